This design comes from an exercise in tuning for small area on the open sky130 flow, not from production work. Where RTL was checked, it was by simulation tests only, not by an equivalence proof against the original. Order is by start time. A run may have started before the one above it ended, and the first run may already hold edits. Not every run is shown, and edits may drop behaviour that the tests do not exercise. Function not checked in runs 2 and 3: the RTL went through the layout flow alone. The clock port is modelled as an ideal driver; clocking choices that lean on that would not hold on a real chip. Power is estimated from default activity; no workload was simulated.

[design.v]
module PWM_gen_x (
    input clk,
    input reset,
    input [11:0] num_1,
    input [11:0] num_2,
    output reg PWM
);
    reg [12:0] sav_num;
    always @(posedge clk, posedge reset) begin
        if (reset) begin
            sav_num <= 13'd0;
            PWM <= 1'b0;
        end else begin
            PWM <= sav_num[12];
            sav_num <= sav_num[11:0] + num_1[11:3] + num_2[11:3] + sav_num[12];
        end
    end
endmodule
module tri_voice (
    input clk,
    input reset,
    input take,             
    input free,             
    input [7:0] note,
    input [10:0] ds_in,
    input [7:0] n1_in,
    input [10:0] ts_in,
    output busy,
    output match,
    output [9:0] num
);
    localparam [10:0] TERM = 11'h7FF;
    reg sel;
    reg [7:0] note_r;
    reg [10:0] ds, ts;
    reg [7:0] n1;
    reg [10:0] q;
    reg ph;
    reg [10:0] z;
    assign busy = sel;
    assign match = (note_r == note);
    assign num = ({10{q[10]}} | q[9:0]) ^ {10{ph}};
    wire ev = (z == TERM);
    wire [10:0] z_step = {z[9:2], z[1] ^ z[10], z[0], z[10]};
    wire rise_end = q[10] & (q[7:0] == n1);
    wire fall_end = &q[9:0];
    always @(posedge clk) begin
        if (!sel) begin
            note_r <= note;
            ds <= ds_in;
            n1 <= n1_in;
            ts <= ts_in;
        end
    end
    always @(posedge clk, posedge reset) begin
        if (reset) begin
            sel <= 1'b0;
        end else begin
            sel <= sel ? !free : take;
        end
    end
    always @(posedge clk, posedge reset) begin
        if (reset) begin
            q <= 11'd0;
            ph <= 1'b0;
        end else begin
            if (!sel || (ev && ph && q[10])) begin
                q <= 11'd0;
                ph <= 1'b0;
            end else if (ev) begin
                if (!ph && rise_end) begin
                    q <= 11'd1;
                    ph <= 1'b1;
                end else begin
                    q <= q + 11'd1;
                end
            end
        end
    end
    always @(posedge clk) begin
        if (!sel || (ev && ph && q[10]))
            z <= TERM;
        else if (ev)
            z <= (ph && fall_end) ? ts : ds;
        else
            z <= z_step;
    end
endmodule
module note_rom(input [7:0] note, output reg [10:0] ds, output reg [7:0] n1, output reg [10:0] ts);
    always @(*) begin
        case (note)
            8'h18: begin ds = 11'd35; n1 = 8'd1; ts = 11'd131; end
            8'h19: begin ds = 11'd919; n1 = 8'd1; ts = 11'd1943; end
            8'h1A: begin ds = 11'd1376; n1 = 8'd1; ts = 11'd2028; end
            8'h1B: begin ds = 11'd660; n1 = 8'd1; ts = 11'd1147; end
            8'h1C: begin ds = 11'd1665; n1 = 8'd1; ts = 11'd370; end
            8'h1D: begin ds = 11'd1119; n1 = 8'd1; ts = 11'd1843; end
            8'h1E: begin ds = 11'd1270; n1 = 8'd1; ts = 11'd680; end
            8'h1F: begin ds = 11'd136; n1 = 8'd1; ts = 11'd20; end
            8'h20: begin ds = 11'd1605; n1 = 8'd1; ts = 11'd1415; end
            8'h21: begin ds = 11'd1940; n1 = 8'd1; ts = 11'd1884; end
            8'h22: begin ds = 11'd696; n1 = 8'd2; ts = 11'd1066; end
            8'h23: begin ds = 11'd1909; n1 = 8'd1; ts = 11'd1399; end
            8'h24: begin ds = 11'd1140; n1 = 8'd1; ts = 11'd434; end
            8'h25: begin ds = 11'd706; n1 = 8'd1; ts = 11'd667; end
            8'h26: begin ds = 11'd1165; n1 = 8'd2; ts = 11'd1496; end
            8'h27: begin ds = 11'd881; n1 = 8'd1; ts = 11'd1075; end
            8'h28: begin ds = 11'd732; n1 = 8'd1; ts = 11'd221; end
            8'h29: begin ds = 11'd1644; n1 = 8'd1; ts = 11'd1072; end
            8'h2A: begin ds = 11'd180; n1 = 8'd2; ts = 11'd340; end
            8'h2B: begin ds = 11'd536; n1 = 8'd1; ts = 11'd1803; end
            8'h2C: begin ds = 11'd1589; n1 = 8'd1; ts = 11'd1856; end
            8'h2D: begin ds = 11'd1550; n1 = 8'd3; ts = 11'd1874; end
            8'h2E: begin ds = 11'd1441; n1 = 8'd3; ts = 11'd1259; end
            8'h2F: begin ds = 11'd1623; n1 = 8'd3; ts = 11'd275; end
            8'h30: begin ds = 11'd1129; n1 = 8'd3; ts = 11'd1611; end
            8'h31: begin ds = 11'd1368; n1 = 8'd3; ts = 11'd170; end
            8'h32: begin ds = 11'd125; n1 = 8'd1; ts = 11'd1157; end
            8'h33: begin ds = 11'd636; n1 = 8'd1; ts = 11'd334; end
            8'h34: begin ds = 11'd362; n1 = 8'd4; ts = 11'd64; end
            8'h35: begin ds = 11'd1037; n1 = 8'd3; ts = 11'd663; end
            8'h36: begin ds = 11'd1125; n1 = 8'd4; ts = 11'd1447; end
            8'h37: begin ds = 11'd1993; n1 = 8'd1; ts = 11'd1531; end
            8'h38: begin ds = 11'd1808; n1 = 8'd4; ts = 11'd1016; end
            8'h39: begin ds = 11'd759; n1 = 8'd5; ts = 11'd1254; end
            8'h3A: begin ds = 11'd604; n1 = 8'd3; ts = 11'd793; end
            8'h3B: begin ds = 11'd1618; n1 = 8'd4; ts = 11'd433; end
            8'h3C: begin ds = 11'd1813; n1 = 8'd3; ts = 11'd472; end
            8'h3D: begin ds = 11'd423; n1 = 8'd2; ts = 11'd898; end
            8'h3E: begin ds = 11'd1951; n1 = 8'd1; ts = 11'd2020; end
            8'h3F: begin ds = 11'd123; n1 = 8'd1; ts = 11'd1660; end
            8'h40: begin ds = 11'd1225; n1 = 8'd7; ts = 11'd252; end
            8'h41: begin ds = 11'd1021; n1 = 8'd7; ts = 11'd1346; end
            8'h42: begin ds = 11'd1155; n1 = 8'd8; ts = 11'd1868; end
            8'h43: begin ds = 11'd232; n1 = 8'd5; ts = 11'd1414; end
            8'h44: begin ds = 11'd1078; n1 = 8'd6; ts = 11'd997; end
            8'h45: begin ds = 11'd591; n1 = 8'd10; ts = 11'd1280; end
            8'h46: begin ds = 11'd922; n1 = 8'd8; ts = 11'd1215; end
            8'h47: begin ds = 11'd1772; n1 = 8'd9; ts = 11'd937; end
            8'h48: begin ds = 11'd1527; n1 = 8'd3; ts = 11'd482; end
            8'h49: begin ds = 11'd1707; n1 = 8'd2; ts = 11'd1308; end
            8'h4A: begin ds = 11'd1298; n1 = 8'd1; ts = 11'd649; end
            8'h4B: begin ds = 11'd516; n1 = 8'd7; ts = 11'd447; end
            8'h4C: begin ds = 11'd168; n1 = 8'd14; ts = 11'd635; end
            8'h4D: begin ds = 11'd645; n1 = 8'd15; ts = 11'd85; end
            8'h4E: begin ds = 11'd65; n1 = 8'd16; ts = 11'd1503; end
            8'h4F: begin ds = 11'd520; n1 = 8'd5; ts = 11'd1957; end
            8'h50: begin ds = 11'd148; n1 = 8'd15; ts = 11'd1631; end
            8'h51: begin ds = 11'd1184; n1 = 8'd10; ts = 11'd67; end
            8'h52: begin ds = 11'd1300; n1 = 8'd8; ts = 11'd1760; end
            8'h53: begin ds = 11'd177; n1 = 8'd9; ts = 11'd876; end
            8'h54: begin ds = 11'd1416; n1 = 8'd14; ts = 11'd1597; end
            8'h55: begin ds = 11'd1578; n1 = 8'd2; ts = 11'd959; end
            8'h56: begin ds = 11'd334; n1 = 8'd13; ts = 11'd1924; end
            8'h57: begin ds = 11'd1336; n1 = 8'd7; ts = 11'd31; end
            8'h58: begin ds = 11'd465; n1 = 8'd29; ts = 11'd1; end
            8'h59: begin ds = 11'd1860; n1 = 8'd30; ts = 11'd64; end
            8'h5A: begin ds = 11'd1311; n1 = 8'd32; ts = 11'd955; end
            8'h5B: begin ds = 11'd571; n1 = 8'd5; ts = 11'd1251; end
            8'h5C: begin ds = 11'd233; n1 = 8'd15; ts = 11'd1049; end
            8'h5D: begin ds = 11'd932; n1 = 8'd29; ts = 11'd190; end
            8'h5E: begin ds = 11'd1864; n1 = 8'd8; ts = 11'd1970; end
            8'h5F: begin ds = 11'd1327; n1 = 8'd31; ts = 11'd1422; end
            8'h60: begin ds = 11'd603; n1 = 8'd14; ts = 11'd739; end
            8'h61: begin ds = 11'd1206; n1 = 8'd2; ts = 11'd354; end
            8'h62: begin ds = 11'd722; n1 = 8'd39; ts = 11'd947; end
            8'h63: begin ds = 11'd1444; n1 = 8'd34; ts = 11'd777; end
            8'h64: begin ds = 11'd845; n1 = 8'd29; ts = 11'd765; end
            8'h65: begin ds = 11'd1690; n1 = 8'd30; ts = 11'd2018; end
            8'h66: begin ds = 11'd1329; n1 = 8'd32; ts = 11'd612; end
            8'h67: begin ds = 11'd615; n1 = 8'd39; ts = 11'd183; end
            8'h68: begin ds = 11'd1230; n1 = 8'd52; ts = 11'd793; end
            8'h69: begin ds = 11'd409; n1 = 8'd69; ts = 11'd1074; end
            8'h6A: begin ds = 11'd409; n1 = 8'd8; ts = 11'd1182; end
            8'h6B: begin ds = 11'd818; n1 = 8'd31; ts = 11'd1397; end
            default: begin ds = 11'd2045; n1 = 8'd226; ts = 11'd855; end
        endcase
    end
endmodule
module tri_track (
    input clk,
    input reset,
    input on,
    input valid,
    input on_off,
    input [7:0] note,
    output [11:0] num
);
    wire [10:0] ds, ts;
    wire [7:0] n1;
    wire [3:0] busy, match;
    wire [9:0] num_1, num_2, num_3, num_4;
    wire note_on = valid & on_off;
    wire note_off = valid & ~on_off;
    wire [3:0] take = {note_on & busy[0] & busy[1] & busy[2] & ~busy[3],
                       note_on & busy[0] & busy[1] & ~busy[2],
                       note_on & busy[0] & ~busy[1],
                       note_on & ~busy[0]};
    wire [3:0] free = {4{note_off}} & match;
    note_rom rom(.note(note), .ds(ds), .n1(n1), .ts(ts));
    tri_voice v1(.clk(clk), .reset(reset), .take(take[0]), .free(free[0]), .note(note),
                 .ds_in(ds), .n1_in(n1), .ts_in(ts), .busy(busy[0]), .match(match[0]), .num(num_1));
    tri_voice v2(.clk(clk), .reset(reset), .take(take[1]), .free(free[1]), .note(note),
                 .ds_in(ds), .n1_in(n1), .ts_in(ts), .busy(busy[1]), .match(match[1]), .num(num_2));
    tri_voice v3(.clk(clk), .reset(reset), .take(take[2]), .free(free[2]), .note(note),
                 .ds_in(ds), .n1_in(n1), .ts_in(ts), .busy(busy[2]), .match(match[2]), .num(num_3));
    tri_voice v4(.clk(clk), .reset(reset), .take(take[3]), .free(free[3]), .note(note),
                 .ds_in(ds), .n1_in(n1), .ts_in(ts), .busy(busy[3]), .match(match[3]), .num(num_4));
    assign num = on ? (num_1 + num_2 + num_3 + num_4) : 12'd0;
endmodule
module wave_synth(
    input clk,
    input rst,
    input on,
    input valid_1,
    input on_off_1,
    input [7:0] note_1,
    input valid_2,
    input on_off_2,
    input [7:0] note_2,
    output [11:0] num_track_1,
    output [11:0] num_track_2,
    output pwm
);
    tri_track track_1(.clk(clk), .reset(rst), .on(on), .valid(valid_1), .on_off(on_off_1),
                      .note(note_1), .num(num_track_1));
    tri_track track_2(.clk(clk), .reset(rst), .on(on), .valid(valid_2), .on_off(on_off_2),
                      .note(note_2), .num(num_track_2));
    PWM_gen_x all_track(.clk(clk), .reset(rst), .num_1(num_track_1), .num_2(num_track_2), .PWM(pwm));
endmodule
[run.sh]
#!/bin/bash
# synth_recipe.tcl (not shown) runs the flow's synth.tcl, then flattens the netlist and writes it again
# the make line also repeats each setting of config.mk as NAME=value (left out here)
make -C /OpenROAD-flow-scripts/flow DESIGN_CONFIG=/design/flow/config.mk WORK_HOME=/design/flow/orfs CLKGATE_MAP_FILE= SYNTH_SCRIPT=/design/flow/synth_recipe.tcl finish
[config.mk]
export PLATFORM = sky130hd
export DESIGN_NAME = wave_synth
export DESIGN_NICKNAME = wave_synth
export VERILOG_FILES = /design/flow/design.v
export SDC_FILE = /design/flow/constraint.sdc
export NUM_CORES = 4
export LEC_CHECK = 0
export CAP_MARGIN = 20
export CORE_MARGIN = 2
export CORE_UTILIZATION = 30
export SLEW_MARGIN = 20
[constraint.sdc]
create_clock -name core_clock -period 200.0 [get_ports {clk}]
set_input_delay 40.0000 -clock core_clock [delete_from_list [all_inputs] [get_ports {clk}]]
set_output_delay 40.0000 -clock core_clock [all_outputs]
set_load 0.01 [all_outputs]
==> out/results.txt, run 1 <==
Post-cts repair resize count - 0
Initial antenna violation count - 5
Antenna-violating nets left - 0
Overflow left after global routing - 0
Share of the clock period used by the worst path after layout - 40.86%
CTS tree - done
Std-Cell Rows - 118
Number of remaining DRC errors - 0
VDD IR-drop max - 0.006340 mV
Portion of the post-synthesis area used by sequential elements - 43.93%
Most Crowded Layer GR - met2
Total area of sequential cells - 13,840 um2
Pin count of the biggest net entering global routing - 79
WHS - 0.3949 ns
DIE AREA - 107,700 um2
Die width - 328.1 um
Data required time at the worst endpoint - 160.00 ns
IO Count - 48
Startpoint of the most critical hold path - all_track.sav_num[12]
Via total after detailed routing - 26,430
Result of the run - complete, no violations
Total standard cell area after synthesis - 31,510 um2
Upper clock frequency limit - 0.01224 GHz
Drt initial violations - 3,184
Top cells by area, synth - sky130_fd_sc_hd__edfxtp_1 29%, sky130_fd_sc_hd__dfrtp_1 9.4%, sky130_fd_sc_hd__dfxtp_1 5.6%
Max-Cap Viols - 0
Final setup viols - 0
Cell type with the largest total area after synthesis - sky130_fd_sc_hd__edfxtp_1
Layout overhead on the synthesized area - 10.36%
Starting Density - 30.36%
Maximum clock path buffer count - 3
Number of enable-type register cells in the synthesized netlist - 304
Area of placed instances - 33,060 um2
Via-per-instance ratio - 5.551
Maximum level of the CTS H-tree - 2
Syn Area/Cell - 9.169 um2
Reg2Reg Launch Point - track_1.v1.ph
Most numerous cell types in the synthesized netlist - 358 x sky130_fd_sc_hd__nand2_1, 304 x sky130_fd_sc_hd__edfxtp_1, 298 x sky130_fd_sc_hd__o21ai_0
Post-Route Skew - 0.01413 ns
Net count after synthesis - 3,586
Master cell of the clock root buffer - sky130_fd_sc_hd__clkbuf_16
Clock buffer count from CTS - 53
Kind of path behind the tightest hold check - flop to flop
Clock transition at the register clock pins on the worst setup and hold paths after CTS - 0.06 ns
Worst max-slew margin expressed relative to the limit - 24.59%
Number of post-CTS setup repair buffers - 0
Most frequent cell after synthesis - sky130_fd_sc_hd__nand2_1
Die span in y - 328.1 um
Number of flip-flops in the largest register - 13
Multi-input gate area in the final layout - 16,370 um2
Total power per unit cell area - 8.377 nW/um2
Number of fill cells in the layout - 10,580
Post-layout minimum cycle time - 81.71 ns
FFs w/ async S/R, synth - 23.14%
Total count of max-transition violations in the final report - 0
Type of element launching the critical path - input port
Fraction of synthesized cell area taken by the top area cell type - 28.97%
Summed area of non-filler cells in the final layout - 34,780 um2
Clock sink total - 510
Quantity of I/O buffers inserted on ports - 47
Global-route wire length before repair - 148.7 mm
Flip-flop cell with the highest count after synthesis - sky130_fd_sc_hd__edfxtp_1
Fin. Hold Viols - 0
First element of the critical path - on
# nets final - 3,485
Unique cell type count in the Yosys netlist - 77
Setup Crit Path Kind - input port to primary output
Cts hold-fix bufs - 0
Critical path arrival - 41.71 ns
Mean routed wirelength per cell - 20.34 um
Final setup TNS - 0 ns
Count of TritonRoute iterations in the first routing pass - 6
Estimated wirelength of the detail-placed design - 65.67 mm
Number of synthesized register bits - 510
Final RePlAce weighted congestion - 0.9711
Reported leakage power - 12.66 nW
Transition at the pin with the smallest max-transition slack - 1.129 ns
CP endpoint kind - primary output
Setup repair after global routing missed its margin - false
Clock latency (worst-skew pair) - 0.60 ns
CORE AREA - 103,800 um2
Vias in the first global route - 24,480
Met3 GRT Util - 3.478%
Total routed wirelength - 96.83 mm
Fraction of final layout cells with drive strength greater than 1 - 6.450%
Synthesized instance count - 3,437
Met2 usage - 25.78%
Most flop-heavy register - all_track.sav_num
Global Route met1 Usage - 25.04%
Synthesis Warnings - 3
Total global routing track utilization - 17.50%
Maximum fanout along the worst path - 29
==> routing by layer <==
metal  part of all wire [%]  vias up
met5                  0.043        -
met4                    4.0        8
met3                    8.6      276
met2                     42     1267
met1                     45    12640
li1                       -    12240
==> worst max-delay path, stage by stage <==
cell and delay [ns]:
sky130_fd_sc_hd__clkdlybuf4s50_1 0.46, sky130_fd_sc_hd__buf_4 0.28, sky130_fd_sc_hd__nor3b_1 0.36, sky130_fd_sc_hd__clkdlybuf4s50_1 0.61
==> through the flow <==
stage,setup WS (ns),power [W],cells,utilization [%]
4_1_cts,118.24,0.0002931,4759,33.48
2_1_floorplan,119.51,0.0001768,3437,-
6_report,118.29,0.0002913,4761,33.51
5_1_grt,118.13,0.0003057,4760,33.51
3_5_place_dp,118.26,0.0001965,4660,31.85
3_3_place_gp,118.32,0.0001962,4660,31.85
==> path summary, 6_finish.rpt <==
kind | to | slack (ns) | depth (start not counted)
max | num_track_2[3] | 118.29 | 4
min | all_track.PWM | 0.39 | 0
max reg2reg | all_track.sav_num[12] | 193.24 | 23
min reg2reg | all_track.PWM | 0.39 | 0
max in group asynchronous | track_1.v1.q[3] | 158.94 | 3
min in group asynchronous | track_2.v1.sel | 39.88 | 2
==> cells in the final DEF (no fill, tap or decap), types with 88 or more instances in the layout <==
master	synthesis	final
sky130_fd_sc_hd__a21oi_1	240	240
sky130_fd_sc_hd__dfrtp_1	118	118
sky130_fd_sc_hd__dfxtp_1	88	88
sky130_fd_sc_hd__edfxtp_1	304	304
sky130_fd_sc_hd__ha_1	92	92
sky130_fd_sc_hd__nand2_1	358	358
sky130_fd_sc_hd__nand3_1	104	104
sky130_fd_sc_hd__nor2_1	275	275
sky130_fd_sc_hd__nor3_1	102	101
sky130_fd_sc_hd__o21ai_0	298	296
sky130_fd_sc_hd__xnor2_1	186	186
==> logic make-up (layout without fill, tap and decap cells) <==
family                     Yosys count  count (layout)  share of synthesized area, %
adders and majority gates          127             127                         5.844
xor gates and xnor gates           256             256                         7.115
AOI/OAI and AO/OA                  972             972                         19.36
muxes                               62              62                         2.136
buffers and inverters              343             286                         4.173
DFF                                510             510                         43.93
other                                0               1                             0
and+or+nand+nor                   1167            1167                         17.44
==> area by class of cell <==
type	count	area share, %
inverter	92	1.007
timing repair buffer	95	2.295
sequential	510	39.80
clock inverter	25	0.5900
antenna	1	0.007195
clock buffer	74	4.256
tap	1380	4.965
multi-input combinational	2584	47.08
==> power breakdown <==
part / switching [W] / total (W) / internal (W)
sequential: 0.00000889 / 0.000137 / 0.000128
clock: 0.0000412 / 0.0000956 / 0.0000544
combinational: 0.0000360 / 0.0000584 / 0.0000224
==> run 2, diff against run 1 <==
--- a/design.v
+++ b/design.v
@@ -6,13 +6,24 @@
     output reg PWM
 );
     reg [12:0] sav_num;
+    wire [8:0] x = num_1[11:3], y = num_2[11:3];
+    wire [11:0] a = sav_num[11:0];
+    wire [12:0] s1 = {1'b0, a ^ {3'b0, x} ^ {3'b0, y}};
+    wire [12:0] c1 = {(a & {3'b0, x}) | ({3'b0, y} & (a ^ {3'b0, x})), sav_num[12]};
+    wire [13:0] rc;
+    assign rc[0] = 1'b0;
+    genvar gi;
+    generate for (gi = 0; gi < 13; gi = gi + 1) begin : rca
+        assign rc[gi+1] = (s1[gi] & c1[gi]) | (rc[gi] & (s1[gi] ^ c1[gi]));
+    end endgenerate
+    wire [12:0] acc_next = s1 ^ c1 ^ rc[12:0];
     always @(posedge clk, posedge reset) begin
         if (reset) begin
             sav_num <= 13'd0;
             PWM <= 1'b0;
         end else begin
             PWM <= sav_num[12];
-            sav_num <= sav_num[11:0] + num_1[11:3] + num_2[11:3] + sav_num[12];
+            sav_num <= acc_next;
         end
     end
 endmodule
@@ -40,6 +51,13 @@
     assign busy = sel;
     assign match = (note_r == note);
     assign num = ({10{q[10]}} | q[9:0]) ^ {10{ph}};
+    wire [11:0] qc;
+    assign qc[0] = 1'b1;
+    genvar gi;
+    generate for (gi = 0; gi < 11; gi = gi + 1) begin : inc
+        assign qc[gi+1] = qc[gi] & q[gi];
+    end endgenerate
+    wire [10:0] q_inc = q ^ qc[10:0];
     wire ev = (z == TERM);
     wire [10:0] z_step = {z[9:2], z[1] ^ z[10], z[0], z[10]};
     wire rise_end = q[10] & (q[7:0] == n1);
@@ -72,7 +90,7 @@
                     q <= 11'd1;
                     ph <= 1'b1;
                 end else begin
-                    q <= q + 11'd1;
+                    q <= q_inc;
                 end
             end
         end
@@ -206,7 +224,20 @@
                  .ds_in(ds), .n1_in(n1), .ts_in(ts), .busy(busy[2]), .match(match[2]), .num(num_3));
     tri_voice v4(.clk(clk), .reset(reset), .take(take[3]), .free(free[3]), .note(note),
                  .ds_in(ds), .n1_in(n1), .ts_in(ts), .busy(busy[3]), .match(match[3]), .num(num_4));
-    assign num = on ? (num_1 + num_2 + num_3 + num_4) : 12'd0;
+    wire [9:0] s1 = num_1 ^ num_2 ^ num_3;
+    wire [9:0] c1 = (num_1 & num_2) | (num_3 & (num_1 ^ num_2));
+    wire [10:0] s2 = {1'b0, s1} ^ {c1, 1'b0} ^ {1'b0, num_4};
+    wire [10:0] c2 = ({1'b0, s1} & {c1, 1'b0}) | ({1'b0, num_4} & ({1'b0, s1} ^ {c1, 1'b0}));
+    wire [12:0] rc;
+    wire [11:0] a = {1'b0, s2};
+    wire [11:0] b = {c2, 1'b0};
+    assign rc[0] = 1'b0;
+    genvar gi;
+    generate for (gi = 0; gi < 12; gi = gi + 1) begin : rca
+        assign rc[gi+1] = (a[gi] & b[gi]) | (rc[gi] & (a[gi] ^ b[gi]));
+    end endgenerate
+    wire [11:0] sum = a ^ b ^ rc[11:0];
+    assign num = on ? sum : 12'd0;
 endmodule
 module wave_synth(
     input clk,
--- a/config.mk
+++ b/config.mk
@@ -7,5 +7,6 @@
 export LEC_CHECK = 0
 export CAP_MARGIN = 20
 export CORE_MARGIN = 2
-export CORE_UTILIZATION = 30
+export CORE_UTILIZATION = 50
+export CTS_BUF_LIST = sky130_fd_sc_hd__clkbuf_2
 export SLEW_MARGIN = 20
==> run 2 against run 1 <==
Against the previous run:
- still clean on timing, DRC and antenna
- worst setup slack got worse by 0.11 ns
- routed wire length fell by 1.4%
- clock skew rose by 0.063 ns
- flip-flop and latch count did not move
- critical path depth did not move
- die area fell by 42%
- non-clock buffer count rose by 2
- total power fell by 12%
- core utilization rose by 21 points
- register-to-register slack got worse by 2.2 ns
- highest routed layer is now met4
==> out/results.txt, run 2 <==
Layout overhead on the synthesized area - 7.198% (was 10.36%)
Count of TritonRoute iterations in the first routing pass - 6 (unchanged)
Pin count of the biggest net entering global routing - 79 (unchanged)
Drt initial violations - 2,607 (was 3,184)
Number of cells on the worst hold path - 2 (was 0)
Std-Cell Rows - 90 (was 118)
FFs w/ async S/R, synth - 23.14% (unchanged)
Unique cell type count in the Yosys netlist - 91 (was 77)
Share of the clock period used by the worst path after layout - 40.91% (was 40.86%)
Fin. Hold Viols - 0 (unchanged)
Post-Route Skew - 0.07686 ns (was 0.01413 ns)
Setup repair after global routing missed its margin - false (unchanged)
Overflow left after global routing - 0 (unchanged)
CTS tree - done (unchanged)
Post-layout minimum cycle time - 81.83 ns (was 81.71 ns)
Transition at the pin with the smallest max-transition slack - 1.208 ns (was 1.129 ns)
Number of flip-flops in the largest register - 13 (unchanged)
Total count of max-transition violations in the final report - 0 (unchanged)
IO Count - 48 (unchanged)
Cts hold-fix bufs - 0 (unchanged)
Reg2Reg Setup Slack - 191.06 ns (was 193.24 ns)
Portion of the post-synthesis area used by sequential elements - 45.64% (was 43.93%)
Commonest cells after routing, fill and taps aside - 304 x sky130_fd_sc_hd__edfxtp_1, 287 x sky130_fd_sc_hd__nand2_1, 204 x sky130_fd_sc_hd__nor2_1 (was 358 x sky130_fd_sc_hd__nand2_1, 304 x sky130_fd_sc_hd__edfxtp_1, 296 x sky130_fd_sc_hd__o21ai_0)
Flip-flop cell with the highest count after synthesis - sky130_fd_sc_hd__edfxtp_1 (unchanged)
Initial antenna violation count - 3 (was 5)
Capture instance of the worst register-to-register path - all_track.sav_num[11] (was all_track.sav_num[12])
Most numerous cell types in the synthesized netlist - 304 x sky130_fd_sc_hd__edfxtp_1, 287 x sky130_fd_sc_hd__nand2_1, 206 x sky130_fd_sc_hd__o21ai_0 (was 358 x sky130_fd_sc_hd__nand2_1, 304 x sky130_fd_sc_hd__edfxtp_1, 298 x sky130_fd_sc_hd__o21ai_0)
Final RePlAce weighted congestion - 0.9916 (was 0.9711)
Final setup TNS - 0 ns (unchanged)
Vias in the first global route - 23,400 (was 24,480)
Estimated wirelength of the detail-placed design - 66.44 mm (was 65.67 mm)
Maximum clock path buffer count - 3 (unchanged)
Synthesized instance count - 2,982 (was 3,437)
Net count after synthesis - 3,192 (was 3,586)
CP endpoint kind - primary output (unchanged)
Upper clock frequency limit - 0.01222 GHz (was 0.01224 GHz)
Reg2Reg Launch Point - track_2.v2.ph (was track_1.v1.ph)
Mean routed wirelength per cell - 24.59 um (was 20.34 um)
Reported leakage power - 12.85 nW (was 12.66 nW)
Total global routing track utilization - 30.42% (was 17.50%)
Maximum fanout along the worst path - 24 (was 29)
Setup Crit Path Kind - input port to primary output (unchanged)
Cell type with the largest total area after synthesis - sky130_fd_sc_hd__edfxtp_1 (unchanged)
Result of the run - complete, no violations (unchanged)
Instance count after placement with tap cells included - 3,652 (was 4,660)
DIE AREA - 62,660 um2 (was 107,700 um2)
R2R depth - 25 (was 23)
Via-per-instance ratio - 6.216 (was 5.551)
Data required time at the worst endpoint - 160.00 ns (about the same)
Share of cell area taken by muxes after synthesis - 3.457% (was 2.136%)
Final setup viols - 0 (unchanged)
Startpoint of the most critical hold path - track_1.v4.z[9] (was all_track.sav_num[12])
Most frequent cell after synthesis - sky130_fd_sc_hd__edfxtp_1 (was sky130_fd_sc_hd__nand2_1)
Fraction of final layout cells with drive strength greater than 1 - 10.69% (was 6.450%)
Top cells by area, synth - sky130_fd_sc_hd__edfxtp_1 30%, sky130_fd_sc_hd__dfrtp_1 9.7%, sky130_fd_sc_hd__dfxtp_1 5.8% (was sky130_fd_sc_hd__edfxtp_1 29%, sky130_fd_sc_hd__dfrtp_1 9.4%, sky130_fd_sc_hd__dfxtp_1 5.6%)
Master cell of the clock root buffer - sky130_fd_sc_hd__clkbuf_2 (was sky130_fd_sc_hd__clkbuf_16)
Global-route wire length before repair - 145.4 mm (was 148.7 mm)
Total power per unit cell area - 7.923 nW/um2 (was 8.377 nW/um2)
Filler-free cell count of the finished design - 3,881 (was 4,761)
# nets final - 3,201 (was 3,485)
Maximum level of the CTS H-tree - 3 (was 2)
Fraction of synthesized cell area taken by the top area cell type - 30.09% (was 28.97%)
Post-cts repair resize count - 0 (unchanged)
Kind of path behind the tightest hold check - flop to flop (unchanged)
Critical path arrival - 41.83 ns (was 41.71 ns)
Synthesis Warnings - 3 (unchanged)
Dominant combinational cell family by area after synthesis - compound AO/OA/AOI/OAI gates (unchanged)
VDD IR-drop max - 0.004234 mV (was 0.006340 mV)
WHS - 0.4141 ns (was 0.3949 ns)
CORE AREA - 60,130 um2 (was 103,800 um2)
Syn Area/Cell - 10.17 um2 (was 9.169 um2)
Max-Cap Viols - 0 (unchanged)
Synth Area in XOR/XNOR - 6.237% (was 7.115%)
Type of element launching the critical path - input port (unchanged)
Most common cell after layout, fill and taps aside - sky130_fd_sc_hd__edfxtp_1 (was sky130_fd_sc_hd__nand2_1)
Core utilization of the finished layout - 54.08% (was 33.51%)
Die span in y - 250.3 um (was 328.1 um)
Hold endpoint - track_1.v4.z[10] (was all_track.PWM)
Clock latency (worst-skew pair) - 1.10 ns (was 0.60 ns)
Clock transition at the register clock pins on the worst setup and hold paths after CTS - 0.11 ns (was 0.06 ns)
Synthesized-area fraction occupied by and/or/nand/nor cells - 13.62% (was 17.44%)
Via total after detailed routing - 24,130 (was 26,430)
Total routed wirelength - 95.43 mm (was 96.83 mm)
Antenna-violating nets left - 0 (unchanged)
Number of enable-type register cells in the synthesized netlist - 304 (unchanged)
Worst max-slew margin expressed relative to the limit - 19.48% (was 24.59%)
Share of the synthesized area in compound gates (AO/OA/AOI/OAI) - 16.96% (was 19.36%)
Starting Density - 50.45% (was 30.36%)
Total standard cell area after synthesis - 30,330 um2 (was 31,510 um2)
Number of synthesized register bits - 510 (unchanged)
Clock buffer count from CTS - 118 (was 53)
Number of remaining DRC errors - 0 (unchanged)
Quantity of I/O buffers inserted on ports - 47 (unchanged)
Clock sink total - 510 (unchanged)
Synth Area in Adders - 9.578% (was 5.844%)
Die width - 250.3 um (was 328.1 um)
Most flop-heavy register - all_track.sav_num (unchanged)
Number of post-CTS setup repair buffers - 0 (unchanged)
[run 2: cell count changes after synthesis, moves of 28 or more]
cell	change
sky130_fd_sc_hd__mux2i_1	+33
sky130_fd_sc_hd__a22o_1	+41
sky130_fd_sc_hd__a21oi_1	-73
sky130_fd_sc_hd__clkbuf_1	-91
sky130_fd_sc_hd__inv_1	+28
sky130_fd_sc_hd__nor3_1	-53
sky130_fd_sc_hd__xnor2_1	-65
sky130_fd_sc_hd__o21ai_0	-92
sky130_fd_sc_hd__fa_1	+40
sky130_fd_sc_hd__nor2_1	-71
sky130_fd_sc_hd__buf_2	+63
sky130_fd_sc_hd__nand2_1	-71
sky130_fd_sc_hd__nand3_1	-42
[run 2: cells by family (layout without fill, tap and decap cells)]
family,after synthesis,count (layout)
AO/OA/AOI/OAI,773,773
XOR/XNOR,216,216
adder cells (fa/ha/maj),188,188
buffers and inverters,328,442
flip-flops,510,510
multiplexers,98,98
other,0,3
AND/OR/NAND/NOR,869,869
[run 2: layer usage]
metal	track usage, %	share of wire (%)
met1	43.46	44
met2	45.67	44
met3	5.632	7.9
met4	12.47	3.8
met5	0	0
[run 2: metrics by stage]
stage	instance area, um2	setup slack, ns	total power, W
2_1_floorplan	30330	119.51	0.0001702
3_3_place_gp	31260	118.25	0.0001875
3_5_place_dp	31260	118.18	0.0001886
4_1_cts	32460	118.18	0.0002594
6_report	32520	118.17	0.0002576
5_1_grt	32520	118.06	0.0002724
[run 2: worst max path at each step]
stage | from | end | slack [ns]
floorplan | on | num_track_1[6] | 119.51
global placement | on | num_track_2[5] | 118.25
detailed placement | on | num_track_2[5] | 118.18
CTS | on | num_track_2[5] | 118.18
global route | on | num_track_2[5] | 118.06
finish | on | num_track_2[5] | 118.17
[run 2: power breakdown]
group          leakage (nW)  switching (W)  total [W]  internal [W]
combinational          6.95      0.0000327  0.0000514     0.0000187
sequential             5.03     0.00000868   0.000136      0.000127
clock                 0.873      0.0000412  0.0000701     0.0000289
total                  12.9      0.0000826   0.000258      0.000175
[run 2: layout make-up]
type	count	area [um2]
well taps	782	978.4
fillers	5441	27620
flip-flops and latches	510	13840
repair buffers	97	810.8
diodes	3	7.507
inverters	120	455.4
clock inverters	66	410.4
multi-input cells	2144	15220
clock buffers	159	795.8
[run 2: worst max-delay path: stages]
cell	delay (ns)
sky130_fd_sc_hd__clkdlybuf4s50_1	0.93
sky130_fd_sc_hd__nand2_1	0.26
sky130_fd_sc_hd__inv_1	0.10
sky130_fd_sc_hd__clkdlybuf4s50_1	0.53
==> run 3, diff against run 2 <==
--- a/config.mk
+++ b/config.mk
@@ -8,5 +8,5 @@
 export CAP_MARGIN = 20
 export CORE_MARGIN = 2
 export CORE_UTILIZATION = 50
-export CTS_BUF_LIST = sky130_fd_sc_hd__clkbuf_2
+export CTS_BUF_LIST = sky130_fd_sc_hd__clkbuf_4
 export SLEW_MARGIN = 20
==> run 3 against run 2 <==
Against the previous run:
- critical path depth stayed put
- register-to-register slack better by 0.08 ns
- area after synthesis is the same
- synthesized cell count is the same
- worst setup slack better by 0.010 ns
- sequential share of layout area down 0.84 points
- critical endpoint unchanged
- largest power group unchanged
==> out/results.txt, run 3 <==
Portion of the post-synthesis area used by sequential elements - 45.64% (unchanged)
Most numerous cell on the critical path - sky130_fd_sc_hd__clkdlybuf4s50_1 (unchanged)
Fraction of final layout cells with drive strength greater than 1 - 11.96% (was 10.69%)
Post-cts repair resize count - 0 (unchanged)
Number of synthesized register bits - 510 (unchanged)
Total global routing track utilization - 30.54% (was 30.42%)
Number of post-CTS setup repair buffers - 0 (unchanged)
Setup repair after global routing missed its margin - false (unchanged)
Total count of max-transition violations in the final report - 0 (unchanged)
# nets final - 3,213 (was 3,201)
Worst max-slew margin expressed relative to the limit - 19.11% (was 19.48%)
FFs w/ async S/R, synth - 23.14% (unchanged)
Most common cell after layout, fill and taps aside - sky130_fd_sc_hd__edfxtp_1 (unchanged)
Net count after synthesis - 3,192 (unchanged)
Post-Route Skew - 0.06502 ns (was 0.07686 ns)
Type of element launching the critical path - input port (unchanged)
Number of flip-flops in the largest register - 13 (unchanged)
Data required time at the worst endpoint - 160.00 ns (about the same)
Fraction of synthesized cell area taken by the top area cell type - 30.09% (unchanged)
IO Count - 48 (unchanged)
Critical Path Max Stage Delay - 0.93 ns (about the same)
Clock transition at the register clock pins on the worst setup and hold paths after CTS - 0.06 ns (was 0.11 ns)
Critical path arrival - 41.82 ns (was 41.83 ns)
Worst Setup Slack, final - 118.18 ns (was 118.17 ns)
Setup Crit Path Kind - input port to primary output (unchanged)
Top cells by area, synth - sky130_fd_sc_hd__edfxtp_1 30%, sky130_fd_sc_hd__dfrtp_1 9.7%, sky130_fd_sc_hd__dfxtp_1 5.8% (unchanged)
Count of TritonRoute iterations in the first routing pass - 6 (unchanged)
Total power per unit cell area - 8.580 nW/um2 (was 7.923 nW/um2)
Layout overhead on the synthesized area - 9.363% (was 7.198%)
Clock sink total - 510 (unchanged)
Total routed wirelength - 96.02 mm (was 95.43 mm)
Overflow left after global routing - 0 (unchanged)
Core utilization of the finished layout - 55.17% (was 54.08%)
Fin. Hold Viols - 0 (unchanged)
Number of enable-type register cells in the synthesized netlist - 304 (unchanged)
Die span in y - 250.3 um (unchanged)
Multi-input gate area in the final layout - 15,220 um2 (unchanged)
Clock buffer count from CTS - 130 (was 118)
Cell type with the largest total area after synthesis - sky130_fd_sc_hd__edfxtp_1 (unchanged)
Reported leakage power - 13.09 nW (was 12.85 nW)
Quantity of I/O buffers inserted on ports - 47 (unchanged)
Commonest cells after routing, fill and taps aside - 304 x sky130_fd_sc_hd__edfxtp_1, 287 x sky130_fd_sc_hd__nand2_1, 212 x sky130_fd_sc_hd__clkbuf_4 (was 304 x sky130_fd_sc_hd__edfxtp_1, 287 x sky130_fd_sc_hd__nand2_1, 204 x sky130_fd_sc_hd__nor2_1)
CP endpoint kind - primary output (unchanged)
Slowest CP cell - sky130_fd_sc_hd__clkdlybuf4s50_1 (unchanged)
Via total after detailed routing - 24,370 (was 24,130)
Starting Density - 50.45% (unchanged)
Drt initial violations - 2,658 (was 2,607)
Initial antenna violation count - 2 (was 3)
Share of the clock period used by the worst path after layout - 40.91% (about the same)
Total standard cell area after synthesis - 30,330 um2 (unchanged)
Critical-path cell list - clkdlybuf4s50_1, nand2_1, inv_1, clkdlybuf4s50_1 (unchanged)
Upper clock frequency limit - 0.01222 GHz (about the same)
Mean routed wirelength per cell - 24.65 um (was 24.59 um)
Final setup viols - 0 (unchanged)
Final RePlAce weighted congestion - 0.9916 (unchanged)
Synthesis Warnings - 3 (unchanged)
Transition at the pin with the smallest max-transition slack - 1.201 ns (was 1.208 ns)
CP delay by family, top - buffers and inverters (unchanged)
Max-Cap Viols - 0 (unchanged)
Cts hold-fix bufs - 0 (unchanged)
Std-Cell Rows - 90 (unchanged)
Estimated wirelength of the detail-placed design - 66.44 mm (unchanged)
Most frequent cell after synthesis - sky130_fd_sc_hd__edfxtp_1 (unchanged)
Post-layout minimum cycle time - 81.82 ns (was 81.83 ns)
Vias in the first global route - 23,550 (was 23,400)
Most numerous cell types in the synthesized netlist - 304 x sky130_fd_sc_hd__edfxtp_1, 287 x sky130_fd_sc_hd__nand2_1, 206 x sky130_fd_sc_hd__o21ai_0 (unchanged)
Maximum fanout along the worst path - 24 (unchanged)
Result of the run - complete, no violations (unchanged)
Total area of sequential cells - 13,840 um2 (unchanged)
DIE AREA - 62,660 um2 (unchanged)
Via-per-instance ratio - 6.254 (was 6.216)
Number of remaining DRC errors - 0 (unchanged)
VDD IR-drop max - 0.004801 mV (was 0.004234 mV)
Pin count of the biggest net entering global routing - 79 (unchanged)
Global-route wire length before repair - 145.8 mm (was 145.4 mm)
Unique cell type count in the Yosys netlist - 91 (unchanged)
Synthesized instance count - 2,982 (unchanged)
Syn Area/Cell - 10.17 um2 (unchanged)
Final setup TNS - 0 ns (unchanged)
CORE AREA - 60,130 um2 (unchanged)
Maximum level of the CTS H-tree - 4 (was 3)
Buffers plus inverters on the worst setup path - 3 (unchanged)
Flip-flop cell with the highest count after synthesis - sky130_fd_sc_hd__edfxtp_1 (unchanged)
CTS tree - done (unchanged)
Clock latency (worst-skew pair) - 0.87 ns (was 1.10 ns)
Die width - 250.3 um (unchanged)
Antenna-violating nets left - 0 (unchanged)
Kind of path behind the tightest hold check - flop to flop (unchanged)
Maximum clock path buffer count - 3 (unchanged)
Most flop-heavy register - all_track.sav_num (unchanged)
Number of fill cells in the layout - 5,341 (was 5,441)
Pre-CTS setup slack - 118.18 ns (unchanged)
Master cell of the clock root buffer - sky130_fd_sc_hd__clkbuf_4 (was sky130_fd_sc_hd__clkbuf_2)
==> run 3: cell counts after synthesis <==
Identical to the previous run, type by type.
==> run 3: final timing paths <==
check | depth (start not counted) | to | start | slack (ns)
worst min-delay path | 0 | all_track.PWM | all_track.sav_num[12] | 0.41
worst max-delay path | 4 | num_track_2[5] | on | 118.18
min in group asynchronous | 2 | all_track.sav_num[12] | rst | 39.65
worst max register to register | 25 | all_track.sav_num[11] | track_2.v3.ph | 191.14
worst min register to register | 0 | all_track.PWM | all_track.sav_num[12] | 0.41
max in group asynchronous | 3 | track_1.v3.q[0] | rst | 159.06
==> run 3: per-stage QoR <==
step / area (um2) / power (W) / hold slack (ns) / instances
floorplan: 30330 / 0.0001702 / 0.3597 / 2982
global placement: 31260 / 0.0001875 / 0.3955 / 3652
detailed placement: 31260 / 0.0001886 / 0.3978 / 3652
CTS: 33120 / 0.0002865 / 0.4177 / 3892
global route: 33170 / 0.0002991 / 0.4316 / 3894
finish: 33170 / 0.0002846 / 0.4064 / 3896
==> run 3: cell type report <==
| type | count | share of cell area, % |
|---|---|---|
| sequential | 510 | 41.73 |
| tap | 782 | 2.949 |
| inverter | 120 | 1.373 |
| antenna | 3 | 0.02263 |
| multi-input combinational | 2144 | 45.87 |
| clock buffer | 211 | 4.775 |
| clock inverter | 29 | 0.8411 |
| timing repair buffer | 97 | 2.444 |
==> run 3: logic make-up (layout without fill, tap and decap cells) <==
family,Yosys count,in the layout,synth area share [%]
buffers and inverters,328,457,4.517
multiplexers,98,98,3.457
flip-flops,510,510,45.64
XOR/XNOR,216,216,6.237
adder cells (fa/ha/maj),188,188,9.578
other,0,3,0
AND/OR/NAND/NOR,869,869,13.62
AO/OA/AOI/OAI,773,773,16.96
==> run 3: layer usage <==
metal | vias to the layer above | global-route usage [%] | wire length (um) | share of wire, %
li1 | 10960 | - | - | -
met1 | 11980 | 43.32 | 41970 | 44
met2 | 1183 | 45.91 | 42660 | 44
met3 | 241 | 5.819 | 7790 | 8.1
met4 | 0 | 12.88 | 3602 | 3.8
met5 | - | 0 | 0 | 0
==> run 3: report_power, final <==
group	switching (W)	internal [W]	leakage [nW]
Clock	0.0000413	0.0000556	1.11
Sequential	0.00000864	0.000128	5.03
Combinational	0.0000328	0.0000187	6.95
==> run 4, diff against run 3 <==
==> design.v (replaced) <==
module PWM_gen_x (
    input clk,
    input reset,
    input [11:0] num_1,
    input [11:0] num_2,
    output reg PWM
);
    reg [12:0] sav_num;
    wire [8:0] x = num_1[11:3], y = num_2[11:3];
    wire [11:0] a = sav_num[11:0];
    wire [12:0] s1 = {1'b0, a ^ {3'b0, x} ^ {3'b0, y}};
    wire [12:0] c1 = {(a & {3'b0, x}) | ({3'b0, y} & (a ^ {3'b0, x})), sav_num[12]};
    wire [13:0] rc;
    assign rc[0] = 1'b0;
    genvar gi;
    generate for (gi = 0; gi < 13; gi = gi + 1) begin : rca
        assign rc[gi+1] = (s1[gi] & c1[gi]) | (rc[gi] & (s1[gi] ^ c1[gi]));
    end endgenerate
    wire [12:0] acc_next = s1 ^ c1 ^ rc[12:0];
    always @(posedge clk, posedge reset) begin
        if (reset) begin
            sav_num <= 13'd0;
            PWM <= 1'b0;
        end else begin
            PWM <= sav_num[12];
            sav_num <= acc_next;
        end
    end
endmodule
module tri_voice (
    input clk,
    input reset,
    input take,             
    input slot,             
    input free,             
    input [7:0] note,
    input [10:0] ds_in,
    input [10:0] aux_in,
    output busy,
    output phase,
    output match,
    output [7:0] note_q,
    output [9:0] num
);
    localparam [10:0] TERM = 11'd1282;
    reg sel;
    reg [7:0] note_r;
    reg [10:0] ds;
    reg [10:0] aux;    
    reg [10:0] q;
    reg ph;
    reg [10:0] z;
    assign busy = sel;
    assign phase = ph;
    assign note_q = note_r;
    assign match = (note_r == note);
    assign num = ({10{q[10]}} | q[9:0]) ^ {10{ph}};
    wire [11:0] qc;
    assign qc[0] = 1'b1;
    genvar gi;
    generate for (gi = 0; gi < 11; gi = gi + 1) begin : inc
        assign qc[gi+1] = qc[gi] & q[gi];
    end endgenerate
    wire [10:0] q_inc = q ^ qc[10:0];
    wire ev = (z == TERM);
    wire [10:0] z_step = {z[9:0], z[10] ^ z[8]};
    wire rise_end = q[10] & (q[7:0] == aux[7:0]);
    wire fall_end = &q[9:0];
    always @(posedge clk) begin
        if (!sel) begin
            note_r <= note;
            ds <= ds_in;
        end
    end
    always @(posedge clk) begin
        if (slot)
            aux <= aux_in;
    end
    always @(posedge clk, posedge reset) begin
        if (reset) begin
            sel <= 1'b0;
        end else begin
            sel <= sel ? !free : take;
        end
    end
    always @(posedge clk) begin
        if (!sel || (ev && ph && q[10])) begin
            q <= 11'd0;
            ph <= 1'b0;
        end else if (ev) begin
            if (!ph && rise_end) begin
                q <= 11'd1;
                ph <= 1'b1;
            end else begin
                q <= q_inc;
            end
        end
    end
    always @(posedge clk) begin
        if (!sel || (ev && ph && q[10]))
            z <= TERM;
        else if (ev)
            z <= (ph && fall_end) ? aux : ds;
        else
            z <= z_step;
    end
endmodule
module ds_rom(input [7:0] note, output reg [10:0] ds);
    always @(*) begin
        case (note)
            8'h18: ds = 11'd1137;
            8'h19: ds = 11'd1336;
            8'h1A: ds = 11'd1966;
            8'h1B: ds = 11'd226;
            8'h1C: ds = 11'd1631;
            8'h1D: ds = 11'd1876;
            8'h1E: ds = 11'd614;
            8'h1F: ds = 11'd1728;
            8'h20: ds = 11'd499;
            8'h21: ds = 11'd1817;
            8'h22: ds = 11'd475;
            8'h23: ds = 11'd1089;
            8'h24: ds = 11'd1321;
            8'h25: ds = 11'd1048;
            8'h26: ds = 11'd1124;
            8'h27: ds = 11'd1316;
            8'h28: ds = 11'd1672;
            8'h29: ds = 11'd1037;
            8'h2A: ds = 11'd992;
            8'h2B: ds = 11'd292;
            8'h2C: ds = 11'd1471;
            8'h2D: ds = 11'd987;
            8'h2E: ds = 11'd1221;
            8'h2F: ds = 11'd617;
            8'h30: ds = 11'd1019;
            8'h31: ds = 11'd1416;
            8'h32: ds = 11'd1671;
            8'h33: ds = 11'd1655;
            8'h34: ds = 11'd66;
            8'h35: ds = 11'd1192;
            8'h36: ds = 11'd753;
            8'h37: ds = 11'd429;
            8'h38: ds = 11'd211;
            8'h39: ds = 11'd1269;
            8'h3A: ds = 11'd1604;
            8'h3B: ds = 11'd1710;
            8'h3C: ds = 11'd1044;
            8'h3D: ds = 11'd547;
            8'h3E: ds = 11'd1367;
            8'h3F: ds = 11'd1538;
            8'h40: ds = 11'd772;
            8'h41: ds = 11'd1250;
            8'h42: ds = 11'd749;
            8'h43: ds = 11'd1685;
            8'h44: ds = 11'd716;
            8'h45: ds = 11'd1567;
            8'h46: ds = 11'd2035;
            8'h47: ds = 11'd1217;
            8'h48: ds = 11'd63;
            8'h49: ds = 11'd2019;
            8'h4A: ds = 11'd1121;
            8'h4B: ds = 11'd1079;
            8'h4C: ds = 11'd1779;
            8'h4D: ds = 11'd1850;
            8'h4E: ds = 11'd935;
            8'h4F: ds = 11'd1341;
            8'h50: ds = 11'd979;
            8'h51: ds = 11'd1692;
            8'h52: ds = 11'd1252;
            8'h53: ds = 11'd1831;
            8'h54: ds = 11'd315;
            8'h55: ds = 11'd1262;
            8'h56: ds = 11'd1911;
            8'h57: ds = 11'd1501;
            8'h58: ds = 11'd1770;
            8'h59: ds = 11'd938;
            8'h5A: ds = 11'd1706;
            8'h5B: ds = 11'd1365;
            8'h5C: ds = 11'd1364;
            8'h5D: ds = 11'd1360;
            8'h5E: ds = 11'd672;
            8'h5F: ds = 11'd640;
            8'h60: ds = 11'd1280;
            8'h61: ds = 11'd512;
            8'h62: ds = 11'd1;
            8'h63: ds = 11'd2;
            8'h64: ds = 11'd4;
            8'h65: ds = 11'd8;
            8'h66: ds = 11'd16;
            8'h67: ds = 11'd32;
            8'h68: ds = 11'd64;
            8'h69: ds = 11'd128;
            8'h6A: ds = 11'd128;
            8'h6B: ds = 11'd256;
            default: ds = 11'd641;
        endcase
    end
endmodule
module nt_rom(input [7:0] note, output reg [7:0] n1, output reg [10:0] ts);
    always @(*) begin
        case (note)
            8'h18: begin n1 = 8'd1; ts = 11'd1166; end
            8'h19: begin n1 = 8'd1; ts = 11'd859; end
            8'h1A: begin n1 = 8'd1; ts = 11'd1369; end
            8'h1B: begin n1 = 8'd1; ts = 11'd97; end
            8'h1C: begin n1 = 8'd1; ts = 11'd599; end
            8'h1D: begin n1 = 8'd1; ts = 11'd1186; end
            8'h1E: begin n1 = 8'd1; ts = 11'd1474; end
            8'h1F: begin n1 = 8'd1; ts = 11'd799; end
            8'h20: begin n1 = 8'd1; ts = 11'd1139; end
            8'h21: begin n1 = 8'd1; ts = 11'd447; end
            8'h22: begin n1 = 8'd2; ts = 11'd2015; end
            8'h23: begin n1 = 8'd1; ts = 11'd243; end
            8'h24: begin n1 = 8'd1; ts = 11'd765; end
            8'h25: begin n1 = 8'd1; ts = 11'd1450; end
            8'h26: begin n1 = 8'd2; ts = 11'd1348; end
            8'h27: begin n1 = 8'd1; ts = 11'd1547; end
            8'h28: begin n1 = 8'd1; ts = 11'd1656; end
            8'h29: begin n1 = 8'd1; ts = 11'd585; end
            8'h2A: begin n1 = 8'd2; ts = 11'd737; end
            8'h2B: begin n1 = 8'd1; ts = 11'd1668; end
            8'h2C: begin n1 = 8'd1; ts = 11'd1196; end
            8'h2D: begin n1 = 8'd3; ts = 11'd1846; end
            8'h2E: begin n1 = 8'd3; ts = 11'd1204; end
            8'h2F: begin n1 = 8'd3; ts = 11'd451; end
            8'h30: begin n1 = 8'd3; ts = 11'd1914; end
            8'h31: begin n1 = 8'd3; ts = 11'd368; end
            8'h32: begin n1 = 8'd1; ts = 11'd616; end
            8'h33: begin n1 = 8'd1; ts = 11'd1911; end
            8'h34: begin n1 = 8'd4; ts = 11'd102; end
            8'h35: begin n1 = 8'd3; ts = 11'd1184; end
            8'h36: begin n1 = 8'd4; ts = 11'd1088; end
            8'h37: begin n1 = 8'd1; ts = 11'd309; end
            8'h38: begin n1 = 8'd4; ts = 11'd37; end
            8'h39: begin n1 = 8'd5; ts = 11'd1663; end
            8'h3A: begin n1 = 8'd3; ts = 11'd893; end
            8'h3B: begin n1 = 8'd4; ts = 11'd1727; end
            8'h3C: begin n1 = 8'd3; ts = 11'd807; end
            8'h3D: begin n1 = 8'd2; ts = 11'd1510; end
            8'h3E: begin n1 = 8'd1; ts = 11'd853; end
            8'h3F: begin n1 = 8'd1; ts = 11'd20; end
            8'h40: begin n1 = 8'd7; ts = 11'd1418; end
            8'h41: begin n1 = 8'd7; ts = 11'd30; end
            8'h42: begin n1 = 8'd8; ts = 11'd1446; end
            8'h43: begin n1 = 8'd5; ts = 11'd1970; end
            8'h44: begin n1 = 8'd6; ts = 11'd1783; end
            8'h45: begin n1 = 8'd10; ts = 11'd2043; end
            8'h46: begin n1 = 8'd8; ts = 11'd1997; end
            8'h47: begin n1 = 8'd9; ts = 11'd1947; end
            8'h48: begin n1 = 8'd3; ts = 11'd1666; end
            8'h49: begin n1 = 8'd2; ts = 11'd744; end
            8'h4A: begin n1 = 8'd1; ts = 11'd1584; end
            8'h4B: begin n1 = 8'd7; ts = 11'd54; end
            8'h4C: begin n1 = 8'd14; ts = 11'd1331; end
            8'h4D: begin n1 = 8'd15; ts = 11'd184; end
            8'h4E: begin n1 = 8'd16; ts = 11'd1536; end
            8'h4F: begin n1 = 8'd5; ts = 11'd242; end
            8'h50: begin n1 = 8'd15; ts = 11'd1125; end
            8'h51: begin n1 = 8'd10; ts = 11'd1060; end
            8'h52: begin n1 = 8'd8; ts = 11'd1483; end
            8'h53: begin n1 = 8'd9; ts = 11'd1014; end
            8'h54: begin n1 = 8'd14; ts = 11'd947; end
            8'h55: begin n1 = 8'd2; ts = 11'd775; end
            8'h56: begin n1 = 8'd13; ts = 11'd768; end
            8'h57: begin n1 = 8'd7; ts = 11'd337; end
            8'h58: begin n1 = 8'd29; ts = 11'd961; end
            8'h59: begin n1 = 8'd30; ts = 11'd102; end
            8'h5A: begin n1 = 8'd32; ts = 11'd1025; end
            8'h5B: begin n1 = 8'd5; ts = 11'd696; end
            8'h5C: begin n1 = 8'd15; ts = 11'd1975; end
            8'h5D: begin n1 = 8'd29; ts = 11'd623; end
            8'h5E: begin n1 = 8'd8; ts = 11'd1967; end
            8'h5F: begin n1 = 8'd31; ts = 11'd446; end
            8'h60: begin n1 = 8'd14; ts = 11'd2026; end
            8'h61: begin n1 = 8'd2; ts = 11'd1614; end
            8'h62: begin n1 = 8'd39; ts = 11'd525; end
            8'h63: begin n1 = 8'd34; ts = 11'd1892; end
            8'h64: begin n1 = 8'd29; ts = 11'd1402; end
            8'h65: begin n1 = 8'd30; ts = 11'd976; end
            8'h66: begin n1 = 8'd32; ts = 11'd1122; end
            8'h67: begin n1 = 8'd39; ts = 11'd1954; end
            8'h68: begin n1 = 8'd52; ts = 11'd893; end
            8'h69: begin n1 = 8'd69; ts = 11'd1482; end
            8'h6A: begin n1 = 8'd8; ts = 11'd1087; end
            8'h6B: begin n1 = 8'd31; ts = 11'd1904; end
            default: begin n1 = 8'd226; ts = 11'd1426; end
        endcase
    end
endmodule
module tri_track (
    input clk,
    input reset,
    input on,
    input started,
    input valid,
    input on_off,
    input [7:0] note,
    input [3:0] slot,
    input [10:0] aux,
    output [31:0] notes,
    output [3:0] phases,
    output [11:0] num
);
    wire [10:0] ds;
    wire [3:0] busy, match;
    wire [9:0] num_1, num_2, num_3, num_4;
    wire note_on = valid & on_off;
    wire note_off = valid & ~on_off;
    wire [3:0] take = {note_on & busy[0] & busy[1] & busy[2] & ~busy[3],
                       note_on & busy[0] & busy[1] & ~busy[2],
                       note_on & busy[0] & ~busy[1],
                       note_on & ~busy[0]};
    wire [3:0] free = {4{note_off}} & match;
    ds_rom rom(.note(note), .ds(ds));
    tri_voice v1(.clk(clk), .reset(reset), .take(take[0]), .slot(slot[0]), .free(free[0]), .note(note),
                 .ds_in(ds), .aux_in(aux), .busy(busy[0]), .phase(phases[0]), .match(match[0]),
                 .note_q(notes[7:0]), .num(num_1));
    tri_voice v2(.clk(clk), .reset(reset), .take(take[1]), .slot(slot[1]), .free(free[1]), .note(note),
                 .ds_in(ds), .aux_in(aux), .busy(busy[1]), .phase(phases[1]), .match(match[1]),
                 .note_q(notes[15:8]), .num(num_2));
    tri_voice v3(.clk(clk), .reset(reset), .take(take[2]), .slot(slot[2]), .free(free[2]), .note(note),
                 .ds_in(ds), .aux_in(aux), .busy(busy[2]), .phase(phases[2]), .match(match[2]),
                 .note_q(notes[23:16]), .num(num_3));
    tri_voice v4(.clk(clk), .reset(reset), .take(take[3]), .slot(slot[3]), .free(free[3]), .note(note),
                 .ds_in(ds), .aux_in(aux), .busy(busy[3]), .phase(phases[3]), .match(match[3]),
                 .note_q(notes[31:24]), .num(num_4));
    wire [9:0] s1 = num_1 ^ num_2 ^ num_3;
    wire [9:0] c1 = (num_1 & num_2) | (num_3 & (num_1 ^ num_2));
    wire [10:0] s2 = {1'b0, s1} ^ {c1, 1'b0} ^ {1'b0, num_4};
    wire [10:0] c2 = ({1'b0, s1} & {c1, 1'b0}) | ({1'b0, num_4} & ({1'b0, s1} ^ {c1, 1'b0}));
    wire [12:0] rc;
    wire [11:0] a = {1'b0, s2};
    wire [11:0] b = {c2, 1'b0};
    assign rc[0] = 1'b0;
    genvar gi;
    generate for (gi = 0; gi < 12; gi = gi + 1) begin : rca
        assign rc[gi+1] = (a[gi] & b[gi]) | (rc[gi] & (a[gi] ^ b[gi]));
    end endgenerate
    wire [11:0] sum = a ^ b ^ rc[11:0];
    assign num = (on & started) ? sum : 12'd0;
endmodule
module wave_synth(
    input clk,
    input rst,
    input on,
    input valid_1,
    input on_off_1,
    input [7:0] note_1,
    input valid_2,
    input on_off_2,
    input [7:0] note_2,
    output [11:0] num_track_1,
    output [11:0] num_track_2,
    output pwm
);
    reg started;
    always @(posedge clk, posedge rst) begin
        if (rst)
            started <= 1'b0;
        else
            started <= 1'b1;
    end
    reg [2:0] turn;
    always @(posedge clk, posedge rst) begin
        if (rst)
            turn <= 3'd0;
        else
            turn <= turn + 3'd1;
    end
    wire [7:0] slot = 8'd1 << turn;
    wire [31:0] notes_1, notes_2;
    wire [63:0] notes = {notes_2, notes_1};
    wire [3:0] phases_1, phases_2;
    wire [7:0] phases = {phases_2, phases_1};
    wire [7:0] rom_note = notes[turn*8 +: 8];
    wire [7:0] n1;
    wire [10:0] ts;
    nt_rom rom(.note(rom_note), .n1(n1), .ts(ts));
    wire [10:0] aux = phases[turn] ? ts : {3'b000, n1};
    tri_track track_1(.clk(clk), .reset(rst), .on(on), .started(started),
                      .slot(slot[3:0]), .aux(aux), .notes(notes_1), .phases(phases_1), .valid(valid_1), .on_off(on_off_1),
                      .note(note_1), .num(num_track_1));
    tri_track track_2(.clk(clk), .reset(rst), .on(on), .started(started),
                      .slot(slot[7:4]), .aux(aux), .notes(notes_2), .phases(phases_2), .valid(valid_2), .on_off(on_off_2),
                      .note(note_2), .num(num_track_2));
    PWM_gen_x all_track(.clk(clk), .reset(rst), .num_1(num_track_1), .num_2(num_track_2), .PWM(pwm));
endmodule
==> flow/run.sh (new file) <==
#!/bin/bash
# Own flow: the standard layout (standard.sh) with an area-oriented ABC
# script for the technology mapping step, no full-adder cell extraction, a
# smaller clock tree and the smallest port buffers. Each tool's output is
# logged in this folder (make_*.log) and under orfs/logs/.
set -euo pipefail
work=$(pwd)
export MY_ABC_DIR="$work/flow"
export FLOW_SYNTH_TCL="$work/synth_recipe.tcl"
# clock tree: no dummy loads, small buffers, larger sink clusters
export CTS_ARGS="$(cat "$work/flow/cts_args.txt")"
# no full-adder cell extraction: ABC maps the adders as plain logic
export ADDER_MAP_FILE=
# port buffers: the smallest buffer
export BUFFER_PORTS_ARGS="-buffer_cell sky130_fd_sc_hd__buf_1"
grep -q "SYNTH_SCRIPT=$work/synth_recipe.tcl " standard.sh
sed "s#SYNTH_SCRIPT=$work/synth_recipe.tcl #SYNTH_SCRIPT=$work/flow/my_synth.tcl #" standard.sh > my_standard.sh
bash my_standard.sh synth > make_synth.log 2>&1
bash my_standard.sh > make_layout.log 2>&1
test -f out/final.def
==> flow/abc_s1.script (new file) <==
strash
&get -n
&deepsyn -T 60 -S 1
&dch -f
&nf -R 1000
&put
topo
==> flow/abc_s2.script (new file) <==
strash
&get -n
&deepsyn -T 60 -S 2
&dch -f
&nf -R 1000
&put
topo
==> flow/abc_s3.script (new file) <==
strash
&get -n
&deepsyn -T 60 -S 3
&dch -f
&nf -R 1000
&put
topo
==> flow/abc_s4.script (new file) <==
strash
&get -n
&deepsyn -T 60 -S 4
&dch -f
&nf -R 1000
&put
topo
==> flow/abc_s5.script (new file) <==
strash
&get -n
&deepsyn -T 60 -S 5
&dch -f
&nf -R 1000
&put
topo
==> flow/cts_args.txt (new file) <==
-sink_clustering_enable -repair_clock_nets -dont_use_dummy_load -buf_list sky130_fd_sc_hd__clkbuf_8 -sink_clustering_size 14 -sink_clustering_max_diameter 60
==> flow/my_synth.tcl (new file) <==
# The standard flow's synthesis (synth_recipe.tcl, unchanged) with one difference: the
# technology-mapping ABC call uses area-oriented scripts (abc_s*.script in
# this folder: &deepsyn with different seeds) in place of ORFS's speed script,
# and keeps the smallest result. Registers are mapped by dfflibmap before this
# call, so they are the standard synthesis's.
proc abc {args} {
  set i [lsearch -exact $args -script]
  if { $i >= 0 } {
    set args [lreplace $args $i [expr {$i + 1}]]
  }
  set i [lsearch -exact $args -D]
  if { $i >= 0 } {
    set args [lreplace $args $i [expr {$i + 1}]]
  }
  set lib [lindex $args [expr {[lsearch -exact $args -liberty] + 1}]]
  yosys design -save pre_abc
  set best -1
  set n 0
  foreach script [lsort [glob $::env(MY_ABC_DIR)/abc_s*.script]] {
    yosys design -load pre_abc
    puts "area abc: -script $script $args"
    yosys abc -script $script {*}$args
    set st [yosys tee -q -s result.string stat -liberty $lib]
    if { ![regexp {Chip area for module[^:]*: +([0-9.]+)} $st -> area] } {
      error "no area from stat"
    }
    puts "area abc result: $script $area"
    if { $best < 0 || $area < $best } {
      set best $area
      yosys design -save best_abc
    }
    incr n
  }
  puts "area abc best: $best of $n"
  yosys design -load best_abc
}
source $::env(FLOW_SYNTH_TCL)
==> standard.sh (new file) <==
#!/bin/bash
# synth_recipe.tcl (not shown) runs the flow's synth.tcl, then flattens the netlist and writes it again
# the make line also repeats each setting of config.mk as NAME=value (left out here)
make -C /OpenROAD-flow-scripts/flow DESIGN_CONFIG=/design/flow/config.mk WORK_HOME=/design/flow/orfs CLKGATE_MAP_FILE= SYNTH_SCRIPT=/design/flow/synth_recipe.tcl "${@:-finish}"
--- a/config.mk
+++ b/config.mk
@@ -7,6 +7,6 @@
 export LEC_CHECK = 0
 export CAP_MARGIN = 20
 export CORE_MARGIN = 2
-export CORE_UTILIZATION = 50
-export CTS_BUF_LIST = sky130_fd_sc_hd__clkbuf_4
+export CORE_UTILIZATION = 65
+export GPL_TIMING_DRIVEN = 0
 export SLEW_MARGIN = 20
removed: run.sh
==> run 4 against run 3 <==
Against the previous run:
- first-iteration DRC count rose by 9.5%
- critical path depth up 1
- count of clock-buffer cells in the layout decreased by 173
- total power shrank 31%
- fmax grew 0.48%
- clock skew decreased by 0.0068 ns
- non-clock buffer count is 32 lower
- global-route usage increased by 7.3 points
- cell area is 24% lower
- largest power group unchanged
- highest routed layer unchanged
==> out/results.txt, run 4 <==
Quantity of I/O buffers inserted on ports - 47 (unchanged)
Drt initial violations - 2,911 (was 2,658)
Unique cell type count in the Yosys netlist - 63 (was 91)
Net switching share of the total power - 28.79% (was 29.07%)
FFs w/ async S/R, synth - 5.778% (was 23.14%)
Buffers plus inverters on the worst setup path - 2 (was 3)
Most common cell after layout, fill and taps aside - sky130_fd_sc_hd__nor2_1 (was sky130_fd_sc_hd__edfxtp_1)
IO Count - 48 (unchanged)
CORE AREA - 36,260 um2 (was 60,130 um2)
Number of remaining DRC errors - 0 (unchanged)
# nets final - 2,724 (was 3,213)
Total standard cell area after synthesis - 23,760 um2 (was 30,330 um2)
Setup repair after global routing missed its margin - false (unchanged)
Max-Cap Viols - 0 (unchanged)
Net count after synthesis - 2,619 (was 3,192)
Worst Setup Slack, final - 118.57 ns (was 118.18 ns)
Most numerous cell types in the synthesized netlist - 360 x sky130_fd_sc_hd__nor2_1, 248 x sky130_fd_sc_hd__nand2_1, 240 x sky130_fd_sc_hd__edfxtp_1 (was 304 x sky130_fd_sc_hd__edfxtp_1, 287 x sky130_fd_sc_hd__nand2_1, 206 x sky130_fd_sc_hd__o21ai_0)
Combinational cell fraction of total power - 17.0% (was 18.1%)
Commonest cells after routing, fill and taps aside - 359 x sky130_fd_sc_hd__nor2_1, 248 x sky130_fd_sc_hd__nand2_1, 240 x sky130_fd_sc_hd__edfxtp_1 (was 304 x sky130_fd_sc_hd__edfxtp_1, 287 x sky130_fd_sc_hd__nand2_1, 212 x sky130_fd_sc_hd__clkbuf_4)
Via-per-instance ratio - 6.927 (was 6.254)
Estimated wirelength of the detail-placed design - 52.39 mm (was 66.44 mm)
Number of post-CTS setup repair buffers - 0 (unchanged)
Global-route wire length before repair - 113.5 mm (was 145.8 mm)
Most numerous cell on the critical path - sky130_fd_sc_hd__buf_1 (was sky130_fd_sc_hd__clkdlybuf4s50_1)
Final setup viols - 0 (unchanged)
Multi-input gate area in the final layout - 11,810 um2 (was 15,220 um2)
Starting Density - 65.52% (was 50.45%)
Number of flip-flops in the largest register - 13 (unchanged)
Final RePlAce weighted congestion - 1.011 (was 0.9916)
Synthesis Warnings - 5 (was 3)
Share of total power in the clock network - 23.0% (was 34.0%)
Die width - 195.2 um (was 250.3 um)
Worst max-slew margin expressed relative to the limit - 16.75% (was 19.11%)
Number of fill cells in the layout - 2,721 (was 5,341)
Portion of the post-synthesis area used by sequential elements - 48.58% (was 45.64%)
CP endpoint kind - primary output (unchanged)
Number of enable-type register cells in the synthesized netlist - 240 (was 304)
Maximum fanout along the worst path - 13 (was 24)
Total global routing track utilization - 37.80% (was 30.54%)
Kind of path behind the tightest hold check - flop to flop (unchanged)
Diodes inserted - 0 (was 3)
Post-cts repair resize count - 0 (unchanged)
Antenna-violating nets left - 0 (unchanged)
Fraction of final layout cells with drive strength greater than 1 - 2.964% (was 11.96%)
Pre-CTS setup slack - 118.59 ns (was 118.18 ns)
VDD IR-drop max - 0.004324 mV (was 0.004801 mV)
Top cells by area, synth - sky130_fd_sc_hd__edfxtp_1 30%, sky130_fd_sc_hd__dfxtp_1 16%, sky130_fd_sc_hd__nor2_1 5.7% (was sky130_fd_sc_hd__edfxtp_1 30%, sky130_fd_sc_hd__dfrtp_1 9.7%, sky130_fd_sc_hd__dfxtp_1 5.8%)
Maximum level of the CTS H-tree - 2 (was 4)
Post-layout minimum cycle time - 81.43 ns (was 81.82 ns)
Overflow left after global routing - 0 (unchanged)
Reported net switching power - 0.00005635 W (was 0.00008274 W)
Critical-path cell list - buf_1, and2_0, o21ai_0, a21oi_1, buf_1 (was clkdlybuf4s50_1, nand2_1, inv_1, clkdlybuf4s50_1)
Synthesized instance count - 2,596 (was 2,982)
Die span in y - 195.2 um (was 250.3 um)
Core utilization of the finished layout - 69.75% (was 55.17%)
Syn Area/Cell - 9.152 um2 (was 10.17 um2)
Share of the clock period used by the worst path after layout - 40.72% (was 40.91%)
Via total after detailed routing - 21,940 (was 24,370)
Transition at the pin with the smallest max-transition slack - 1.241 ns (was 1.201 ns)
Std-Cell Rows - 70 (was 90)
Master cell of the clock root buffer - sky130_fd_sc_hd__clkbuf_8 (was sky130_fd_sc_hd__clkbuf_4)
Most flop-heavy register - all_track.sav_num (unchanged)
Count of TritonRoute iterations in the first routing pass - 10 (was 6)
Post-route total power - 0.0001957 W (was 0.0002846 W)
Number of synthesized register bits - 450 (was 510)
Cell type with the largest total area after synthesis - sky130_fd_sc_hd__edfxtp_1 (unchanged)
Post-Route Skew - 0.05820 ns (was 0.06502 ns)
Area of placed instances - 24,750 um2 (was 31,260 um2)
Result of the run - complete, no violations (unchanged)
Most frequent cell after synthesis - sky130_fd_sc_hd__nor2_1 (was sky130_fd_sc_hd__edfxtp_1)
Total power per unit cell area - 7.739 nW/um2 (was 8.580 nW/um2)
CTS tree - done (unchanged)
Vias in the first global route - 20,950 (was 23,550)
Total area of sequential cells - 11,540 um2 (was 13,840 um2)
CP delay by family, top - simple AND/OR/NAND/NOR gates (was buffers and inverters)
Type of element launching the critical path - input port (unchanged)
Cts hold-fix bufs - 0 (unchanged)
Clock sink total - 450 (was 510)
Clock transition at the register clock pins on the worst setup and hold paths after CTS - 0.08 ns (was 0.06 ns)
DIE AREA - 38,100 um2 (was 62,660 um2)
Reported leakage power - 8.498 nW (was 13.09 nW)
Internal Pwr Total - 0.0001394 W (was 0.0002019 W)
Total count of max-transition violations in the final report - 0 (unchanged)
Maximum clock path buffer count - 3 (unchanged)
Mean routed wirelength per cell - 22.94 um (was 24.65 um)
Summed area of non-filler cells in the final layout - 25,290 um2 (was 33,170 um2)
Initial antenna violation count - 0 (was 2)
Fraction of synthesized cell area taken by the top area cell type - 30.33% (was 30.09%)
Sequential fraction of design power - 59.9% (was 47.9%)
Pin count of the biggest net entering global routing - 39 (was 79)
Flip-flop cell with the highest count after synthesis - sky130_fd_sc_hd__edfxtp_1 (unchanged)
Layout overhead on the synthesized area - 6.457% (was 9.363%)
Final setup TNS - 0 ns (unchanged)
Slowest CP cell - sky130_fd_sc_hd__and2_0 (was sky130_fd_sc_hd__clkdlybuf4s50_1)
Setup Crit Path Kind - input port to primary output (unchanged)
Clock buffer count from CTS - 38 (was 130)
Critical Path Max Stage Delay - 0.60 ns (was 0.93 ns)
Total routed wirelength - 72.64 mm (was 96.02 mm)
Fin. Hold Viols - 0 (unchanged)
Critical path arrival - 41.43 ns (was 41.82 ns)
Clock latency (worst-skew pair) - 0.60 ns (was 0.87 ns)
Upper clock frequency limit - 0.01228 GHz (was 0.01222 GHz)
Data required time at the worst endpoint - 160.00 ns (about the same)
-- run 4: changes by cell type in the layout (fill, tap and decap cells not counted), moves of 64 or more --
cell / before / now
sky130_fd_sc_hd__nor2_1: 204 / 359
sky130_fd_sc_hd__nor3_1: 40 / 129
sky130_fd_sc_hd__dfrtp_1: 118 / 26
sky130_fd_sc_hd__ha_1: 113 / 0
sky130_fd_sc_hd__dfxtp_1: 88 / 184
sky130_fd_sc_hd__fa_1: 74 / 0
sky130_fd_sc_hd__clkinv_1: 20 / 127
sky130_fd_sc_hd__edfxtp_1: 304 / 240
sky130_fd_sc_hd__inv_1: 111 / 0
sky130_fd_sc_hd__clkbuf_4: 212 / 0
-- run 4: metrics by stage --
stage               instances  hold WS, ns
floorplan                2596       0.4025
global placement         3111       0.4077
detailed placement       3127       0.4203
CTS                      3165       0.4323
global route             3167       0.4534
finish                   3167       0.4340
-- run 4: power groups by stage --
stage / Clock, W / Sequential (W) / Combinational (W)
finish: 0.0000451 / 0.000117 / 0.0000334
global route: 0.0000484 / 0.000118 / 0.0000373
CTS: 0.0000452 / 0.000117 / 0.0000327
detailed placement: 0 / 0.000119 / 0.0000324
global placement: 0 / 0.000117 / 0.0000306
floorplan: 0 / 0.000116 / 0.0000238
-- run 4: cell type report --
cell class	count	share of cell area (%)
clock buffer	38	2.068
timing repair buffer	65	1.400
sequential	450	45.63
inverter	128	1.905
tap	468	2.315
multi-input combinational	2018	46.68
-- run 4: metal layers --
metal / share of wire, % / wire length [um] / GRT usage, %
met4: 4.7 / 3407 / 17.13
met3: 11 / 8314 / 8.100
met2: 45 / 32620 / 59.97
met5: 0 / 0 / 0
met1: 39 / 28300 / 50.13
-- run 4: logic make-up (layout without fill, tap and decap cells) --
family	Yosys count	in the layout	share of synthesized area [%]
muxes	36	36	1.517
other	1	1	0.01578
AOI/OAI and AO/OA	733	733	19.65
and+or+nand+nor	1016	1016	19.55
buffers and inverters	128	231	2.022
xor gates and xnor gates	210	210	7.742
adders and majority gates	22	22	0.9269
DFF	450	450	48.58
-- run 4: path summary, 6_finish.rpt --
check / startpoint / endpoint / slack [ns] / cells past startpoint
worst min-delay path: track_1.v4.z[1] / track_1.v4.z[2] / 0.43 / 2
worst min register to register: track_1.v4.z[1] / track_1.v4.z[2] / 0.43 / 2
max in group asynchronous: rst / all_track.PWM / 160.15 / 2
worst max register to register: track_2.v1.ph / all_track.sav_num[12] / 192.55 / 30
min in group asynchronous: rst / track_1.v2.sel / 39.44 / 2
worst max-delay path: on / num_track_2[7] / 118.57 / 5
-- run 4: worst register-to-register path, delay by kind of cell (launching register included) --
kind	cells	cell delay, ns
simple gates	16	2.10
compound gates	7	2.06
fa+ha+maj	4	1.47
xor+xnor	3	1.01
flops	1	0.70
==> run 5, diff against run 4 <==
==> flow/abc_s1.script (replaced) <==
strash
&get -n
&deepsyn -T 60 -S 1
&dch -f
&nf -R 1000 -p -F 8 -a -A 4
&st
&deepsyn -T 30 -S 1
&dch -f
&nf -R 1000 -p -F 8 -a -A 4
&st
&dch -f
&nf -R 1000 -p -F 8 -a -A 4
&st
&dch -f
&nf -R 1000 -p -F 8 -a -A 4
&put
topo
==> flow/abc_s2.script (replaced) <==
strash
&get -n
&deepsyn -T 60 -S 2
&dch -f
&nf -R 1000 -p -F 8 -a -A 4
&st
&deepsyn -T 30 -S 2
&dch -f
&nf -R 1000 -p -F 8 -a -A 4
&st
&dch -f
&nf -R 1000 -p -F 8 -a -A 4
&st
&dch -f
&nf -R 1000 -p -F 8 -a -A 4
&put
topo
==> flow/abc_s3.script (replaced) <==
strash
&get -n
&deepsyn -T 60 -S 3
&dch -f
&nf -R 1000 -p -F 8 -a -A 4
&st
&deepsyn -T 30 -S 3
&dch -f
&nf -R 1000 -p -F 8 -a -A 4
&st
&dch -f
&nf -R 1000 -p -F 8 -a -A 4
&st
&dch -f
&nf -R 1000 -p -F 8 -a -A 4
&put
topo
==> flow/abc_s4.script (replaced) <==
strash
&get -n
&deepsyn -T 60 -S 4
&dch -f
&nf -R 1000 -p -F 8 -a -A 4
&st
&deepsyn -T 30 -S 4
&dch -f
&nf -R 1000 -p -F 8 -a -A 4
&st
&dch -f
&nf -R 1000 -p -F 8 -a -A 4
&st
&dch -f
&nf -R 1000 -p -F 8 -a -A 4
&put
topo
==> flow/abc_s5.script (replaced) <==
strash
&get -n
&deepsyn -T 60 -S 5
&dch -f
&nf -R 1000 -p -F 8 -a -A 4
&st
&deepsyn -T 30 -S 5
&dch -f
&nf -R 1000 -p -F 8 -a -A 4
&st
&dch -f
&nf -R 1000 -p -F 8 -a -A 4
&st
&dch -f
&nf -R 1000 -p -F 8 -a -A 4
&put
topo
==> run 5 against run 4 <==
Against the previous run:
- fmax barely moved
- final cell count fell by 2.7%
- still clean on timing, DRC and antenna
- first-iteration DRC count rose by 3.9%
- area after synthesis fell by 1.5%
==> out/results.txt, run 5 <==
Worst Setup Slack, final - 118.52 ns (was 118.57 ns)
Reg2Reg Setup Slack - 191.89 ns (was 192.55 ns)
Capture instance of the worst register-to-register path - all_track.sav_num[10] (was all_track.sav_num[12])
Most flop-heavy register - all_track.sav_num (unchanged)
Final RePlAce weighted congestion - 0.9932 (was 1.011)
Via-per-instance ratio - 6.881 (was 6.927)
Syn Area/Cell - 9.268 um2 (was 9.152 um2)
Clock buffer count from CTS - 38 (unchanged)
Clock transition at the register clock pins on the worst setup and hold paths after CTS - 0.09 ns (was 0.08 ns)
Fin. Hold Viols - 0 (unchanged)
Final setup TNS - 0 ns (unchanged)
Total routed wirelength - 69.44 mm (was 72.64 mm)
Maximum fanout along the worst path - 23 (was 13)
Data required time at the worst endpoint - 160.00 ns (about the same)
Setup repair after global routing missed its margin - false (unchanged)
Post-layout minimum cycle time - 81.48 ns (was 81.43 ns)
Transition at the pin with the smallest max-transition slack - 1.209 ns (was 1.241 ns)
Critical path arrival - 41.48 ns (was 41.43 ns)
Number of synthesized register bits - 450 (unchanged)
Multi-input gate area in the final layout - 11,560 um2 (was 11,810 um2)
Net count after synthesis - 2,548 (was 2,619)
VDD IR-drop max - 0.007408 mV (was 0.004324 mV)
Kind of path behind the tightest hold check - flop to flop (unchanged)
Post-Route Skew - 0.08131 ns (was 0.05820 ns)
# nets final - 2,647 (was 2,724)
Mean routed wirelength per cell - 22.52 um (was 22.94 um)
Cell type with the largest total area after synthesis - sky130_fd_sc_hd__edfxtp_1 (unchanged)
Core utilization of the finished layout - 70.22% (was 69.75%)
Total area of sequential cells - 11,540 um2 (unchanged)
Estimated wirelength of the detail-placed design - 49.95 mm (was 52.39 mm)
Total global routing track utilization - 36.04% (was 37.80%)
Total count of max-transition violations in the final report - 0 (unchanged)
R2R depth - 28 (was 30)
Global-route wire length before repair - 107.9 mm (was 113.5 mm)
Max-Cap Viols - 0 (unchanged)
Commonest cells after routing, fill and taps aside - 360 x sky130_fd_sc_hd__nor2_1, 249 x sky130_fd_sc_hd__a21oi_1, 240 x sky130_fd_sc_hd__edfxtp_1 (was 359 x sky130_fd_sc_hd__nor2_1, 248 x sky130_fd_sc_hd__nand2_1, 240 x sky130_fd_sc_hd__edfxtp_1)
Reported leakage power - 8.405 nW (was 8.498 nW)
Layout overhead on the synthesized area - 6.469% (was 6.457%)
Flip-flop cell with the highest count after synthesis - sky130_fd_sc_hd__edfxtp_1 (unchanged)
Hold endpoint - track_1.v2.z[8] (was track_1.v4.z[2])
Quantity of I/O buffers inserted on ports - 47 (unchanged)
Fraction of synthesized cell area taken by the top area cell type - 30.80% (was 30.33%)
Number of flip-flops in the largest register - 13 (unchanged)
Synthesis Warnings - 5 (unchanged)
Number of remaining DRC errors - 0 (unchanged)
CTS tree - done (unchanged)
First element of the critical path - on (unchanged)
Number of enable-type register cells in the synthesized netlist - 240 (unchanged)
Top cells by area, synth - sky130_fd_sc_hd__edfxtp_1 31%, sky130_fd_sc_hd__dfxtp_1 16%, sky130_fd_sc_hd__nor2_1 5.8% (was sky130_fd_sc_hd__edfxtp_1 30%, sky130_fd_sc_hd__dfxtp_1 16%, sky130_fd_sc_hd__nor2_1 5.7%)
Number of fill cells in the layout - 2,590 (was 2,721)
Final setup viols - 0 (unchanged)
Vias in the first global route - 19,840 (was 20,950)
Result of the run - complete, no violations (unchanged)
Antenna-violating nets left - 0 (unchanged)
Maximum clock path buffer count - 3 (unchanged)
Drt initial violations - 3,025 (was 2,911)
Pin count of the biggest net entering global routing - 41 (was 39)
Share of the clock period used by the worst path after layout - 40.74% (was 40.72%)
Post-cts repair resize count - 0 (unchanged)
Die span in y - 193.7 um (was 195.2 um)
Reg2Reg Launch Point - track_2.v1.ph (unchanged)
Starting Density - 65.95% (was 65.52%)
Fraction of final layout cells with drive strength greater than 1 - 3.280% (was 2.964%)
Initial antenna violation count - 1 (was 0)
CP endpoint kind - primary output (unchanged)
Std-Cell Rows - 69 (was 70)
Pre-CTS setup slack - 118.48 ns (was 118.59 ns)
CORE AREA - 35,480 um2 (was 36,260 um2)
Clock latency (worst-skew pair) - 0.61 ns (was 0.60 ns)
Startpoint of the most critical hold path - track_1.v2.z[7] (was track_1.v4.z[1])
Overflow left after global routing - 0 (unchanged)
Setup Crit Path Kind - input port to primary output (unchanged)
Type of element launching the critical path - input port (unchanged)
Upper clock frequency limit - 0.01227 GHz (was 0.01228 GHz)
IO Count - 48 (unchanged)
DIE AREA - 37,540 um2 (was 38,100 um2)
Most common cell after layout, fill and taps aside - sky130_fd_sc_hd__nor2_1 (unchanged)
Count of TritonRoute iterations in the first routing pass - 9 (was 10)
Number of post-CTS setup repair buffers - 0 (unchanged)
Synthesized instance count - 2,525 (was 2,596)
Worst max-slew margin expressed relative to the limit - 18.56% (was 16.75%)
FFs w/ async S/R, synth - 5.778% (unchanged)
Master cell of the clock root buffer - sky130_fd_sc_hd__clkbuf_8 (unchanged)
Most numerous cell types in the synthesized netlist - 363 x sky130_fd_sc_hd__nor2_1, 254 x sky130_fd_sc_hd__a21oi_1, 240 x sky130_fd_sc_hd__edfxtp_1 (was 360 x sky130_fd_sc_hd__nor2_1, 248 x sky130_fd_sc_hd__nand2_1, 240 x sky130_fd_sc_hd__edfxtp_1)
Unique cell type count in the Yosys netlist - 62 (was 63)
Via total after detailed routing - 21,220 (was 21,940)
Total power per unit cell area - 8.045 nW/um2 (was 7.739 nW/um2)
Maximum level of the CTS H-tree - 2 (unchanged)
Portion of the post-synthesis area used by sequential elements - 49.32% (was 48.58%)
Die width - 193.7 um (was 195.2 um)
Cts hold-fix bufs - 0 (unchanged)
Total standard cell area after synthesis - 23,400 um2 (was 23,760 um2)
Clock sink total - 450 (unchanged)
Diodes inserted - 0 (unchanged)
Number of cells on the worst hold path - 2 (unchanged)
Most frequent cell after synthesis - sky130_fd_sc_hd__nor2_1 (unchanged)
==> run 5: cell count changes in the layout (fill, tap and decap cells not counted), sizes merged, moves of 17 or more <==
| cell | change |
|---|---|
| a21oi | +45 |
| clkinv | -17 |
| mux2i | -32 |
| nand2 | -34 |
| nor2b | +19 |
| nor3 | -21 |
| o21ai | -33 |
==> run 5: worst max-delay path by stage <==
stage,to
floorplan,num_track_2[10]
global placement,num_track_2[9]
detailed placement,num_track_2[10]
CTS,num_track_2[10]
global route,num_track_2[10]
finish,num_track_2[9]
==> run 5: power by group <==
part           switching (W)  internal [W]
clock network      0.0000277     0.0000171
logic              0.0000212     0.0000146
registers         0.00000933      0.000110
==> run 5: through the flow <==
stage / hold slack, ns / cell area (um2) / power, W / instances
floorplan: 0.3999 / 23400 / 0.0001439 / 2525
global placement: 0.4108 / 24150 / 0.0001529 / 3033
detailed placement: 0.4184 / 24340 / 0.0001558 / 3043
CTS: 0.4358 / 24870 / 0.0001990 / 3081
global route: 0.4429 / 24920 / 0.0002082 / 3083
finish: 0.4324 / 24920 / 0.0002004 / 3083
==> run 5: cell type report <==
cell class | count | area share (%)
sequential | 450 | 46.32
timing repair buffer | 59 | 1.185
multi-input combinational | 1964 | 46.40
inverter | 111 | 1.677
tap | 461 | 2.315
clock buffer | 38 | 2.099
==> run 5: worst max-delay path, cell delays in order <==
cell	delay, ns
sky130_fd_sc_hd__buf_1	0.09
sky130_fd_sc_hd__nand2_1	0.46
sky130_fd_sc_hd__nor3b_1	0.71
sky130_fd_sc_hd__buf_1	0.21
==> run 5: kinds of logic after synthesis <==
logic type | share of synthesized area (%)
AO/OA/AOI/OAI | 19.46
AND/OR/NAND/NOR | 19.33
buffers and inverters | 1.780
XOR/XNOR | 8.421
flip-flops | 49.32
adder cells (fa/ha/maj) | 1.497
other | 0.01602
multiplexers | 0.1711
==> run 5: routing by layer <==
layer  wire [um]  vias to the layer above  GRT usage, %
met5          13                        -             0
li1            -                     9579             -
met4        3464                        2         17.36
met1       26950                     9896         49.28
met3        7684                      277         5.705
met2       31320                     1461         56.49
==> run 6, diff against run 5 <==
--- a/flow/run.sh
+++ b/flow/run.sh
@@ -16,5 +16,14 @@
 grep -q "SYNTH_SCRIPT=$work/synth_recipe.tcl " standard.sh
 sed "s#SYNTH_SCRIPT=$work/synth_recipe.tcl #SYNTH_SCRIPT=$work/flow/my_synth.tcl #" standard.sh > my_standard.sh
 bash my_standard.sh synth > make_synth.log 2>&1
+bash my_standard.sh cts > make_cts.log 2>&1
+export CTS_RESULTS="$work/orfs/results/sky130hd/wave_synth/base"
+openroad -no_init -exit flow/clk_slew.tcl > clk_slew.log 2>&1
+slew=$(awk '/^CLK_SLEW/ {print $2}' clk_slew.log)
+if [[ -z "$slew" ]] || awk -v s="$slew" 'BEGIN { exit !(s > 0.105) }'; then
+  bash my_standard.sh clean_cts > make_clean_cts.log 2>&1
+  export CTS_ARGS="$(cat "$work/flow/cts_args_safe.txt")"
+  bash my_standard.sh cts > make_cts_safe.log 2>&1
+fi
 bash my_standard.sh > make_layout.log 2>&1
 test -f out/final.def
==> flow/clk_slew.tcl (new file) <==
# Prints the worst estimated (placement parasitics) slew at any flip-flop
# clock pin of the clock tree in 4_cts.odb, in ns.
set platform $::env(FLOW_HOME)/platforms/sky130hd
read_lef $platform/lef/sky130_fd_sc_hd.tlef
read_lef $platform/lef/sky130_fd_sc_hd_merged.lef
read_liberty $platform/lib/sky130_fd_sc_hd__tt_025C_1v80.lib
read_db $::env(CTS_RESULTS)/4_cts.odb
read_sdc $::env(CTS_RESULTS)/4_cts.sdc
source $platform/setRC.tcl
set_wire_rc -clock -layer met5
set_wire_rc -signal -layer met2
set_propagated_clock [all_clocks]
estimate_parasitics -placement
set worst 0
foreach pin [get_pins -hierarchical */CLK] {
  set s [get_property $pin slew_max]
  if { $s > $worst } { set worst $s }
}
puts "CLK_SLEW $worst"
==> flow/cts_args.txt (replaced) <==
-sink_clustering_enable -repair_clock_nets -dont_use_dummy_load -buf_list sky130_fd_sc_hd__clkbuf_8 -sink_clustering_size 18 -sink_clustering_max_diameter 60
==> flow/cts_args_safe.txt (new file) <==
-sink_clustering_enable -repair_clock_nets -dont_use_dummy_load -buf_list sky130_fd_sc_hd__clkbuf_8 -sink_clustering_size 14 -sink_clustering_max_diameter 60
==> run 6 against run 5 <==
Against the previous run:
- flip-flop and latch count unchanged
- final cell count decreased by 0.29%
- area after synthesis unchanged
- cell area decreased by 0.47%
- count of clock-buffer cells in the layout decreased by 8
- die area unchanged
- routed wire length decreased by 0.71%
- core utilization decreased by 0.33 points
- total power decreased by 2.7%
==> out/results.txt, run 6 <==
Maximum level of the CTS H-tree - 1 (was 2)
Reg2Reg Setup Slack - 191.92 ns (was 191.89 ns)
Pre-CTS setup slack - 118.48 ns (unchanged)
Most flop-heavy register - all_track.sav_num (unchanged)
DIE AREA - 37,540 um2 (unchanged)
Capture instance of the worst register-to-register path - all_track.sav_num[10] (unchanged)
Sequential fraction of design power - 61.4% (was 59.8%)
Reg2Reg Launch Point - track_2.v1.ph (unchanged)
Initial antenna violation count - 1 (unchanged)
Total routed wirelength - 68.94 mm (was 69.44 mm)
Fraction of final layout cells with drive strength greater than 1 - 2.909% (was 3.280%)
Diodes inserted - 0 (unchanged)
Count of TritonRoute iterations in the first routing pass - 8 (was 9)
Fraction of synthesized cell area taken by the top area cell type - 30.80% (unchanged)
Net count after synthesis - 2,548 (unchanged)
CP endpoint kind - primary output (unchanged)
Total standard cell area after synthesis - 23,400 um2 (unchanged)
Post-layout minimum cycle time - 81.51 ns (was 81.48 ns)
Type of element launching the critical path - input port (unchanged)
Final setup viols - 0 (unchanged)
Die span in y - 193.7 um (unchanged)
Synthesis Warnings - 5 (unchanged)
Die width - 193.7 um (unchanged)
Net switching share of the total power - 28.98% (was 29.06%)
VDD IR-drop max - 0.005647 mV (was 0.007408 mV)
Share of total power in the clock network - 20.3% (was 22.3%)
Number of enable-type register cells in the synthesized netlist - 240 (unchanged)
Starting Density - 65.95% (unchanged)
Std-Cell Rows - 69 (unchanged)
Clock latency (worst-skew pair) - 0.66 ns (was 0.61 ns)
Estimated wirelength of the detail-placed design - 49.95 mm (unchanged)
Drt initial violations - 2,957 (was 3,025)
Share of the clock period used by the worst path after layout - 40.75% (was 40.74%)
Setup Crit Path Kind - input port to primary output (unchanged)
Post-Route Skew - 0.07077 ns (was 0.08131 ns)
Mean routed wirelength per cell - 22.43 um (was 22.52 um)
Summed area of non-filler cells in the final layout - 24,800 um2 (was 24,920 um2)
Via-per-instance ratio - 6.866 (was 6.881)
Internal Pwr Total - 0.0001385 W (was 0.0001422 W)
Final setup TNS - 0 ns (unchanged)
CORE AREA - 35,480 um2 (unchanged)
Cell type with the largest total area after synthesis - sky130_fd_sc_hd__edfxtp_1 (unchanged)
Total global routing track utilization - 35.79% (was 36.04%)
Clock sink total - 450 (unchanged)
IO Count - 48 (unchanged)
Number of flip-flops in the largest register - 13 (unchanged)
Upper clock frequency limit - 0.01227 GHz (about the same)
Clock transition at the register clock pins on the worst setup and hold paths after CTS - 0.10 ns (was 0.09 ns)
Final RePlAce weighted congestion - 0.9932 (unchanged)
Quantity of I/O buffers inserted on ports - 47 (unchanged)
Commonest cells after routing, fill and taps aside - 361 x sky130_fd_sc_hd__nor2_1, 249 x sky130_fd_sc_hd__a21oi_1, 240 x sky130_fd_sc_hd__edfxtp_1 (was 360 x sky130_fd_sc_hd__nor2_1, 249 x sky130_fd_sc_hd__a21oi_1, 240 x sky130_fd_sc_hd__edfxtp_1)
Most numerous cell types in the synthesized netlist - 363 x sky130_fd_sc_hd__nor2_1, 254 x sky130_fd_sc_hd__a21oi_1, 240 x sky130_fd_sc_hd__edfxtp_1 (unchanged)
Most common cell after layout, fill and taps aside - sky130_fd_sc_hd__nor2_1 (unchanged)
Number of post-CTS setup repair buffers - 0 (unchanged)
Worst Setup Slack, final - 118.49 ns (was 118.52 ns)
Syn Area/Cell - 9.268 um2 (unchanged)
Synthesized instance count - 2,525 (unchanged)
Via total after detailed routing - 21,110 (was 21,220)
Maximum fanout along the worst path - 23 (unchanged)
Total count of max-transition violations in the final report - 0 (unchanged)
Multi-input gate area in the final layout - 11,560 um2 (about the same)
Most frequent cell after synthesis - sky130_fd_sc_hd__nor2_1 (unchanged)
Result of the run - complete, no violations (unchanged)
Number of synthesized register bits - 450 (unchanged)
CTS tree - done (unchanged)
Fin. Hold Viols - 0 (unchanged)
Global-route wire length before repair - 107.5 mm (was 107.9 mm)
FFs w/ async S/R, synth - 5.778% (unchanged)
Unique cell type count in the Yosys netlist - 62 (unchanged)
Vias in the first global route - 19,880 (was 19,840)
Area of placed instances - 24,340 um2 (unchanged)
Reported net switching power - 0.00005650 W (was 0.00005824 W)
Reported leakage power - 8.343 nW (was 8.405 nW)
# nets final - 2,638 (was 2,647)
Transition at the pin with the smallest max-transition slack - 1.234 ns (was 1.209 ns)
Core utilization of the finished layout - 69.89% (was 70.22%)
Total power per unit cell area - 7.863 nW/um2 (was 8.045 nW/um2)
Clock buffer count from CTS - 30 (was 38)
Data required time at the worst endpoint - 160.00 ns (about the same)
Kind of path behind the tightest hold check - flop to flop (unchanged)
Cts hold-fix bufs - 0 (unchanged)
Post-cts repair resize count - 0 (unchanged)
Portion of the post-synthesis area used by sequential elements - 49.32% (unchanged)
Startpoint of the most critical hold path - track_1.v1.aux[10] (was track_1.v2.z[7])
Top cells by area, synth - sky130_fd_sc_hd__edfxtp_1 31%, sky130_fd_sc_hd__dfxtp_1 16%, sky130_fd_sc_hd__nor2_1 5.8% (unchanged)
Overflow left after global routing - 0 (unchanged)
Max-Cap Viols - 0 (unchanged)
Worst max-slew margin expressed relative to the limit - 16.86% (was 18.56%)
Master cell of the clock root buffer - sky130_fd_sc_hd__clkbuf_8 (unchanged)
R2R depth - 28 (unchanged)
Antenna-violating nets left - 0 (unchanged)
Critical path arrival - 41.51 ns (was 41.48 ns)
Flip-flop cell with the highest count after synthesis - sky130_fd_sc_hd__edfxtp_1 (unchanged)
Maximum clock path buffer count - 3 (unchanged)
Number of fill cells in the layout - 2,612 (was 2,590)
Setup repair after global routing missed its margin - false (unchanged)
Number of cells on the worst hold path - 2 (unchanged)
Combinational cell fraction of total power - 18.4% (was 17.9%)
Hold endpoint - track_1.v1.z[10] (was track_1.v2.z[8])
Number of remaining DRC errors - 0 (unchanged)
Total area of sequential cells - 11,540 um2 (unchanged)
Layout overhead on the synthesized area - 5.967% (was 6.469%)
Pin count of the biggest net entering global routing - 41 (unchanged)
run 6: critical path, cell delays in order:
cell and delay, ns:
sky130_fd_sc_hd__buf_1 0.09, sky130_fd_sc_hd__nand2_1 0.47, sky130_fd_sc_hd__nor3_1 0.73, sky130_fd_sc_hd__buf_1 0.21
run 6: per-layer routing:
| metal | wire length, um | part of all wire (%) | global-route usage [%] | vias up |
|---|---|---|---|---|
| li1 | - | - | - | 9560 |
| met1 | 26940 | 39 | 49.23 | 9880 |
| met2 | 31130 | 45 | 55.81 | 1400 |
| met3 | 7350 | 11 | 5.288 | 265 |
| met4 | 3510 | 5.1 | 17.81 | 2 |
| met5 | 13 | 0.019 | 0 | - |
run 6: metrics by stage:
step                      hold WS, ns  power (W)  instances
after floorplan                0.3999  0.0001439       2525
after global placement         0.4108  0.0001529       3033
after detailed placement       0.4184  0.0001558       3043
after CTS                      0.4096  0.0001939       3073
after global routing           0.4189  0.0002034       3074
final                          0.4036  0.0001950       3074
run 6: worst max path at each step:
stage,startpoint,to,slack [ns],depth (start not counted)
global route,on,num_track_2[10],118.39,4
CTS,on,num_track_2[10],118.48,4
floorplan,on,num_track_2[10],119.15,2
detailed placement,on,num_track_2[10],118.48,4
global placement,on,num_track_2[9],118.51,4
finish,on,num_track_2[10],118.49,4
run 6: power groups by stage:
stage	logic (W)	clock network, W	registers (W)
after floorplan	0.0000258	0	0.000118
after global placement	0.0000329	0	0.000120
after detailed placement	0.0000347	0	0.000121
after CTS	0.0000352	0.0000397	0.000119
after global routing	0.0000397	0.0000430	0.000121
final	0.0000358	0.0000395	0.000120
run 6: cells by family (layout without fill, tap and decap cells):
| group | count (synthesis) | count (layout) | synth area share [%] |
|---|---|---|---|
| buf+inv | 111 | 199 | 1.780 |
| fa+ha+maj | 35 | 35 | 1.497 |
| other cells | 1 | 1 | 0.01602 |
| flops | 450 | 450 | 49.32 |
| xor+xnor | 225 | 225 | 8.421 |
| compound gates | 726 | 726 | 19.46 |
| mux | 4 | 4 | 0.1711 |
| simple gates | 973 | 973 | 19.33 |
run 6: area by class of cell:
class / count / share of cell area [%]
clock buffer: 30 / 1.665
inverter: 111 / 1.685
multi-input combinational: 1964 / 46.61
sequential: 450 / 46.54
tap: 461 / 2.326
timing repair buffer: 58 / 1.171
==> run 7, diff against run 6 <==
--- a/config.mk
+++ b/config.mk
@@ -7,6 +7,6 @@
 export LEC_CHECK = 0
 export CAP_MARGIN = 20
 export CORE_MARGIN = 2
-export CORE_UTILIZATION = 65
+export CORE_UTILIZATION = 72
 export GPL_TIMING_DRIVEN = 0
 export SLEW_MARGIN = 20
==> run 7 against run 6 <==
Against the previous run:
- worst setup slack got worse by 0.22 ns
- die area decreased by 9.5%
- register-to-register slack got worse by 0.55 ns
- core utilization increased by 7.2 points
==> out/results.txt, run 7 <==
Result of the run - complete, no violations (unchanged)
Clock latency (worst-skew pair) - 0.59 ns (was 0.66 ns)
Met1 routed wirelength after detailed routing - 26.57 mm (was 26.94 mm)
Reg2Reg Setup Slack - 191.37 ns (was 191.92 ns)
Layout overhead on the synthesized area - 6.357% (was 5.967%)
CORE AREA - 32,290 um2 (was 35,480 um2)
Via total after detailed routing - 23,010 (was 21,110)
Share of the clock period used by the worst path after layout - 40.86% (was 40.75%)
Critical path arrival - 41.72 ns (was 41.51 ns)
# nets final - 2,646 (was 2,638)
Syn Area/Cell - 9.268 um2 (unchanged)
Setup Crit Path Kind - input port to primary output (unchanged)
Die span in y - 184.3 um (was 193.7 um)
Post-route total power - 0.0002059 W (was 0.0001950 W)
Net count after synthesis - 2,548 (unchanged)
Core utilization of the finished layout - 77.08% (was 69.89%)
Area of placed instances - 24,270 um2 (was 24,340 um2)
Post-cts repair resize count - 0 (unchanged)
Number of synthesized register bits - 450 (unchanged)
FFs w/ async S/R, synth - 5.778% (unchanged)
Most frequent cell after synthesis - sky130_fd_sc_hd__nor2_1 (unchanged)
Total standard cell area after synthesis - 23,400 um2 (unchanged)
Final RePlAce weighted congestion - 1.029 (was 0.9932)
Number of fill cells in the layout - 1,932 (was 2,612)
Total count of max-transition violations in the final report - 0 (unchanged)
Number of flip-flops in the largest register - 13 (unchanged)
Drt initial violations - 4,171 (was 2,957)
Final setup viols - 0 (unchanged)
Clock sink total - 450 (unchanged)
Post-Route Skew - 0.04351 ns (was 0.07077 ns)
Starting Density - 72.48% (was 65.95%)
Synthesis Warnings - 5 (unchanged)
Data required time at the worst endpoint - 160.00 ns (about the same)
Final setup TNS - 0 ns (unchanged)
Top cells by area, synth - sky130_fd_sc_hd__edfxtp_1 31%, sky130_fd_sc_hd__dfxtp_1 16%, sky130_fd_sc_hd__nor2_1 5.8% (unchanged)
Clock buffer count from CTS - 38 (was 30)
CP endpoint kind - primary output (unchanged)
Estimated wirelength of the detail-placed design - 52.24 mm (was 49.95 mm)
Met2 layer wire length in the routed design - 34.45 mm (was 31.13 mm)
Setup repair after global routing missed its margin - false (unchanged)
Uppermost metal layer occupied by signal nets - met5 (unchanged)
Portion of the post-synthesis area used by sequential elements - 49.32% (unchanged)
Total routed wirelength - 78.92 mm (was 68.94 mm)
Count of TritonRoute iterations in the first routing pass - 10 (was 8)
Pin count of the biggest net entering global routing - 41 (unchanged)
Transition at the pin with the smallest max-transition slack - 1.283 ns (was 1.234 ns)
Global-route wire length before repair - 120.9 mm (was 107.5 mm)
Diodes inserted - 0 (unchanged)
IO Count - 48 (unchanged)
Worst max-slew margin expressed relative to the limit - 13.59% (was 16.86%)
Summed area of non-filler cells in the final layout - 24,890 um2 (was 24,800 um2)
Most flop-heavy register - all_track.sav_num (unchanged)
Antenna-violating nets left - 0 (unchanged)
Post-layout minimum cycle time - 81.72 ns (was 81.51 ns)
Synthesized instance count - 2,525 (unchanged)
Via-per-instance ratio - 7.511 (was 6.866)
Pre-CTS setup slack - 118.51 ns (was 118.48 ns)
Maximum level of the CTS H-tree - 2 (was 1)
Upper clock frequency limit - 0.01224 GHz (was 0.01227 GHz)
Fin. Hold Viols - 0 (unchanged)
Wire length on met3 - 11.77 mm (was 7.350 mm)
Initial antenna violation count - 3 (was 1)
Maximum fanout along the worst path - 23 (unchanged)
Most numerous cell types in the synthesized netlist - 363 x sky130_fd_sc_hd__nor2_1, 254 x sky130_fd_sc_hd__a21oi_1, 240 x sky130_fd_sc_hd__edfxtp_1 (unchanged)
DIE AREA - 33,960 um2 (was 37,540 um2)
Number of enable-type register cells in the synthesized netlist - 240 (unchanged)
Vias in the first global route - 21,720 (was 19,880)
Unique cell type count in the Yosys netlist - 62 (unchanged)
Most common cell after layout, fill and taps aside - sky130_fd_sc_hd__nor2_1 (unchanged)
Std-Cell Rows - 66 (was 69)
Clock transition at the register clock pins on the worst setup and hold paths after CTS - 0.09 ns (was 0.10 ns)
Type of element launching the critical path - input port (unchanged)
Mean routed wirelength per cell - 25.76 um (was 22.43 um)
Number of post-CTS setup repair buffers - 0 (unchanged)
VDD IR-drop max - 0.004479 mV (was 0.005647 mV)
Total global routing track utilization - 46.23% (was 35.79%)
Flip-flop cell with the highest count after synthesis - sky130_fd_sc_hd__edfxtp_1 (unchanged)
Kind of path behind the tightest hold check - flop to flop (unchanged)
Reported leakage power - 8.409 nW (was 8.343 nW)
Die width - 184.3 um (was 193.7 um)
CTS tree - done (unchanged)
Quantity of I/O buffers inserted on ports - 47 (unchanged)
Overflow left after global routing - 0 (unchanged)
Fraction of synthesized cell area taken by the top area cell type - 30.80% (unchanged)
Total power per unit cell area - 8.273 nW/um2 (was 7.863 nW/um2)
Cell type with the largest total area after synthesis - sky130_fd_sc_hd__edfxtp_1 (unchanged)
Fraction of final layout cells with drive strength greater than 1 - 3.434% (was 2.909%)
Master cell of the clock root buffer - sky130_fd_sc_hd__clkbuf_8 (unchanged)
Maximum clock path buffer count - 3 (unchanged)
Cts hold-fix bufs - 0 (unchanged)
Number of remaining DRC errors - 0 (unchanged)
Max-Cap Viols - 0 (unchanged)
Commonest cells after routing, fill and taps aside - 361 x sky130_fd_sc_hd__nor2_1, 249 x sky130_fd_sc_hd__a21oi_1, 240 x sky130_fd_sc_hd__edfxtp_1 (unchanged)
Worst Setup Slack, final - 118.28 ns (was 118.49 ns)
## run 7: changes by cell type in the layout (fill, tap and decap cells not counted), sizes merged
| cell | delta |
|---|---|
| inv | +1 |
| buf | -1 |
| clkinv | -1 |
| clkbuf | +9 |
## run 7: logic make-up after synthesis
group,after synthesis,share of synthesized area (%)
simple gates,973,19.33
compound gates,726,19.46
flops,450,49.32
xor+xnor,225,8.421
buf+inv,111,1.780
fa+ha+maj,35,1.497
mux,4,0.1711
other cells,1,0.01602
## run 7: area by class of cell
type	count	area (um2)	area share, %
tap	442	553.0	2.222
timing repair buffer	58	270.3	1.086
sequential	450	11540	46.37
clock buffer	38	523.0	2.101
inverter	111	416.7	1.674
multi-input combinational	1964	11580	46.55
## run 7: power breakdown
part	total [W]	leakage (nW)	internal, W	switching (W)
combinational	0.0000388	4.18	0.0000147	0.0000241
sequential	0.000121	3.95	0.000111	0.0000107
clock	0.0000459	0.273	0.0000171	0.0000288
total	0.000206	8.41	0.000142	0.0000636
## run 7: stage by stage
step / std cells / hold WS (ns)
6_report: 3063 / 0.4504
5_1_grt: 3063 / 0.4632
4_1_cts: 3059 / 0.4408
3_5_place_dp: 3021 / 0.4256
3_3_place_gp: 3014 / 0.4102
2_1_floorplan: 2525 / 0.3999
## run 7: critical path: stages
cell	delay, ns
sky130_fd_sc_hd__buf_1	0.10
sky130_fd_sc_hd__nand2_1	0.46
sky130_fd_sc_hd__nor3b_1	0.94
sky130_fd_sc_hd__buf_1	0.22
## run 7: layer usage
| metal | global-route usage (%) | up-vias |
|---|---|---|
| met1 | 57.71 | 10540 |
| met4 | 28.35 | 2 |
| li1 | - | 9570 |
| met5 | 0 | - |
| met3 | 13.40 | 619 |
| met2 | 71.35 | 2272 |
## run 7: final timing paths
| kind | start | cells past startpoint | end |
|---|---|---|---|
| setup / recovery | on | 4 | num_track_2[7] |
| hold / removal | track_2.v4.z[9] | 2 | track_2.v4.z[10] |
| setup reg to reg | track_2.v1.ph | 28 | all_track.sav_num[10] |
| hold reg to reg | track_2.v4.z[9] | 2 | track_2.v4.z[10] |
| max in group asynchronous | rst | 2 | all_track.sav_num[4] |
| min in group asynchronous | rst | 2 | all_track.sav_num[7] |

-- re-timing with driven ports --
The results above use ideal ports. As a check the final layouts listed here were re-extracted and re-timed, cells and wires unchanged.
Step 1 sets driving cells, clkbuf_16 on the clock port and buf_2 on the other inputs (assumed; they add their load-dependent delay and slew).
Step 2 moves the port delays by t, midway between the first and last clock arrival at a register: inputs arrive t later, outputs are due t later. That takes back most of the time a late clock gives input paths.
a / b / c = ideal / step 1 / step 2; a / b = the first two.
| run | shift t [ns] | setup WS [ns] | hold WS [ns] | worst register clock-pin slew, ns | worst slew at a driven data input, ns |
|---|---|---|---|---|---|
| run 1 | 0.656 | 118.286 / 118.262 / 118.262 | 0.395 / 0.395 / 0.395 | 0.06 / 0.06 | 0.07 |
| run 2 | 1.130 | 118.172 / 118.146 / 118.146 | 0.414 / 0.414 / 0.414 | 0.12 / 0.12 | 0.03 |
| run 3 | 0.889 | 118.182 / 118.155 / 118.155 | 0.406 / 0.406 / 0.406 | 0.07 / 0.07 | 0.03 |
| run 4 | 0.629 | 118.569 / 118.535 / 118.535 | 0.434 / 0.434 / 0.434 | 0.09 / 0.09 | 0.04 |
| run 5 | 0.624 | 118.522 / 118.493 / 118.493 | 0.432 / 0.432 / 0.432 | 0.09 / 0.09 | 0.04 |
| run 6 | 0.673 | 118.494 / 118.465 / 118.465 | 0.404 / 0.404 / 0.404 | 0.11 / 0.11 | 0.04 |
| run 7 | 0.627 | 118.278 / 118.240 / 118.240 | 0.450 / 0.450 / 0.450 | 0.11 / 0.11 | 0.04 |
After both steps every run listed still meets setup and hold. The setup slack of run 7, which loses most, moves by -0.038 ns with the drivers and by -0.038 ns with both steps.
